Source: an optimization exercise on an open RTL-to-GDS flow (aim: small area). Production flows keep margins and buffers that such runs may drop. Where RTL was checked, it was by simulation tests only, not by an equivalence proof against the original. The runs stand in the order in which they began. Some may have run side by side, so a run need not build on the results above it, and the first need not be the original design. Not every run is shown, and edits may drop behaviour that the tests do not exercise. For runs 4 to 6, only the layout was checked, not whether the RTL still works. Power and IR drop assume default switching activity.

==> flow/design.v <==
module gaincontroller (
    input clk,
    input rst,
    input [7:0] input_signal,
    output reg [7:0] output_signal,
    output reg vsync,
    output reg hsync
);
reg [5:0] i;
reg [5:0] j;
wire [7:0] multiplied_input;
always @(posedge clk) begin
  if (rst) begin
    i <= 0;
    j <= 0;
    vsync <= 0;
    hsync <= 0;
    output_signal <= 0;
  end else begin
    if (i >= 32) begin
        i <= 0;
        j <= j+1;
        vsync <= 1;
        if (j >= 32) begin
           j <= 0;
           hsync <= 1;
        end 
        else begin
           hsync <= 0;
        end
    end else begin
        i <= i + 1;
        vsync <= 0;
    end
    if (input_signal + ((16-i)*(16-i)+(16-j)*(16-j))/10 > 255) begin
        output_signal <= 255;
    end 
    else begin
        output_signal <= input_signal  + ((16-i)*(16-i)+(16-j)*(16-j))/10;
    end
  end
end
endmodule
==> flow/run.sh <==
#!/bin/bash
# synth_recipe.tcl (not shown) runs the flow's synth.tcl, then flattens the netlist and writes it again
# the make line also repeats each setting of config.mk as NAME=value (left out here)
make -C /OpenROAD-flow-scripts/flow DESIGN_CONFIG=/design/flow/config.mk WORK_HOME=/design/flow/orfs CLKGATE_MAP_FILE= SYNTH_SCRIPT=/design/flow/synth_recipe.tcl finish
==> flow/config.mk <==
export PLATFORM = sky130hd
export DESIGN_NAME = gaincontroller
export DESIGN_NICKNAME = gaincontroller
export VERILOG_FILES = /design/flow/design.v
export SDC_FILE = /design/flow/constraint.sdc
export NUM_CORES = 4
export LEC_CHECK = 0
export CAP_MARGIN = 20
export CORE_MARGIN = 2
export CORE_UTILIZATION = 40
export SLEW_MARGIN = 20
==> flow/constraint.sdc <==
create_clock -name core_clock -period 14.0 [get_ports {clk}]
set_input_delay 2.8000 -clock core_clock [delete_from_list [all_inputs] [get_ports {clk}]]
set_output_delay 2.8000 -clock core_clock [all_outputs]
set_load 0.01 [all_outputs]
==> results.cfg, run 1 <==
[status]
status = finished clean

[sta]
slew_headroom_pct = 40.4
max_freq_mhz = 78.4
clock-skew-final_ns = 0.00438
fin_hold_ws_ns = 0.511
rsz0062_at_grt = no
hold_viol = 0
min_period_ns = 12.75
drv_slew = 0
finalCritPeriodShare_pct = 91.1
tns_ns = 0
worstMarginPinSlew_ns = 0.890
finalSetupViolCount = 0

[yosys]
seq_area_frac_synth_pct = 6.34
synth_seq_cells = 22
ys.warnings.count = 1
postSynthCellCount = 833
syn_area_mm2 = 0.00694
synthesis.nets = 991
synth_cell_types = 99
synth_area_per_cell_um2 = 8.33
ys.flop_type = dfxtp_1
synthArstFlopShare_pct = 0
synth_edf_count = 0

[grt]
grt_first_pass_wirelength_um = 27500
grt-ovfl-total = 0
antenna_found_initial = 0
grt_max_degree = 21
grt_pass1_vias = 5647
grt_usage_pct = 18.0

[routing]
vias_per_cell = 5.31
routed-via-count = 5578
drcViolationCount = 0
antenna_left = 0
drtPass1Iterations = 5
routed_wl_um = 15400
initialDrtViolationCount = 296
wl_per_cell_um = 14.7

[final_layout]
final_common_cell = inv_1
nets = 985
drive_gt1_share_pct = 7.75
area_delta_synth_final_pct = 6.31
antenna-diode-count = 0
final_cell_mix = inv_1 (148), fa_1 (87), nor2_1 (66)

[floorplan]
coreArea_mm2 = 0.0171
start_util_pct = 40.6
die_h_um = 136
die_w_um = 136
ios = 20
dieArea_mm2 = 0.0184
placementRows = 48

[job]
drv_cap = 0

[clocking]
post_cts_buffers = 0
htree_levels = 1
numCtsBuffers = 3
clkTransAtPathRegs_ns = 0.06
cts_resized = 0
cts.path.max_buffers = 2
ctsRootBufferMaster = clkbuf_16
clk_latency_ns = 0.25
ctsHoldBuffers = 0
cts_tree = done
clock_sinks = 22

[setup_path]
critPathLaunchType = register
worst_ep_required_time_ns = 14.12
arrival_ns = 12.87
path_max_fanout = 17
critPathSlowestCell = xnor2_2
cp_slowest_stage_delay_ns = 0.66
cp-end-kind = register
criticalPathCategory = reg -> reg

[power_and_ir_drop]
p_leak_nw = 3.55
p_per_area_mw_per_mm2 = 151
ir_drop_v = 0.000201

[hold_path]
worstHoldPathType = reg -> reg

[place]
portBuffers = 19
gp_congestion = 0.872
dp_hpwl_um = 13100
==> synth_stat cells (3+ instances only) <==
cell	number	area, um^2
inv_1	148	556
fa_1	87	1740
nor2_1	66	248
ha_1	61	763
nand2_1	61	229
a21oi_1	38	190
xnor2_1	24	210
nor3_1	23	115
dfxtp_1	22	440
nand3_1	22	110
clkbuf_1	21	78.8
xor2_1	21	184
o21ai_0	19	95.1
and2_1	11	68.8
a21o_1	10	75.1
nand2b_1	8	50.1
or3_1	8	50.1
buf_2	7	35.0
nand4_1	7	43.8
and3_1	6	37.5
mux2i_1	6	60.1
a31oi_1	5	31.3
nor4_1	5	31.3
o211ai_1	5	37.5
o221ai_1	5	43.8
o31ai_1	5	37.5
a211oi_1	4	30.0
a221oi_1	4	35.0
a311o_1	4	40.0
a31o_2	4	35.0
buf_6	4	45.0
o2111ai_1	4	35.0
or2_2	4	25.0
a211o_1	3	26.3
buf_4	3	22.5
mux2_2	3	33.8
nand3_2	3	30.0
o211ai_2	3	37.5
o21a_1	3	22.5
o21ai_1	3	15.0
o21ai_2	3	26.3
o21bai_1	3	22.5
o22a_1	3	26.3
o32ai_1	3	26.3
o41ai_1	3	26.3
==> metrics by stage <==
step	worst slack (ns)	area [um^2]	util, %	cells	total power (W)
4_1_cts	1.27	7380	43.1	1051	0.00111
3_5_place_dp	1.31	7270	42.5	1047	0.00103
3_3_place_gp	1.45	7270	42.5	1047	0.00104
5_1_grt	0.280	7380	43.1	1051	0.00124
2_1_floorplan	1.82	6940	-	833	0.000861
6_report	1.25	7380	43.1	1051	0.00111
==> sequential cells by signal (all words and copies together), names as in the netlist <==
name,cells
j,6
i,6
output_signal,8
hsync,1
vsync,1
==> kinds of logic after synthesis <==
kind of cell / Yosys count / share of synthesized area [%]
adder cells (fa/ha/maj): 149 / 36.2
XOR/XNOR: 50 / 7.16
buffers and inverters: 184 / 10.7
AND/OR/NAND/NOR: 244 / 17.5
flip-flops: 22 / 6.34
AO/OA/AOI/OAI: 173 / 20.3
multiplexers: 11 / 1.77
==> per-layer routing <==
layer | routed length [um] | GRT usage (%)
met2 | 7350 | 31.0
met1 | 7260 | 25.2
met4 | 268 | 3.76
met5 | 0 | 0
met3 | 568 | 0.973
==> layout make-up <==
cell class / instances / area, um^2
Clock buffer: 3 / 75.1
Inverter: 148 / 556
Fill cell: 1699 / 9740
Tap cell: 225 / 282
Timing Repair Buffer: 25 / 235
Multi-Input combinational cell: 627 / 5760
Sequential cell: 22 / 440
Clock inverter: 1 / 30.0
==> where the power goes <==
part / total [W] / switching (W) / leakage [nW] / internal (W)
sequential: 0.0000814 / 0.00000421 / 0.180 / 0.0000772
clock: 0.0000787 / 0.0000219 / 0.0511 / 0.0000567
combinational: 0.000951 / 0.000562 / 3.32 / 0.000389
==> path summary, 6_finish.rpt <==
kind | startpoint | end | slack (ns) | cells past startpoint
hold reg to reg | hsync | hsync | 0.51 | 2
setup reg to reg | j[0] | output_signal[1] | 1.25 | 47
hold / removal | hsync | hsync | 0.51 | 2
setup / recovery | j[0] | output_signal[1] | 1.25 | 47
==> critical path: cells and delay by family, from the launching register on <==
family          cells  cell delay [ns]
mux                 2             0.69
flops               1             0.54
simple gates        9             1.73
buf+inv             8             0.90
compound gates     17             3.90
fa+ha+maj          10             4.18
xor+xnor            1             0.66
==> run 2: changes to the inputs <==
==> flow/design.v (replaced) <==
module gaincontroller (
    input clk,
    input rst,
    input [7:0] input_signal,
    output reg [7:0] output_signal,
    output vsync,
    output hsync
);
reg [5:0] i;
reg [5:0] j;
assign vsync = i[5] & i[4];
assign hsync = j[5] & j[4];
wire i_end = i[5] & ~i[4];
wire [4:0] ai = i[5] ? 5'd16 : i[4] ? {1'b0, i[3:0]} : (5'd16 - {1'b0, i[3:0]});
wire [4:0] aj = j[5] ? 5'd16 : j[4] ? {1'b0, j[3:0]} : (5'd16 - {1'b0, j[3:0]});
function [7:0] FA;
  input [4:0] a;
  case (a)
    5'd0: FA = 8'd0;
    5'd1: FA = 8'd1;
    5'd2: FA = 8'd2;
    5'd3: FA = 8'd7;
    5'd4: FA = 8'd13;
    5'd5: FA = 8'd19;
    5'd6: FA = 8'd29;
    5'd7: FA = 8'd39;
    5'd8: FA = 8'd50;
    5'd9: FA = 8'd65;
    5'd10: FA = 8'd80;
    5'd11: FA = 8'd97;
    5'd12: FA = 8'd114;
    5'd13: FA = 8'd135;
    5'd14: FA = 8'd156;
    5'd15: FA = 8'd179;
    5'd16: FA = 8'd204;
    default: FA = 8'd204;
  endcase
endfunction
function [7:0] FB;
  input [4:0] a;
  case (a)
    5'd0: FB = 8'd0;
    5'd1: FB = 8'd1;
    5'd2: FB = 8'd4;
    5'd3: FB = 8'd7;
    5'd4: FB = 8'd14;
    5'd5: FB = 8'd21;
    5'd6: FB = 8'd30;
    5'd7: FB = 8'd39;
    5'd8: FB = 8'd52;
    5'd9: FB = 8'd66;
    5'd10: FB = 8'd80;
    5'd11: FB = 8'd98;
    5'd12: FB = 8'd116;
    5'd13: FB = 8'd135;
    5'd14: FB = 8'd158;
    5'd15: FB = 8'd181;
    5'd16: FB = 8'd206;
    default: FB = 8'd206;
  endcase
endfunction
wire [7:0] fa = FA(ai);
wire [7:0] fb = FB(aj);
wire c3 = ({1'b0, fa[2:0]} + {1'b0, fb[2:0]}) >> 3;
wire [8:0] sum = input_signal + fa[7:3] + fb[7:3] + c3;
always @(posedge clk) begin
  if (rst) begin
    i <= 6'd0;
    j <= 6'd0;
    output_signal <= 0;
  end else begin
    if (i[5]) i <= i[4] ? 6'd1 : 6'b110000;
    else i <= i + 1'b1;
    if (i_end) begin
      if (j[5]) j <= j[4] ? 6'd1 : 6'b110000;
      else j <= j + 1'b1;
    end
    output_signal <= sum[8] ? 8'd255 : sum[7:0];
  end
end
endmodule
==> run 2 against run 1 <==
Cell count shrank 71%. Die area shrank 71%. Clock power shrank 46%. Sequential power shrank 12%. Critical path type is now in -> reg. Largest power group unchanged. Highest routed layer is now met3.
==> results.cfg, run 2 <==
[final_layout]
antenna-diode-count = 0
nets = 283
reg_top3 = output_signal (8), i (6), j (6)
area_delta_synth_final_pct = 12.7
regMostFlops = output_signal
layout.cells.non_filler = 301
drive_gt1_share_pct = 6.07
largest_reg_flops = 8
fillers = 467
final_common_cell = inv_1
final_core_util_pct = 46.0
final_cell_mix = inv_1 (26), a21oi_1 (20), dfxtp_1 (20)

[grt]
grt_first_pass_wirelength_um = 7070
antenna_found_initial = 0
grt_usage_pct = 16.8
grt_max_degree = 21
grt_pass1_vias = 1516
grt-ovfl-total = 0

[setup_path]
path_max_fanout = 5
criticalPathCategory = in -> reg
arrival_ns = 5.29
cp.buffers_inverters = 4
cpMostUsedCell = inv_1
cp_top_family = adder cells
critPathLaunchType = input port
cp-end-kind = register
cp_cell_sequence = clkdlybuf4s50_1 > inv_1 > fa_1 > inv_1 > ha_1 > inv_1 > fa_1 > nor2b_1 > o31ai_1 > a21oi_1 > nand2_1 > a21oi_1
critPathSlowestCell = fa_1
cp_slowest_stage_delay_ns = 0.46
worst_ep_required_time_ns = 14.16

[yosys]
synth_top_area_share_pct = 21.1
synth_seq_cells = 20
synth.area.top_cells = dfxtp_1 (21%), ha_1 (13%), fa_1 (6.3%)
synthesis.nets = 272
seq_area_frac_synth_pct = 21.1
yosys-top-cells-count = inv_1 (26), a21oi_1 (20), dfxtp_1 (20)
synth_area_per_cell_um2 = 8.02
synthArstFlopShare_pct = 0
synth_cell_types = 50
ys.warnings.count = 1
synth_most_common_cell = inv_1
postSynthCellCount = 237
syn_area_mm2 = 0.00190
synth_edf_count = 0
synth_area_leader_cell = dfxtp_1
ys.flop_type = dfxtp_1

[hold_path]
worstHoldPathType = reg -> reg

[routing]
vias_per_cell = 5.38
drcViolationCount = 0
drtPass1Iterations = 4
antenna_left = 0
wl_per_cell_um = 13.2
routed_wl_um = 3990
routed-via-count = 1618
initialDrtViolationCount = 56

[clocking]
ctsHoldBuffers = 0
cts_tree = done
htree_levels = 1
clock_sinks = 20
post_cts_buffers = 0
clk_latency_ns = 0.25
cts.path.max_buffers = 2
clkTransAtPathRegs_ns = 0.07
ctsRootBufferMaster = clkbuf_8
cts_resized = 0
numCtsBuffers = 3

[floorplan]
start_util_pct = 40.8
placementRows = 25
die_w_um = 72.9
ios = 20
coreArea_mm2 = 0.00466
dieArea_mm2 = 0.00532
die_h_um = 72.9

[power_and_ir_drop]
p_switching_w = 0.0000893
p_per_area_mw_per_mm2 = 112
p_comb_share_pct = 52.4
clkPwrFrac_pct = 17.7
p_total_w = 0.000241
p_sw_share_pct = 37.1
seq_power_share_pct = 29.9
p_leak_nw = 0.861
ir_drop_v = 0.000100
internal-power_w = 0.000151

[sta]
min_period_ns = 5.13
finalCritPeriodShare_pct = 36.6
hold_viol = 0
worstMarginPinSlew_ns = 0.768
clock-skew-final_ns = 0.00312
rsz0062_at_grt = no
max_freq_mhz = 195
tns_ns = 0
slew_headroom_pct = 48.1
drv_slew = 0
finalSetupViolCount = 0
fin_hold_ws_ns = 0.536

[place]
dp_hpwl_um = 3120
gp_congestion = 0.905
portBuffers = 19
placed_cells = 297

[status]
status = finished clean

[job]
drv_cap = 0
## run 2: cell types whose count changed in the layout (fill, tap and decap cells not counted), moves of 18 or more
cell / previous run / this run
nor2_1: 66 / 19
ha_1: 61 / 19
xnor2_1: 24 / 6
nand2_1: 61 / 13
fa_1: 87 / 6
a21oi_1: 38 / 20
inv_1: 148 / 26
## run 2: logic make-up after synthesis
kind of cell | Yosys count | synth area share, %
mux | 5 | 2.63
xor+xnor | 11 | 5.46
compound gates | 59 | 21.7
fa+ha+maj | 25 | 18.8
flops | 20 | 21.1
simple gates | 78 | 21.5
buf+inv | 39 | 8.89
## run 2: metal layers
layer	vias up	global-route usage [%]	routed length (um)
met5	-	0	0
met4	0	1.23	0
met3	0	3.73	140
met2	26	28.1	1920
met1	753	23.3	1920
li1	839	-	-
## run 2: worst paths after layout
path                                 startpoint               end  slack (ns)  depth (start not counted)
worst max register to register             j[0]  output_signal[2]        9.09                         20
worst max-delay path            input_signal[0]  output_signal[2]        8.87                         12
worst min-delay path                       j[1]              j[1]        0.54                          2
worst min register to register             j[1]              j[1]        0.54                          2
## run 2: metrics by stage
step	setup slack [ns]	area (um^2)
2_1_floorplan	9.25	1900
3_3_place_gp	8.62	2090
3_5_place_dp	8.60	2090
4_1_cts	8.86	2140
5_1_grt	8.61	2140
6_report	8.87	2140
## run 2: worst reg2reg max path, stage by stage, from the launching register on
cell,delay [ns]
dfxtp_1,0.49
inv_1,0.15
ha_1,0.24
or3_4,0.33
a21oi_1,0.43
a21oi_1,0.14
a211o_1,0.31
ha_1,0.27
nand3_1,0.09
a2111oi_4,0.31
a221oi_2,0.10
fa_1,0.43
inv_1,0.07
ha_1,0.16
inv_1,0.06
fa_1,0.39
nor2b_1,0.16
o31ai_1,0.11
a21oi_1,0.23
nand2_1,0.16
a21oi_1,0.18
## run 2: final cells by class
cell class | instances | area, um^2 | share of cell area, %
multi-input combinational | 178 | 1330 | 62.1
sequential | 20 | 400 | 18.7
timing repair buffer | 19 | 190 | 8.88
inverter | 26 | 97.6 | 4.56
tap | 54 | 67.6 | 3.15
clock buffer | 4 | 55.1 | 2.57
## run 2: power groups by stage
stage / registers [W] / logic, W / clock network (W)
2_1_floorplan: 0.0000754 / 0.0000823 / 0
3_3_place_gp: 0.0000732 / 0.000126 / 0
3_5_place_dp: 0.0000727 / 0.000127 / 0
4_1_cts: 0.0000721 / 0.000127 / 0.0000442
5_1_grt: 0.0000733 / 0.000143 / 0.0000468
6_report: 0.0000720 / 0.000126 / 0.0000425
==> run 3: changes to the inputs <==
==> flow/flow/run.sh (new file) <==
#!/bin/bash
# Own layout flow: the standard ORFS flow, with two changes to synthesis
# (no full/half-adder cell extraction; an area-oriented ABC script in
# flow/area.abc) and smaller port buffers. Each tool's output goes to a log
# of its own in this folder (and ORFS's per-step logs under orfs/logs).
set -euo pipefail
W=$PWD
F=$W/flow

# ORFS synth.tcl, minus extract_fa, with our ABC script.
sed -e 's/^  extract_fa .*$/  # extract_fa skipped in this flow/' \
    -e 's/^  log_cmd abc {\*}\$abc_args$/  log_cmd abc -script $::env(MY_ABC_SCRIPT) {*}[lrange $abc_args 2 end]/' \
    "$FLOW_HOME/scripts/synth.tcl" > "$W/synth_mod.tcl"
grep -q 'extract_fa skipped' "$W/synth_mod.tcl"
grep -q 'MY_ABC_SCRIPT' "$W/synth_mod.tcl"

# The standard flow's synthesis wrapper, sourcing the modified synth.tcl.
sed -e "s#\$::env(SCRIPTS_DIR)/synth.tcl#$W/synth_mod.tcl#" "$W/synth_recipe.tcl" > "$W/synth_recipe_mod.tcl"
grep -q "synth_mod.tcl" "$W/synth_recipe_mod.tcl"

# standard.sh, using the modified wrapper.
sed -e "s#SYNTH_SCRIPT=[^ ]*#SYNTH_SCRIPT=$W/synth_recipe_mod.tcl#" "$W/standard.sh" > "$W/standard_mod.sh"
grep -q "synth_recipe_mod.tcl" "$W/standard_mod.sh"

export MY_ABC_SCRIPT=$F/area.abc
bash "$W/standard_mod.sh" synth > "$W/synth.log" 2>&1
bash "$W/standard_mod.sh" \
  "BUFFER_PORTS_ARGS=-buffer_cell sky130_fd_sc_hd__buf_1" \
  finish > "$W/finish.log" 2>&1
==> flow/flow/area.abc (new file) <==
strash
&get -n
&fraig -x
&put
scorr
dc2
strash
dch -f
amap
==> flow/standard.sh (new file) <==
#!/bin/bash
# synth_recipe.tcl (not shown) runs the flow's synth.tcl, then flattens the netlist and writes it again
# the make line also repeats each setting of config.mk as NAME=value (left out here)
make -C /OpenROAD-flow-scripts/flow DESIGN_CONFIG=/design/flow/config.mk WORK_HOME=/design/flow/orfs CLKGATE_MAP_FILE= SYNTH_SCRIPT=/design/flow/synth_recipe.tcl "${@:-finish}"
removed: flow/run.sh
==> run 3 against run 2 <==
Still clean on timing, DRC and antenna. Critical path type unchanged. Clock power is 35% lower. Critical endpoint is now output_signal[0]. Via count fell by 11%. Power decreased by 39%. Cell count is 5.3% lower.
==> results.cfg, run 3 <==
[status]
status = finished clean

[power_and_ir_drop]
p_leak_nw = 0.538
p_per_area_mw_per_mm2 = 98.0
ir_drop_v = 0.0000690

[sta]
max_freq_mhz = 196
slew_headroom_pct = 51.4
min_period_ns = 5.11
finalSetupViolCount = 0
clock-skew-final_ns = 0.0112
worstMarginPinSlew_ns = 0.724
hold_viol = 0
drv_slew = 0
fin_hold_ws_ns = 0.505
rsz0062_at_grt = no
finalCritPeriodShare_pct = 36.5
tns_ns = 0

[grt]
grt_max_degree = 17
grt-ovfl-total = 0
grt_usage_pct = 17.4
antenna_found_initial = 0
grt_first_pass_wirelength_um = 4950
grt_pass1_vias = 1160

[floorplan]
die_w_um = 61.8
placementRows = 20
ios = 20
die_h_um = 61.8
start_util_pct = 42.8
coreArea_mm2 = 0.00313
dieArea_mm2 = 0.00382

[setup_path]
cp-end-kind = register
worst_ep_required_time_ns = 14.24
startpoint = input_signal[0]
timing.rr.start = i[0]
criticalPathCategory = in -> reg
critPathLaunchType = input port
path_max_fanout = 6
r2r_slack_ns = 9.39
crit_path_end = output_signal[0]
reg2reg_to = output_signal[0]
worst-r2r-cell-count = 26
arrival_ns = 5.34

[final_layout]
largest_reg_flops = 8
final-seq-area_um2 = 400
multi_input_comb_area_um2 = 851
drive_gt1_share_pct = 1.66
regMostFlops = output_signal
area_delta_synth_final_pct = 11.7
nets = 253
fillers = 344
final_common_cell = nor2_1
reg_top3 = output_signal (8), i (6), j (6)
final_cell_mix = nor2_1 (66), o21ai_0 (25), clkinv_1 (23), a21oi_1 (23), nand2_1 (22)
antenna-diode-count = 0

[hold_path]
worstHoldPathType = reg -> reg

[yosys]
syn_area_mm2 = 0.00134
synth_seq_cells = 20
ys.warnings.count = 1
synth_cell_types = 25
synth_area_per_cell_um2 = 6.14
seq_area_frac_synth_pct = 29.9
synth_most_common_cell = nor2_1
postSynthCellCount = 218
synth_top_area_share_pct = 29.9
synth_edf_count = 0
synthArstFlopShare_pct = 0
yosys-top-cells-count = nor2_1 (66), o21ai_0 (25), a21oi_1 (23), clkinv_1 (23), nand2_1 (22)
ys.flop_type = dfxtp_1
synth.area.top_cells = dfxtp_1 (30%), nor2_1 (19%), o21ai_0 (9.4%)
synthesis.nets = 228
synth_area_leader_cell = dfxtp_1

[routing]
initialDrtViolationCount = 48
drcViolationCount = 0
routed-via-count = 1433
routed_wl_um = 3040
antenna_left = 0
vias_per_cell = 5.03
drtPass1Iterations = 4
wl_per_cell_um = 10.7

[clocking]
numCtsBuffers = 3
cts_tree = done
ctsRootBufferMaster = clkbuf_4
post_cts_buffers = 0
cts.path.max_buffers = 2
clkTransAtPathRegs_ns = 0.12
clk_latency_ns = 0.30
ctsHoldBuffers = 0
cts_resized = 0
htree_levels = 1
clock_sinks = 20

[place]
portBuffers = 19
dp_hpwl_um = 2410
gp_congestion = 0.898

[job]
drv_cap = 0
## run 3: changes by cell type after synthesis, sizes merged, moves of 6 or more
cell / previous run / this run
or3: 6 / 0
buf: 7 / 0
nand3: 10 / 0
fa: 6 / 0
inv: 26 / 0
clkinv: 0 / 23
nand2: 13 / 22
clkbuf: 6 / 0
ha: 19 / 0
nor2: 19 / 66
xnor2: 6 / 0
o21ai: 10 / 25
## run 3: cell families (layout without fill, tap and decap cells)
group                  count (synthesis)  in the layout  synth area share, %
flip-flops                            20             20                 29.9
AO/OA/AOI/OAI                         73             73                 33.2
AND/OR/NAND/NOR                      102            102                 30.4
buffers and inverters                 23             46                 6.45
## run 3: worst min-delay path by stage
stage | to | cells after the start | slack (ns) | startpoint
after floorplan | i[3] | 2 | 0.46 | i[3]
after global placement | i[3] | 2 | 0.49 | i[3]
after detailed placement | i[3] | 2 | 0.49 | i[3]
after CTS | i[3] | 2 | 0.51 | i[3]
after global routing | i[3] | 2 | 0.54 | i[3]
final | i[3] | 2 | 0.51 | i[3]
## run 3: per-stage QoR
step / area (um^2) / total power (W) / utilization, % / instances / setup slack [ns]
6_report: 1490 / 0.000146 / 47.8 / 285 / 8.89
5_1_grt: 1490 / 0.000161 / 47.8 / 285 / 8.57
4_1_cts: 1490 / 0.000149 / 47.8 / 285 / 8.98
3_5_place_dp: 1470 / 0.000120 / 47.0 / 282 / 8.67
3_3_place_gp: 1470 / 0.000120 / 47.0 / 282 / 8.69
2_1_floorplan: 1340 / 0.000107 / - / 218 / 9.11
## run 3: area by class of cell
cell class | instances | share of cell area [%]
tap | 44 | 3.69
clock buffer | 3 | 1.51
inverter | 23 | 5.78
sequential | 20 | 26.8
timing repair buffer | 20 | 5.28
multi-input combinational | 175 | 57.0
## run 3: critical path, stage by stage
cell	delay [ns]
buf_1	0.09
o21ai_0	0.22
nor2_1	0.09
a21oi_1	0.17
nor2_1	0.08
a21oi_1	0.21
a21oi_1	0.12
nor2_1	0.15
nor2_1	0.07
nor2_1	0.12
a21oi_1	0.07
nor2_1	0.17
a21oi_1	0.08
o21ai_0	0.23
nand2_1	0.13
nor2_1	0.33
nor2_1	0.10
nor2_1	0.11
## run 3: report_power, final
part | switching [W] | internal, W
Sequential | 0.00000163 | 0.0000626
Clock | 0.0000176 | 0.0000100
Combinational | 0.0000348 | 0.0000199
## run 3: layer usage
metal | vias to the layer above | track usage, % | share of wire [%]
li1 | 808 | - | -
met1 | 594 | 23.3 | 53
met2 | 26 | 27.8 | 43
met3 | 5 | 3.73 | 3.0
met4 | 0 | 5.78 | 0.86
met5 | - | 0 | 0
==> run 4: changes to the inputs <==
--- a/flow/design.v
+++ b/flow/design.v
@@ -10,5 +10,11 @@
 reg [5:0] j;
-assign vsync = i[5] & i[4];
-assign hsync = j[5] & j[4];
-wire i_end = i[5] & ~i[4];
+wire i_w = i[5] & i[0];           
+wire j_w = j[5] & j[0];
+assign vsync = i_w;
+assign hsync = j_w;
+wire i_end = i[5] & ~i[0];        
+wire [5:0] i_inc = {1'b0, i[4:0]} + {5'd0, ~i_w};
+wire [5:0] j_inc = {1'b0, j[4:0]} + {5'd0, i_end & ~j_w};
+wire [5:0] i_nxt = {(i[5] & ~i_w) | i_inc[5], i_inc[4:0]};
+wire [5:0] j_nxt = {(j[5] & ~(j_w & i_end)) | j_inc[5], j_inc[4:0]};
 wire [4:0] ai = i[5] ? 5'd16 : i[4] ? {1'b0, i[3:0]} : (5'd16 - {1'b0, i[3:0]});
@@ -63,4 +69,4 @@
 wire [7:0] fb = FB(aj);
-wire c3 = ({1'b0, fa[2:0]} + {1'b0, fb[2:0]}) >> 3;
-wire [8:0] sum = input_signal + fa[7:3] + fb[7:3] + c3;
+wire [7:0] sat;
+gain_add u_add (.x(input_signal), .fa(fa), .fb(fb), .y(sat));
 always @(posedge clk) begin
@@ -71,9 +77,5 @@
   end else begin
-    if (i[5]) i <= i[4] ? 6'd1 : 6'b110000;
-    else i <= i + 1'b1;
-    if (i_end) begin
-      if (j[5]) j <= j[4] ? 6'd1 : 6'b110000;
-      else j <= j + 1'b1;
-    end
-    output_signal <= sum[8] ? 8'd255 : sum[7:0];
+    i <= i_nxt;
+    j <= j_nxt;
+    output_signal <= sat;
   end
@@ -81 +83,31 @@
 endmodule
+module gain_add (
+    input [7:0] x,
+    input [7:0] fa,
+    input [7:0] fb,
+    output [7:0] y
+);
+wire k0 = fa[0] & fb[0];
+wire k1 = (fa[1] & fb[1]) | (fa[1] & k0) | (fb[1] & k0);
+wire k2 = (fa[2] & fb[2]) | (fa[2] & k1) | (fb[2] & k1);
+wire [5:0] g;
+wire [5:0] gc;
+assign {gc[0], g[0]} = fa[3] + fb[3] + k2;
+assign {gc[1], g[1]} = fa[4] + fb[4] + gc[0];
+assign {gc[2], g[2]} = fa[5] + fb[5] + gc[1];
+assign {gc[3], g[3]} = fa[6] + fb[6] + gc[2];
+assign {gc[4], g[4]} = fa[7] + fb[7] + gc[3];
+assign g[5] = gc[4];
+wire [8:0] c;
+wire [7:0] s;
+assign c[0] = 1'b0;
+genvar n;
+generate for (n = 0; n < 8; n = n + 1) begin : rip
+  if (n < 6) begin : f
+    assign {c[n+1], s[n]} = x[n] + g[n] + c[n];
+  end else begin : h
+    assign {c[n+1], s[n]} = x[n] + c[n];
+  end
+end endgenerate
+assign y = s | {8{c[8]}};
+endmodule
==> run 4 against run 3 <==
Non-clock buffer count is the same. Register-to-register slack lost 1.4 ns. First-iteration DRC count grew 52%. Critical path type is now reg -> reg. Highest routed layer unchanged.
==> results.cfg, run 4 <==
[status]
status = finished clean

[yosys]
synth_area_per_cell_um2 = 6.27
ys.flop_type = dfxtp_1
synth_top_area_share_pct = 30.4
synth.area.top_cells = dfxtp_1 (30%), nor2_1 (20%), a21oi_1 (7.2%)
synth_edf_count = 0
synth_most_common_cell = nor2_1
synth_area_leader_cell = dfxtp_1
seq_area_frac_synth_pct = 30.4
synth_seq_cells = 20
synth_cell_types = 23
synthesis.nets = 220
ys.warnings.count = 1
syn_area_mm2 = 0.00132
yosys-top-cells-count = nor2_1 (70), dfxtp_1 (20), a21oi_1 (19), clkinv_1 (19), nand2_1 (19)
synthArstFlopShare_pct = 0
postSynthCellCount = 210

[grt]
grt_max_degree = 19
grt_usage_pct = 17.9
grt-ovfl-total = 0
antenna_found_initial = 0
grt_first_pass_wirelength_um = 5160
grt_pass1_vias = 1224

[sta]
slew_headroom_pct = 34.2
min_period_ns = 6.03
finalCritPeriodShare_pct = 43.1
rsz0062_at_grt = no
worstMarginPinSlew_ns = 0.980
clock-skew-final_ns = 0.0122
hold_viol = 0
max_freq_mhz = 166
finalSetupViolCount = 0
drv_slew = 0
tns_ns = 0

[power_and_ir_drop]
p_leak_nw = 0.578
ir_drop_v = 0.0000618
seq_power_share_pct = 38.6
p_comb_share_pct = 41.7
internal-power_w = 0.000108
p_sw_share_pct = 36.9
p_switching_w = 0.0000632
clkPwrFrac_pct = 19.7
p_per_area_mw_per_mm2 = 115

[final_layout]
layout.cells.non_filler = 278
nets = 245
final-seq-area_um2 = 400
drive_gt1_share_pct = 2.14
final_cell_mix = nor2_1 (70), dfxtp_1 (20)
fillers = 348
area_delta_synth_final_pct = 12.9
regMostFlops = output_signal
largest_reg_flops = 8
antenna-diode-count = 0
reg_top3 = output_signal (8), i (6), j (6)
multi_input_comb_area_um2 = 845
final_common_cell = nor2_1

[clocking]
clock_sinks = 20
ctsHoldBuffers = 0
numCtsBuffers = 3
cts_resized = 0
clk_latency_ns = 0.30
cts_tree = done
ctsRootBufferMaster = clkbuf_4
post_cts_buffers = 0
cts.path.max_buffers = 2
clkTransAtPathRegs_ns = 0.11
htree_levels = 1

[setup_path]
cp_top_family = simple AND/OR/NAND/NOR gates
cpMostUsedCell = nor2_1
cp_slowest_stage_delay_ns = 0.87
criticalPathCategory = reg -> reg
critPathLaunchType = register
worst_ep_required_time_ns = 14.23
path_max_fanout = 8
cp.buffers_inverters = 1
arrival_ns = 6.26
cp-end-kind = register
critPathSlowestCell = a311oi_1

[routing]
drcViolationCount = 0
routed_wl_um = 2870
wl_per_cell_um = 10.3
vias_per_cell = 4.96
antenna_left = 0
drtPass1Iterations = 4
initialDrtViolationCount = 73
routed-via-count = 1378

[hold_path]
worstHoldPathType = reg -> reg

[place]
dp_hpwl_um = 2250
placed_cells = 274
gp_congestion = 0.931
portBuffers = 19

[floorplan]
dieArea_mm2 = 0.00377
start_util_pct = 42.4
die_h_um = 61.4
coreArea_mm2 = 0.00310
die_w_um = 61.4
ios = 20
placementRows = 20

[job]
drv_cap = 0
[run 4: changes by cell type after synthesis, moves of 3 or more]
cell      change
a21oi_1       -4
nand2_1       -3
clkinv_1      -4
o21ai_0       -8
nor2_1        +4
nor3_1        -3
o21a_1        +5
a21o_1        +5
o221ai_1      -3
[run 4: final timing paths]
path | from | cells after the start | to | slack [ns]
setup reg to reg | i[0] | 37 | output_signal[4] | 7.97
setup / recovery | i[0] | 37 | output_signal[4] | 7.97
hold reg to reg | i[3] | 1 | i[3] | 0.53
hold / removal | i[3] | 1 | i[3] | 0.53
[run 4: kinds of logic (layout without fill, tap and decap cells)]
kind of cell	after synthesis	after routing	share of synthesized area [%]
simple gates	104	104	31.9
compound gates	67	67	32.2
flops	20	20	30.4
buf+inv	19	43	5.42
[run 4: routing by layer]
layer	share of wire, %	GRT usage (%)	wire [um]	vias up
met4	1.0	5.17	29	0
met5	0	0	0	-
li1	-	-	-	781
met1	56	28.4	1610	566
met3	3.3	2.52	95	4
met2	39	24.8	1130	27
[run 4: through the flow]
step | hold slack (ns) | total power, W | setup WS [ns] | instance area [um^2] | util [%]
after floorplan | 0.467 | 0.000124 | 8.77 | 1320 | -
after global placement | 0.496 | 0.000139 | 8.04 | 1450 | 46.7
after detailed placement | 0.503 | 0.000139 | 8.00 | 1450 | 46.7
after CTS | 0.532 | 0.000173 | 7.94 | 1490 | 47.9
after global routing | 0.572 | 0.000187 | 7.06 | 1490 | 47.9
final | 0.529 | 0.000171 | 7.97 | 1490 | 47.9
[run 4: cell type report]
cell class / instances / share of cell area, %
timing repair buffer: 20 / 5.30
clock buffer: 4 / 2.44
multi-input combinational: 171 / 56.8
tap: 44 / 3.70
inverter: 19 / 4.80
sequential: 20 / 26.9
[run 4: worst reg2reg max path: cells and delay by family, from the launching register on]
kind	cells	cell delay (ns)
flip-flops	1	0.37
AND/OR/NAND/NOR	24	2.89
AO/OA/AOI/OAI	12	2.47
buffers and inverters	1	0.24
[run 4: power groups by stage]
stage          clock network (W)  logic (W)  registers, W
6_report               0.0000337  0.0000715     0.0000662
5_1_grt                0.0000372  0.0000826     0.0000668
4_1_cts                0.0000353  0.0000720     0.0000662
3_5_place_dp                   0  0.0000715     0.0000673
3_3_place_gp                   0  0.0000719     0.0000674
2_1_floorplan                  0  0.0000537     0.0000706
==> run 5: changes to the inputs <==
--- a/flow/flow/run.sh
+++ b/flow/flow/run.sh
@@ -28,2 +28,3 @@
   "BUFFER_PORTS_ARGS=-buffer_cell sky130_fd_sc_hd__buf_1" \
+  "CTS_BUF_LIST=sky130_fd_sc_hd__clkbuf_8" CTS_CLUSTER_SIZE=30 CTS_CLUSTER_DIAMETER=200 \
   finish > "$W/finish.log" 2>&1
==> run 5 against run 4 <==
Non-clock buffer count stayed put. Count of clock-buffer cells in the layout stayed put. Routed wire length hardly changed. Sequential share of layout area is 0.34 points lower. Via count is 0.29% lower. Clock power is about 30% higher. Global-route usage is 0.13 points lower. Utilization is 0.60 points higher. Sequential power hardly changed. Design area is 1.3% higher. Highest routed layer unchanged.
==> results.cfg, run 5 <==
[yosys]
synth_area_per_cell_um2 = 6.27
synth.area.top_cells = dfxtp_1 (30%), nor2_1 (20%), a21oi_1 (7.2%)
synth_fa_ha_area_share_pct = 0
synth_seq_cells = 20
synth_cell_types = 23
synth_top_area_share_pct = 30.4
syn_area_mm2 = 0.00132
synth_top_family_by_area = compound AO/OA/AOI/OAI gates
synth-simple-area-share_pct = 31.9
yosys-top-cells-count = nor2_1 (70), dfxtp_1 (20), a21oi_1 (19), clkinv_1 (19), nand2_1 (19)
synthMuxAreaShare_pct = 0
seq_area_frac_synth_pct = 30.4
synthesis.nets = 220
synth-compound-area-share_pct = 32.2
synth_area_leader_cell = dfxtp_1
ys.warnings.count = 1
synth_edf_count = 0
synth_most_common_cell = nor2_1
synthArstFlopShare_pct = 0
ys.flop_type = dfxtp_1
postSynthCellCount = 210
synth-xor-area-share_pct = 0

[clocking]
ctsHoldBuffers = 0
cts_resized = 0
numCtsBuffers = 3
cts_tree = done
clock_sinks = 20
clkTransAtPathRegs_ns = 0.08
cts.path.max_buffers = 2
htree_levels = 1
post_cts_buffers = 0
ctsRootBufferMaster = clkbuf_8
clk_latency_ns = 0.26

[routing]
wl_per_cell_um = 10.3
initialDrtViolationCount = 69
drtPass1Iterations = 4
routed-via-count = 1374
routed_wl_um = 2870
drcViolationCount = 0
vias_per_cell = 4.94
antenna_left = 0

[final_layout]
layout.cells.non_filler = 278
antenna-diode-count = 0
largest_reg_flops = 8
drive_gt1_share_pct = 2.14
final_common_cell = nor2_1
area_delta_synth_final_pct = 14.4
reg_top3 = output_signal (8), i (6), j (6)
final_cell_mix = nor2_1 (70), dfxtp_1 (20)
nets = 245
regMostFlops = output_signal

[sta]
max_freq_mhz = 165
drv_slew = 0
worstMarginPinSlew_ns = 0.981
finalCritPeriodShare_pct = 43.2
slew_headroom_pct = 34.2
min_period_ns = 6.04
rsz0062_at_grt = no
clock-skew-final_ns = 0.00881
tns_ns = 0
hold_viol = 0
fin_hold_ws_ns = 0.519
finalSetupViolCount = 0

[status]
status = finished clean

[floorplan]
die_w_um = 61.4
placementRows = 20
ios = 20
coreArea_mm2 = 0.00310
die_h_um = 61.4
start_util_pct = 42.4
dieArea_mm2 = 0.00377

[place]
gp_congestion = 0.931
dp_hpwl_um = 2250
portBuffers = 19
placed_cells = 274

[setup_path]
criticalPathCategory = reg -> reg
worst_ep_required_time_ns = 14.19
cp-end-kind = register
arrival_ns = 6.23
critPathSlowestCell = a311oi_1
critPathLaunchType = register
cpMostUsedCell = nor2_1
cp_slowest_stage_delay_ns = 0.87
path_max_fanout = 8

[grt]
grt_pass1_vias = 1223
grt_first_pass_wirelength_um = 5150
grt_max_degree = 19
grt-ovfl-total = 0
antenna_found_initial = 0
grt_usage_pct = 17.7

[hold_path]
worstHoldPathType = reg -> reg

[power_and_ir_drop]
p_per_area_mw_per_mm2 = 121
ir_drop_v = 0.0000669
p_leak_nw = 0.586

[job]
drv_cap = 0
==> run 5: cell counts after synthesis <==
No cell type changed its count.
==> run 5: power by group <==
part / leakage, nW / internal (W) / total, W / switching [W]
combinational: 0.393 / 0.0000286 / 0.0000715 / 0.0000429
clock: 0.0288 / 0.0000250 / 0.0000439 / 0.0000189
sequential: 0.164 / 0.0000638 / 0.0000662 / 0.00000246
==> run 5: logic make-up after synthesis <==
logic type | after synthesis
AND/OR/NAND/NOR | 104
AO/OA/AOI/OAI | 67
flip-flops | 20
buffers and inverters | 19
==> run 5: path summary, 6_finish.rpt <==
check	endpoint	slack [ns]	depth (start not counted)	start
worst max-delay path	output_signal[4]	7.96	37	i[0]
worst min-delay path	j[2]	0.52	1	j[2]
worst max register to register	output_signal[4]	7.96	37	i[0]
worst min register to register	j[2]	0.52	1	j[2]
==> run 5: area by class of cell <==
| cell class | instances | area [um^2] |
|---|---|---|
| fill | 346 | 1600 |
| clock buffer | 4 | 55.1 |
| multi-input combinational | 171 | 845 |
| tap | 44 | 55.1 |
| inverter | 19 | 71.3 |
| sequential | 20 | 400 |
| timing repair buffer | 20 | 78.8 |
==> run 5: per-stage QoR <==
stage          setup slack, ns  util (%)  cell area (um^2)  power (W)
5_1_grt                   7.07      48.5              1510   0.000197
6_report                  7.96      48.5              1510   0.000182
3_3_place_gp              8.04      46.7              1450   0.000139
2_1_floorplan             8.77         -              1320   0.000124
4_1_cts                   7.95      48.5              1510   0.000183
3_5_place_dp              8.00      46.7              1450   0.000139
==> run 5: worst max-delay path, delay by kind of cell (launching register included) <==
kind | cells | cell delay (ns)
buffers and inverters | 1 | 0.25
AO/OA/AOI/OAI | 12 | 2.47
flip-flops | 1 | 0.36
AND/OR/NAND/NOR | 24 | 2.89
==> run 5: per-layer routing <==
layer	share of wire (%)	vias to the layer above	routed length (um)	GRT usage, %
li1	-	783	-	-
met1	56	564	1610	28.1
met2	40	25	1150	25.1
met3	3.5	2	101	2.52
met4	0.28	0	8	4.26
met5	0	-	0	0
==> run 6: changes to the inputs <==
--- a/flow/flow/run.sh
+++ b/flow/flow/run.sh
@@ -28,3 +28,3 @@
   "BUFFER_PORTS_ARGS=-buffer_cell sky130_fd_sc_hd__buf_1" \
-  "CTS_BUF_LIST=sky130_fd_sc_hd__clkbuf_8" CTS_CLUSTER_SIZE=30 CTS_CLUSTER_DIAMETER=200 \
+  "CTS_BUF_LIST=sky130_fd_sc_hd__clkbuf_16" CTS_CLUSTER_SIZE=30 CTS_CLUSTER_DIAMETER=200 \
   finish > "$W/finish.log" 2>&1
==> run 6 against run 5 <==
Global-route usage is 0.39 points higher. Die area unchanged. First-iteration DRC count is 20% lower. Cell count stayed put. Sequential cell count unchanged. Synthesized cell count unchanged. Sequential share of layout area down 0.41 points. Via count did not move. Combinational power about the same. Highest routed layer unchanged. Critical path type unchanged.
==> results.cfg, run 6 <==
[yosys]
synth_edf_count = 0
synth_area_leader_cell = dfxtp_1
synth_seq_cells = 20
synthesis.nets = 220
synth.area.top_cells = dfxtp_1 (30%), nor2_1 (20%), a21oi_1 (7.2%)
seq_area_frac_synth_pct = 30.4
synth_cell_types = 23
postSynthCellCount = 210
synth_top_area_share_pct = 30.4
ys.flop_type = dfxtp_1
syn_area_mm2 = 0.00132
synthArstFlopShare_pct = 0
synth_most_common_cell = nor2_1
yosys-top-cells-count = nor2_1 (70), dfxtp_1 (20), a21oi_1 (19), clkinv_1 (19), nand2_1 (19)
ys.warnings.count = 1
synth_area_per_cell_um2 = 6.27

[setup_path]
reg2reg_to = output_signal[4]
cpMostUsedCell = nor2_1
critPathLaunchType = register
path_max_fanout = 8
timing.rr.start = i[0]
cp_slowest_stage_delay_ns = 0.85
arrival_ns = 6.19
r2r_slack_ns = 8.00
cp-end-kind = register
worst_ep_required_time_ns = 14.19
critPathSlowestCell = a311oi_1
criticalPathCategory = reg -> reg
worst-r2r-cell-count = 37

[routing]
routed-via-count = 1374
routed_wl_um = 2870
vias_per_cell = 4.94
wl_per_cell_um = 10.3
initialDrtViolationCount = 55
antenna_left = 0
drcViolationCount = 0
drtPass1Iterations = 4

[clocking]
cts_resized = 0
cts.path.max_buffers = 2
clk_latency_ns = 0.25
ctsRootBufferMaster = clkbuf_16
numCtsBuffers = 3
htree_levels = 1
post_cts_buffers = 0
ctsHoldBuffers = 0
cts_tree = done
clkTransAtPathRegs_ns = 0.06
clock_sinks = 20

[sta]
worstMarginPinSlew_ns = 0.954
hold_viol = 0
drv_slew = 0
min_period_ns = 6.00
finalSetupViolCount = 0
slew_headroom_pct = 35.9
max_freq_mhz = 167
tns_ns = 0
finalCritPeriodShare_pct = 42.9
rsz0062_at_grt = no
clock-skew-final_ns = 0.00330

[place]
gp_congestion = 0.931
placed_cells = 274
dp_hpwl_um = 2250
place_area_mm2 = 0.00145
portBuffers = 19

[final_layout]
final_cell_mix = nor2_1 (70), clkinv_1 (20), dfxtp_1 (20)
layout.cells.non_filler = 278
final_common_cell = nor2_1
area_delta_synth_final_pct = 16.2
largest_reg_flops = 8
drive_gt1_share_pct = 1.71
final_area_mm2 = 0.00153
regMostFlops = output_signal
nets = 245
antenna-diode-count = 0
reg_top3 = output_signal (8), i (6), j (6)

[hold_path]
min_path_cells = 1
hold_end = j[2]
hp-start = j[2]
worstHoldPathType = reg -> reg

[grt]
grt_first_pass_wirelength_um = 5180
grt-ovfl-total = 0
grt_max_degree = 19
grt_usage_pct = 18.1
antenna_found_initial = 0
grt_pass1_vias = 1225

[floorplan]
placementRows = 20
ios = 20
dieArea_mm2 = 0.00377
die_w_um = 61.4
start_util_pct = 42.4
coreArea_mm2 = 0.00310
die_h_um = 61.4

[power_and_ir_drop]
p_per_area_mw_per_mm2 = 129
ir_drop_v = 0.0000785
p_leak_nw = 0.596

[status]
status = finished clean

[job]
drv_cap = 0
-- run 6: cell families (layout without fill, tap and decap cells) --
| family | count (synthesis) | in the layout | synth area share [%] |
|---|---|---|---|
| AOI/OAI and AO/OA | 67 | 67 | 32.2 |
| and+or+nand+nor | 104 | 104 | 31.9 |
| buffers and inverters | 19 | 43 | 5.42 |
| DFF | 20 | 20 | 30.4 |
-- run 6: how the worst max path moves through the flow --
| stage | startpoint | endpoint | slack (ns) | cells after the start |
|---|---|---|---|---|
| after global routing | i[0] | output_signal[3] | 7.08 | 37 |
| after CTS | i[0] | output_signal[4] | 7.95 | 37 |
| after floorplan | i[0] | output_signal[0] | 8.77 | 37 |
| after global placement | i[0] | output_signal[0] | 8.04 | 37 |
| after detailed placement | i[0] | output_signal[0] | 8.00 | 37 |
| final | i[0] | output_signal[4] | 8.00 | 37 |
-- run 6: critical path: cells and delay by family, from the launching register on --
| family | cells | cell delay, ns |
|---|---|---|
| buffers and inverters | 1 | 0.24 |
| AND/OR/NAND/NOR | 24 | 2.89 |
| flip-flops | 1 | 0.35 |
| AO/OA/AOI/OAI | 12 | 2.45 |
-- run 6: per-stage QoR --
stage          hold WS (ns)  power (W)  util (%)  worst slack [ns]
2_1_floorplan         0.467   0.000124         -              8.77
3_3_place_gp          0.496   0.000139      46.7              8.04
3_5_place_dp          0.503   0.000139      46.7              8.00
4_1_cts               0.517   0.000200      49.3              7.95
5_1_grt               0.562   0.000213      49.3              7.08
6_report              0.513   0.000197      49.3              8.00
-- run 6: final cells by class --
type | instances | area [um^2]
Tap cell | 44 | 55.1
Sequential cell | 20 | 400
Inverter | 19 | 71.3
Clock inverter | 1 | 3.75
Clock buffer | 3 | 75.1
Fill cell | 343 | 1570
Timing Repair Buffer | 20 | 78.8
Multi-Input combinational cell | 171 | 845
-- run 6: metal layers --
layer,part of all wire [%],vias up,GRT usage [%]
met4,1.4,0,6.08
met1,56,567,28.4
met2,39,21,24.8
met3,3.0,5,3.15
met5,0,-,0
li1,-,781,-
-- run 6: report_power, final --
group	total (W)	internal [W]	switching [W]
Combinational	0.0000715	0.0000286	0.0000429
Clock	0.0000594	0.0000381	0.0000213
Sequential	0.0000663	0.0000639	0.00000246
==> run 7: changes to the inputs <==
--- a/flow/design.v
+++ b/flow/design.v
@@ -28,5 +28,5 @@
     5'd3: FA = 8'd7;
-    5'd4: FA = 8'd13;
+    5'd4: FA = 8'd14;
     5'd5: FA = 8'd19;
-    5'd6: FA = 8'd29;
+    5'd6: FA = 8'd30;
     5'd7: FA = 8'd39;
@@ -38,6 +38,6 @@
     5'd13: FA = 8'd135;
-    5'd14: FA = 8'd156;
+    5'd14: FA = 8'd158;
     5'd15: FA = 8'd179;
-    5'd16: FA = 8'd204;
-    default: FA = 8'd204;
+    5'd16: FA = 8'd205;
+    default: FA = 8'd205;
   endcase
@@ -56,5 +56,5 @@
     5'd8: FB = 8'd52;
-    5'd9: FB = 8'd66;
+    5'd9: FB = 8'd65;
     5'd10: FB = 8'd80;
-    5'd11: FB = 8'd98;
+    5'd11: FB = 8'd97;
     5'd12: FB = 8'd116;
--- a/flow/flow/run.sh
+++ b/flow/flow/run.sh
@@ -28,3 +28,2 @@
   "BUFFER_PORTS_ARGS=-buffer_cell sky130_fd_sc_hd__buf_1" \
-  "CTS_BUF_LIST=sky130_fd_sc_hd__clkbuf_16" CTS_CLUSTER_SIZE=30 CTS_CLUSTER_DIAMETER=200 \
   finish > "$W/finish.log" 2>&1
==> flow/flow/area.abc (replaced) <==
strash
&get -n
&fraig -x
&put
scorr
dc2
strash
dch -f
amap
strash
dch -f
amap
strash
dch -f
amap
==> run 7 against run 6 <==
Utilization is 2.4 points lower. Register-to-register slack lost 0.03 ns. Critical path type unchanged. Clock skew hardly changed. Largest power group unchanged. Routed wire length decreased by 3.9%.
==> results.cfg, run 7 <==
[sta]
finalSetupViolCount = 0
hold_viol = 0
max_freq_mhz = 166
rsz0062_at_grt = no
worstMarginPinSlew_ns = 0.830
drv_slew = 0
tns_ns = 0
fin_hold_ws_ns = 0.516
finalCritPeriodShare_pct = 43.1
min_period_ns = 6.04
clock-skew-final_ns = 0.00291
slew_headroom_pct = 44.7

[grt]
grt_usage_pct = 16.2
grt_pass1_vias = 1125
antenna_found_initial = 0
grt_first_pass_wirelength_um = 4630
grt-ovfl-total = 0
grt_max_degree = 20

[power_and_ir_drop]
ir_drop_v = 0.0000510
internal-power_w = 0.000100
p_comb_share_pct = 42.2
p_switching_w = 0.0000600
p_sw_share_pct = 37.5
seq_power_share_pct = 41.1
clkPwrFrac_pct = 16.7
p_per_area_mw_per_mm2 = 112
p_leak_nw = 0.522

[yosys]
synth_most_common_cell = nor2_1
syn_area_mm2 = 0.00128
synth-compound-area-share_pct = 32.8
synth_top_family_by_area = compound AO/OA/AOI/OAI gates
synth.area.top_cells = dfxtp_1 (31%), nor2_1 (16%), nand2_1 (6.7%)
synth_edf_count = 0
synth-simple-area-share_pct = 29.8
synth_fa_ha_area_share_pct = 0
synthMuxAreaShare_pct = 0
synth-xor-area-share_pct = 0
synth_area_leader_cell = dfxtp_1
yosys-top-cells-count = nor2_1 (55), nand2_1 (23), clkinv_1 (21)
postSynthCellCount = 201
seq_area_frac_synth_pct = 31.3
synth_top_area_share_pct = 31.3
synth_cell_types = 23
synth_seq_cells = 20
synth_area_per_cell_um2 = 6.37
ys.warnings.count = 1
synthArstFlopShare_pct = 0
synthesis.nets = 211
ys.flop_type = dfxtp_1

[final_layout]
final_cell_mix = nor2_1 (55), nand2_1 (23), clkinv_1 (21)
regMostFlops = output_signal
area_delta_synth_final_pct = 11.6
nets = 235
reg_top3 = output_signal (8), i (6), j (6)
antenna-diode-count = 0
final_common_cell = nor2_1
final_core_util_pct = 46.8
layout.cells.non_filler = 267
largest_reg_flops = 8
drive_gt1_share_pct = 1.35
final_area_mm2 = 0.00143
fillers = 339

[routing]
drtPass1Iterations = 4
drcViolationCount = 0
routed-via-count = 1348
vias_per_cell = 5.05
routed_wl_um = 2760
antenna_left = 0
initialDrtViolationCount = 45
wl_per_cell_um = 10.3

[place]
gp_congestion = 0.847
dp_hpwl_um = 2220
place_area_mm2 = 0.00141
portBuffers = 19
placed_cells = 264

[setup_path]
cp-end-kind = register
criticalPathCategory = reg -> reg
crit_path_end = output_signal[1]
cpMostUsedCell = nor2_1
startpoint = i[0]
reg2reg_to = output_signal[1]
cp_slowest_stage_delay_ns = 0.73
critPathLaunchType = register
arrival_ns = 6.27
path_max_fanout = 7
worst_ep_required_time_ns = 14.23
worst-r2r-cell-count = 38
r2r_slack_ns = 7.96
timing.rr.start = i[0]
critPathSlowestCell = a311oi_1

[floorplan]
die_w_um = 60.6
die_h_um = 60.6
placementRows = 20
dieArea_mm2 = 0.00367
start_util_pct = 42.0
ios = 20
coreArea_mm2 = 0.00305

[clocking]
cts_tree = done
ctsHoldBuffers = 0
ctsRootBufferMaster = clkbuf_4
htree_levels = 1
numCtsBuffers = 3
cts.path.max_buffers = 2
clock_sinks = 20
clkTransAtPathRegs_ns = 0.11
clk_latency_ns = 0.29
cts_resized = 0
post_cts_buffers = 0

[hold_path]
worstHoldPathType = reg -> reg
min_path_cells = 2

[status]
status = finished clean

[job]
drv_cap = 0
[run 7: changes by cell type after synthesis, moves of 3 or more]
cell | before | now
nor2_1 | 70 | 55
a31oi_1 | 1 | 7
nand2_1 | 19 | 23
o21ai_0 | 17 | 14
or3_1 | 1 | 4
[run 7: how the worst min path moves through the flow]
stage               start  endpoint  slack (ns)
floorplan            i[2]      i[2]        0.47
global placement     i[4]      i[4]        0.49
detailed placement   i[4]      i[4]        0.50
CTS                  i[4]      i[4]        0.52
global route         j[3]      j[3]        0.56
finish               i[4]      i[4]        0.52
[run 7: cell type report]
cell class                      count  area (um^2)  area share [%]
Sequential cell                    20          400            28.0
Inverter                           21         78.8            5.51
Tap cell                           44         55.1            3.85
Multi-Input combinational cell    160          802            56.1
Timing Repair Buffer               19         71.3            4.99
Clock buffer                        3         22.5            1.57
[run 7: per-stage QoR]
stage,setup slack (ns),total power (W)
detailed placement,8.03,0.000135
global placement,8.21,0.000133
finish,7.96,0.000160
CTS,7.97,0.000163
global route,7.05,0.000176
floorplan,8.86,0.000121
[run 7: worst max-delay path, delay by kind of cell (launching register included)]
| family | cells | cell delay (ns) |
|---|---|---|
| AO/OA/AOI/OAI | 12 | 2.54 |
| flip-flops | 1 | 0.37 |
| AND/OR/NAND/NOR | 23 | 2.50 |
| buffers and inverters | 3 | 0.54 |
[run 7: layer usage]
| metal | up-vias | routed length [um] | track usage (%) |
|---|---|---|---|
| li1 | 756 | - | - |
| met5 | - | 0 | 0 |
| met4 | 0 | 10 | 4.66 |
| met3 | 2 | 93 | 2.13 |
| met1 | 570 | 1490 | 24.2 |
| met2 | 20 | 1170 | 24.3 |
[run 7: kinds of logic (layout without fill, tap and decap cells)]
group,count (synthesis),count (layout)
and+or+nand+nor,94,94
AOI/OAI and AO/OA,66,66
buffers and inverters,21,43
DFF,20,20
[run 7: power groups by stage]
stage / Sequential, W / Combinational (W) / Clock [W]
global placement: 0.0000667 / 0.0000662 / 0
CTS: 0.0000658 / 0.0000679 / 0.0000292
detailed placement: 0.0000671 / 0.0000675 / 0
finish: 0.0000657 / 0.0000675 / 0.0000268
floorplan: 0.0000701 / 0.0000506 / 0
global route: 0.0000664 / 0.0000782 / 0.0000316
==> run 8: changes to the inputs <==
--- a/flow/design.v
+++ b/flow/design.v
@@ -92,21 +92,18 @@
 wire k2 = (fa[2] & fb[2]) | (fa[2] & k1) | (fb[2] & k1);
-wire [5:0] g;
-wire [5:0] gc;
-assign {gc[0], g[0]} = fa[3] + fb[3] + k2;
-assign {gc[1], g[1]} = fa[4] + fb[4] + gc[0];
-assign {gc[2], g[2]} = fa[5] + fb[5] + gc[1];
-assign {gc[3], g[3]} = fa[6] + fb[6] + gc[2];
-assign {gc[4], g[4]} = fa[7] + fb[7] + gc[3];
-assign g[5] = gc[4];
-wire [8:0] c;
+wire [4:0] ps, pc;
+assign {pc[0], ps[0]} = x[0] + fa[3] + fb[3];
+assign {pc[1], ps[1]} = x[1] + fa[4] + fb[4];
+assign {pc[2], ps[2]} = x[2] + fa[5] + fb[5];
+assign {pc[3], ps[3]} = x[3] + fa[6] + fb[6];
+assign {pc[4], ps[4]} = x[4] + fa[7] + fb[7];
+wire [8:1] c;
 wire [7:0] s;
-assign c[0] = 1'b0;
-genvar n;
-generate for (n = 0; n < 8; n = n + 1) begin : rip
-  if (n < 6) begin : f
-    assign {c[n+1], s[n]} = x[n] + g[n] + c[n];
-  end else begin : h
-    assign {c[n+1], s[n]} = x[n] + c[n];
-  end
-end endgenerate
+assign {c[1], s[0]} = ps[0] + k2;
+assign {c[2], s[1]} = ps[1] + pc[0] + c[1];
+assign {c[3], s[2]} = ps[2] + pc[1] + c[2];
+assign {c[4], s[3]} = ps[3] + pc[2] + c[3];
+assign {c[5], s[4]} = ps[4] + pc[3] + c[4];
+assign {c[6], s[5]} = x[5] + pc[4] + c[5];
+assign {c[7], s[6]} = x[6] + c[6];
+assign {c[8], s[7]} = x[7] + c[7];
 assign y = s | {8{c[8]}};
==> flow/flow/run.sh (replaced) <==
#!/bin/bash
# Own layout flow: the standard ORFS flow with these changes:
#  - synthesis: the adder module gain_add is mapped to full/half-adder cells
#    (extract_fa on that module only, before any ABC run); the design is then
#    flattened and mapped by ABC with each script in flow/*.abc, keeping the
#    smallest result (flow/abc_best.tcl);
#  - port buffers are buf_1.
# Each tool's output goes to a log of its own in this folder (synth.log,
# finish.log) and ORFS's per-step logs under orfs/logs.
set -euo pipefail
W=$PWD
F=$W/flow

sed -e 's/synth -top \$::env(DESIGN_NAME) -run fine: /synth -top $::env(DESIGN_NAME) -noabc -run fine: /' \
    -e 's/^  extract_fa .*$/  extract_fa {*}[dont_use_extract_fa_args] gain_add/' \
    -e 's/^  dont_use_after_adder_step$/  dont_use_after_adder_step\n  setattr -mod -unset keep_hierarchy\n  setattr -unset keep_hierarchy\n  flatten\n  opt_clean -purge/' \
    -e 's/^  log_cmd abc {\*}\$abc_args$/  source $::env(MY_ABC_TCL)/' \
    "$FLOW_HOME/scripts/synth.tcl" > "$W/synth_fa.tcl"
grep -q -- '-noabc -run fine:' "$W/synth_fa.tcl"
grep -q 'extract_fa .* gain_add' "$W/synth_fa.tcl"
grep -q '^  flatten$' "$W/synth_fa.tcl"
grep -q 'MY_ABC_TCL' "$W/synth_fa.tcl"

sed -e "s#\$::env(SCRIPTS_DIR)/synth.tcl#$W/synth_fa.tcl#" "$W/synth_recipe.tcl" > "$W/synth_recipe_fa.tcl"
grep -q "synth_fa.tcl" "$W/synth_recipe_fa.tcl"
sed -e "s#SYNTH_SCRIPT=[^ ]*#SYNTH_SCRIPT=$W/synth_recipe_fa.tcl#" "$W/standard.sh" > "$W/standard_fa.sh"
grep -q "synth_recipe_fa.tcl" "$W/standard_fa.sh"

export MY_ABC_TCL=$F/abc_best.tcl
export MY_ABC_SCRIPTS="$F/s_b4.abc $F/s_e1.abc $F/s_a2.abc $F/s_f1.abc $F/s_c4.abc"
bash "$W/standard_fa.sh" SYNTH_HIERARCHICAL=1 synth > "$W/synth.log" 2>&1
bash "$W/standard_fa.sh" SYNTH_HIERARCHICAL=1 \
  "BUFFER_PORTS_ARGS=-buffer_cell sky130_fd_sc_hd__buf_1" \
  finish > "$W/finish.log" 2>&1
==> flow/flow/abc_best.tcl (new file) <==
# Map with each ABC script in MY_ABC_SCRIPTS and keep the result with the
# least cell area (sourced in place of synth.tcl's single abc call).
set my_abc_rest [lrange $abc_args 2 end]
design -save my_pre_abc
set my_best_area ""
set my_best_script ""
foreach my_scr $::env(MY_ABC_SCRIPTS) {
  design -load my_pre_abc
  abc -script $my_scr {*}$my_abc_rest
  set my_st [tee -q -s result.string stat {*}$lib_args]
  if { [regexp {Chip area for module[^:]*: ([0-9.]+)} $my_st -> my_area] } {
    puts "ABC script $my_scr: cell area $my_area"
    if { $my_best_area eq "" || $my_area < $my_best_area } {
      set my_best_area $my_area
      set my_best_script $my_scr
    }
  }
}
design -load my_pre_abc
puts "Using ABC script $my_best_script (cell area $my_best_area)"
abc -script $my_best_script {*}$my_abc_rest
==> flow/flow/s_a2.abc (new file) <==
strash
&get -n
&fraig -x
&put
scorr
dc2
strash
&get -n
&dch -f
&nf -R 1000
&put
==> flow/flow/s_b4.abc (new file) <==
strash
&get -n
&fraig -x
&put
scorr
dc2
strash
dch -f
amap
==> flow/flow/s_c4.abc (new file) <==
strash
dc2
strash
&get -n
&dch -f
&nf -a -R 1000
&put
strash
dch -f
amap
==> flow/flow/s_e1.abc (new file) <==
strash
&get -n
&fraig -x
&put
scorr
dc2
strash
dch -f
amap
strash
dch -f
amap
strash
dch -f
amap
==> flow/flow/s_f1.abc (new file) <==
strash
&get -n
&fraig -x
&put
scorr
dc2
strash
dch -f
amap
strash
dch -f
amap
strash
dch -f
amap
strash
dch -f
amap
strash
dch -f
amap
strash
dch -f
amap
strash
dch -f
amap
strash
dch -f
amap
removed: flow/flow/area.abc
==> run 8 against run 7 <==
Power down 5.7%. Utilization decreased by 0.30 points. Register-to-register slack hardly changed. Cell count down 19%. Critical endpoint is now output_signal[0]. Sequential share of layout area grew 0.65 points. Global-route usage increased by 2.1 points. Non-clock buffer count unchanged. Via count shrank 11%. Sequential cell count did not move. Synthesized area down 2.5%. Count of clock-buffer cells in the layout increased by 1. Still clean on timing, DRC and antenna.
==> results.cfg, run 8 <==
[sta]
min_period_ns = 6.34
rsz0062_at_grt = no
finalCritPeriodShare_pct = 45.3
hold_viol = 0
slew_headroom_pct = 44.1
worstMarginPinSlew_ns = 0.839
drv_slew = 0
tns_ns = 0
clock-skew-final_ns = 0.00280
max_freq_mhz = 158
finalSetupViolCount = 0

[routing]
antenna_left = 0
drcViolationCount = 0
wl_per_cell_um = 12.6
routed-via-count = 1193
vias_per_cell = 5.50
initialDrtViolationCount = 86
drtPass1Iterations = 4
routed_wl_um = 2730

[yosys]
syn_area_mm2 = 0.00125
synth.area.top_cells = dfxtp_1 (32%), fa_1 (16%), nor2_1 (14%)
synthArstFlopShare_pct = 0
synth_cell_types = 21
synth_seq_cells = 20
yosys-top-cells-count = nor2_1 (47), dfxtp_1 (20), clkinv_1 (18)
ys.flop_type = dfxtp_1
synth_most_common_cell = nor2_1
synth_area_leader_cell = dfxtp_1
ys.warnings.count = 7
synth_top_area_share_pct = 32.1
synthesis.nets = 185
seq_area_frac_synth_pct = 32.1
synth_edf_count = 0
postSynthCellCount = 161
synth_area_per_cell_um2 = 7.76

[floorplan]
dieArea_mm2 = 0.00358
die_w_um = 59.9
start_util_pct = 41.6
ios = 20
die_h_um = 59.9
placementRows = 20
coreArea_mm2 = 0.00300

[clocking]
cts_resized = 0
clk_latency_ns = 0.30
htree_levels = 1
clock_sinks = 20
ctsRootBufferMaster = clkbuf_4
post_cts_buffers = 0
cts_tree = done
numCtsBuffers = 3
ctsHoldBuffers = 0
clkTransAtPathRegs_ns = 0.11
cts.path.max_buffers = 2

[final_layout]
reg_top3 = output_signal (8), i (6), j (6)
final_common_cell = nor2_1
drive_gt1_share_pct = 2.17
largest_reg_flops = 8
area_delta_synth_final_pct = 11.9
final_cell_mix = nor2_1 (47), dfxtp_1 (20), buf_1 (19)
nets = 209
regMostFlops = output_signal
layout.cells.non_filler = 217
antenna-diode-count = 0

[job]
drv_cap = 0

[setup_path]
cp_cell_sequence = buf_1 > fa_1 > ha_1 > fa_1 > fa_1 > fa_1 > fa_1 > fa_1 > ha_1 > ha_1 > nor2_1 > nor2_1
cp_slowest_stage_delay_ns = 0.47
r2r_slack_ns = 7.96
critPathLaunchType = input port
worst_ep_required_time_ns = 14.17
path_max_fanout = 7
critPathSlowestCell = fa_1
cp-end-kind = register
arrival_ns = 6.51
cpMostUsedCell = fa_1
criticalPathCategory = in -> reg

[power_and_ir_drop]
seq_power_share_pct = 44.1
p_per_area_mw_per_mm2 = 108
ir_drop_v = 0.0000469
p_comb_share_pct = 33.5
p_switching_w = 0.0000506
clkPwrFrac_pct = 22.4
internal-power_w = 0.000100
p_leak_nw = 0.493
p_sw_share_pct = 33.5
p_total_w = 0.000151

[status]
status = finished clean

[place]
gp_congestion = 0.791
placed_cells = 213
portBuffers = 19
dp_hpwl_um = 2210

[grt]
grt_max_degree = 20
antenna_found_initial = 0
grt-ovfl-total = 0
grt_first_pass_wirelength_um = 4890
grt_usage_pct = 18.2
grt_pass1_vias = 1116

[hold_path]
worstHoldPathType = reg -> reg
-- run 8: cell count changes in the layout (fill, tap and decap cells not counted), sizes merged, moves of 4 or more --
cell	delta
fa	+10
nor2	-8
o21ai	-4
nand2	-14
ha	+4
o21a	-7
a21o	-4
a31oi	-5
-- run 8: cell families (layout without fill, tap and decap cells) --
| kind of cell | after synthesis | in the layout | synth area share [%] |
|---|---|---|---|
| adders and majority gates | 14 | 14 | 20.0 |
| AOI/OAI and AO/OA | 42 | 42 | 20.8 |
| buffers and inverters | 18 | 41 | 5.41 |
| and+or+nand+nor | 67 | 67 | 21.6 |
| DFF | 20 | 20 | 32.1 |
-- run 8: final cells by class --
cell class | count | area [um^2]
clock buffers | 4 | 36.3
repair buffers | 19 | 71.3
fillers | 318 | 1610
well taps | 33 | 41.3
multi-input cells | 123 | 781
flip-flops and latches | 20 | 400
inverters | 18 | 67.6
-- run 8: power groups by stage --
stage                     Sequential (W)  Clock [W]  Combinational [W]
after floorplan                0.0000710          0          0.0000335
after global placement         0.0000676          0          0.0000492
after detailed placement       0.0000680          0          0.0000510
after CTS                      0.0000666  0.0000357          0.0000513
after global routing           0.0000673  0.0000381          0.0000598
final                          0.0000665  0.0000338          0.0000506
-- run 8: critical path: cells and delay by family --
kind,cells,cell delay [ns]
fa+ha+maj,9,3.43
simple gates,2,0.20
buf+inv,1,0.08
-- run 8: stage by stage --
stage          setup slack (ns)  utilization [%]  area (um^2)  hold slack [ns]
4_1_cts                    7.62             46.5         1400            0.519
5_1_grt                    7.41             46.5         1400            0.542
3_3_place_gp               7.36             45.3         1360            0.480
2_1_floorplan              7.60                -         1250            0.457
3_5_place_dp               7.29             45.3         1360            0.501
6_report                   7.66             46.5         1400            0.514
-- run 8: metal layers --
layer / global-route usage (%) / part of all wire (%) / vias to the layer above
li1: - / - / 600
met1: 24.4 / 46 / 552
met2: 26.6 / 46 / 29
met3: 4.33 / 4.4 / 12
met4: 10.8 / 3.6 / 0
met5: 0 / 0 / -
-- run 8: path summary, 6_finish.rpt --
check	startpoint	to	cells past startpoint
min reg2reg	j[1]	j[1]	2
min	j[1]	j[1]	2
max	input_signal[0]	output_signal[0]	12
max reg2reg	j[0]	output_signal[0]	20
==> run 9: changes to the inputs <==
==> flow/design.v (replaced) <==
module gaincontroller (
    input clk,
    input rst,
    input [7:0] input_signal,
    output reg [7:0] output_signal,
    output vsync,
    output hsync
);
reg [5:0] i;
reg [5:0] j;
wire [5:0] i_d;
wire [5:0] j_d;
wire [7:0] fa;
wire [7:0] fb;
wire i_end;                       
gain_iblk u_i (.rst(rst), .i5(i[5]), .i4(i[4]), .i3(i[3]), .i2(i[2]), .i1(i[1]), .i0(i[0]),
    .d5(i_d[5]), .d4(i_d[4]), .d3(i_d[3]), .d2(i_d[2]), .d1(i_d[1]), .d0(i_d[0]),
    .f7(fa[7]), .f6(fa[6]), .f5(fa[5]), .f4(fa[4]), .f3(fa[3]), .f2(fa[2]), .f1(fa[1]), .f0(fa[0]),
    .sync(vsync), .last(i_end));
gain_jblk u_j (.rst(rst), .en(i_end), .j5(j[5]), .j4(j[4]), .j3(j[3]), .j2(j[2]), .j1(j[1]), .j0(j[0]),
    .d5(j_d[5]), .d4(j_d[4]), .d3(j_d[3]), .d2(j_d[2]), .d1(j_d[1]), .d0(j_d[0]),
    .f7(fb[7]), .f6(fb[6]), .f5(fb[5]), .f4(fb[4]), .f3(fb[3]), .f2(fb[2]), .f1(fb[1]), .f0(fb[0]),
    .sync(hsync));
wire [7:0] sat;
gain_add u_add (.x(input_signal), .fa(fa), .fb(fb), .y(sat));
always @(posedge clk) begin
  i <= i_d;
  j <= j_d;
  if (rst)
    output_signal <= 8'd0;
  else
    output_signal <= sat;
end
endmodule
module gain_add (
    input [7:0] x,
    input [7:0] fa,
    input [7:0] fb,
    output [7:0] y
);
wire k0 = fa[0] & fb[0];
wire k1 = (fa[1] & fb[1]) | (fa[1] & k0) | (fb[1] & k0);
wire k2 = (fa[2] & fb[2]) | (fa[2] & k1) | (fb[2] & k1);
wire [4:0] ps, pc;
assign {pc[0], ps[0]} = x[0] + fa[3] + fb[3];
assign {pc[1], ps[1]} = x[1] + fa[4] + fb[4];
assign {pc[2], ps[2]} = x[2] + fa[5] + fb[5];
assign {pc[3], ps[3]} = x[3] + fa[6] + fb[6];
assign {pc[4], ps[4]} = x[4] + fa[7] + fb[7];
wire [8:1] c;
wire [7:0] s;
assign {c[1], s[0]} = ps[0] + k2;
assign {c[2], s[1]} = ps[1] + pc[0] + c[1];
assign {c[3], s[2]} = ps[2] + pc[1] + c[2];
assign {c[4], s[3]} = ps[3] + pc[2] + c[3];
assign {c[5], s[4]} = ps[4] + pc[3] + c[4];
assign {c[6], s[5]} = x[5] + pc[4] + c[5];
assign {c[7], s[6]} = x[6] + c[6];
assign {c[8], s[7]} = x[7] + c[7];
assign y = s | {8{c[8]}};
endmodule
module gain_iblk ( 
    rst, i5, i4, i3, i2, i1, i0,
    d5, d4, d3, d2, d1, d0, f7, f6, f5, f4, f3, f2, f1, f0, sync, last  );
  input  rst, i5, i4, i3, i2, i1, i0;
  output d5, d4, d3, d2, d1, d0, f7, f6, f5, f4, f3, f2, f1, f0, sync, last;
  wire new_n26, new_n27, new_n28, new_n29, new_n30, new_n32, new_n33,
    new_n35, new_n36, new_n38, new_n39, new_n41, new_n42, new_n45, new_n46,
    new_n47, new_n48, new_n49, new_n50, new_n51, new_n52, new_n53, new_n55,
    new_n56, new_n57, new_n59, new_n60, new_n61, new_n62, new_n63, new_n64,
    new_n65, new_n66, new_n67, new_n68, new_n69, new_n70, new_n71, new_n72,
    new_n75, new_n76, new_n77, new_n78, new_n79, new_n80, new_n83, new_n84;
  assign last = i5 & ~i0;
  assign f0 = ~i5 & i0;
  assign new_n26 = i1 & f0;
  assign new_n27 = i2 & new_n26;
  assign new_n28 = i3 & new_n27;
  assign new_n29 = i4 & new_n28;
  assign new_n30 = ~last & ~new_n29;
  assign d5 = ~rst & ~new_n30;
  assign new_n32 = ~i4 & ~new_n28;
  assign new_n33 = ~rst & ~new_n29;
  assign d4 = ~new_n32 & new_n33;
  assign new_n35 = ~i3 & ~new_n27;
  assign new_n36 = ~rst & ~new_n28;
  assign d3 = ~new_n35 & new_n36;
  assign new_n38 = ~i2 & ~new_n26;
  assign new_n39 = ~new_n27 & ~new_n38;
  assign d2 = ~rst & new_n39;
  assign new_n41 = ~i1 & ~f0;
  assign new_n42 = ~new_n26 & ~new_n41;
  assign d1 = ~rst & new_n42;
  assign d0 = ~rst & ~f0;
  assign new_n45 = i4 & ~i2;
  assign new_n46 = i3 & ~new_n45;
  assign new_n47 = i4 & new_n46;
  assign new_n48 = ~i4 & ~i3;
  assign new_n49 = ~new_n47 & ~new_n48;
  assign new_n50 = ~i4 & i2;
  assign new_n51 = ~i3 & ~new_n50;
  assign new_n52 = new_n41 & ~new_n51;
  assign new_n53 = ~new_n50 & ~new_n52;
  assign f7 = ~new_n49 & new_n53;
  assign new_n55 = ~new_n46 & ~new_n51;
  assign new_n56 = ~new_n41 & ~new_n55;
  assign new_n57 = new_n41 & new_n49;
  assign f6 = ~new_n56 & ~new_n57;
  assign new_n59 = ~new_n45 & ~new_n50;
  assign new_n60 = f0 & ~new_n59;
  assign new_n61 = ~new_n52 & ~new_n60;
  assign new_n62 = ~i1 & f0;
  assign new_n63 = ~new_n50 & ~new_n62;
  assign new_n64 = i3 & new_n63;
  assign new_n65 = ~f0 & new_n50;
  assign new_n66 = ~new_n42 & ~new_n65;
  assign new_n67 = ~i3 & ~new_n45;
  assign new_n68 = ~new_n66 & new_n67;
  assign new_n69 = ~new_n64 & ~new_n68;
  assign new_n70 = ~new_n61 & ~new_n69;
  assign new_n71 = f0 & new_n59;
  assign new_n72 = ~new_n39 & new_n71;
  assign f5 = new_n70 | new_n72;
  assign f4 = ~new_n60 & ~new_n69;
  assign new_n75 = i3 & new_n66;
  assign new_n76 = ~i3 & ~new_n63;
  assign new_n77 = i1 & new_n50;
  assign new_n78 = ~new_n26 & new_n45;
  assign new_n79 = ~new_n77 & ~new_n78;
  assign new_n80 = ~new_n76 & new_n79;
  assign f2 = ~new_n75 & new_n80;
  assign f3 = ~f0 & f2;
  assign new_n83 = f0 & ~new_n79;
  assign new_n84 = ~new_n52 & ~new_n56;
  assign f1 = ~new_n83 & ~new_n84;
  assign sync = i5 & i0;
endmodule
module gain_jblk ( 
    rst, en, j5, j4, j3, j2, j1, j0,
    d5, d4, d3, d2, d1, d0, f7, f6, f5, f4, f3, f2, f1, f0, sync  );
  input  rst, en, j5, j4, j3, j2, j1, j0;
  output d5, d4, d3, d2, d1, d0, f7, f6, f5, f4, f3, f2, f1, f0, sync;
  wire new_n24, new_n25, new_n26, new_n27, new_n29, new_n30, new_n31,
    new_n32, new_n33, new_n35, new_n36, new_n37, new_n39, new_n40, new_n42,
    new_n43, new_n45, new_n46, new_n48, new_n49, new_n51, new_n52, new_n53,
    new_n54, new_n55, new_n56, new_n57, new_n58, new_n59, new_n61, new_n62,
    new_n63, new_n64, new_n65, new_n66, new_n67, new_n68, new_n69, new_n70,
    new_n72, new_n73, new_n74, new_n75, new_n77, new_n78, new_n80, new_n81,
    new_n82, new_n84, new_n85, new_n87;
  assign new_n24 = en & j0;
  assign new_n25 = j5 & ~new_n24;
  assign new_n26 = ~j4 & j2;
  assign new_n27 = j3 & ~new_n26;
  assign f0 = ~j5 & j0;
  assign new_n29 = en & f0;
  assign new_n30 = j1 & new_n29;
  assign new_n31 = j2 & new_n30;
  assign new_n32 = new_n27 & new_n31;
  assign new_n33 = ~new_n25 & ~new_n32;
  assign d5 = ~rst & ~new_n33;
  assign new_n35 = j3 & new_n31;
  assign new_n36 = ~j4 & ~new_n35;
  assign new_n37 = ~rst & ~new_n32;
  assign d4 = ~new_n36 & new_n37;
  assign new_n39 = ~j3 & ~new_n31;
  assign new_n40 = ~rst & ~new_n35;
  assign d3 = ~new_n39 & new_n40;
  assign new_n42 = ~j2 & ~new_n30;
  assign new_n43 = ~rst & ~new_n31;
  assign d2 = ~new_n42 & new_n43;
  assign new_n45 = ~j1 & ~new_n29;
  assign new_n46 = ~rst & ~new_n30;
  assign d1 = ~new_n45 & new_n46;
  assign new_n48 = ~en & ~j0;
  assign new_n49 = ~rst & ~new_n48;
  assign d0 = ~new_n29 & new_n49;
  assign new_n51 = j3 & ~j1;
  assign new_n52 = new_n26 & ~new_n51;
  assign new_n53 = ~j1 & ~f0;
  assign new_n54 = ~new_n26 & new_n53;
  assign new_n55 = j3 & new_n54;
  assign new_n56 = ~new_n52 & ~new_n55;
  assign new_n57 = j2 & new_n27;
  assign new_n58 = ~j4 & ~j3;
  assign new_n59 = ~new_n57 & ~new_n58;
  assign f7 = new_n56 & ~new_n59;
  assign new_n61 = new_n53 & ~new_n59;
  assign new_n62 = ~j3 & j1;
  assign new_n63 = j4 & ~j2;
  assign new_n64 = ~new_n62 & new_n63;
  assign new_n65 = ~new_n55 & new_n64;
  assign new_n66 = ~new_n26 & ~new_n65;
  assign new_n67 = ~j3 & ~new_n63;
  assign new_n68 = ~new_n54 & new_n67;
  assign new_n69 = ~new_n27 & ~new_n68;
  assign new_n70 = ~new_n66 & ~new_n69;
  assign f6 = new_n61 | new_n70;
  assign new_n72 = j4 & f0;
  assign new_n73 = ~j1 & ~new_n72;
  assign new_n74 = j1 & new_n72;
  assign new_n75 = ~new_n73 & ~new_n74;
  assign f5 = ~new_n69 & ~new_n75;
  assign new_n77 = ~f0 & ~new_n62;
  assign new_n78 = new_n52 & ~new_n77;
  assign f2 = ~new_n65 & ~new_n78;
  assign new_n80 = ~new_n51 & ~new_n62;
  assign new_n81 = f2 & new_n80;
  assign new_n82 = f0 & ~new_n81;
  assign f4 = ~new_n69 & ~new_n82;
  assign new_n84 = new_n63 & ~new_n74;
  assign new_n85 = new_n56 & ~new_n84;
  assign f3 = ~f0 & new_n85;
  assign new_n87 = f0 & new_n80;
  assign f1 = new_n85 & ~new_n87;
  assign sync = j5 & j0;
endmodule
--- a/flow/flow/run.sh
+++ b/flow/flow/run.sh
@@ -6,3 +6,3 @@
 #    smallest result (flow/abc_best.tcl);
-#  - port buffers are buf_1.
+#  - port buffers are buf_1; CTS adds no dummy loads.
 # Each tool's output goes to a log of its own in this folder (synth.log,
@@ -33,2 +33,3 @@
   "BUFFER_PORTS_ARGS=-buffer_cell sky130_fd_sc_hd__buf_1" \
+  "CTS_ARGS=-sink_clustering_enable -repair_clock_nets -dont_use_dummy_load" \
   finish > "$W/finish.log" 2>&1
--- a/flow/config.mk
+++ b/flow/config.mk
@@ -8,4 +8,4 @@
 export CAP_MARGIN = 20
-export CORE_MARGIN = 2
-export CORE_UTILIZATION = 40
+export CORE_AREA = 2.3 2.72 61.64 59.84
+export DIE_AREA = 0 0 64 62.56
 export SLEW_MARGIN = 20
==> run 9 against run 8 <==
Clock power down about 20%. Highest routed layer unchanged. Synthesized area fell by 3.2%. Global-route usage is 4.9 points lower. Hold slack got worse by 0.016 ns. Die area increased by 12%. Via count is 8.5% lower. Cell count grew 3.7%. Non-clock buffer count stayed put.
==> results.cfg, run 9 <==
[yosys]
synth_cell_types = 21
postSynthCellCount = 157
synth-compound-area-share_pct = 15.2
syn_area_mm2 = 0.00121
synthMuxAreaShare_pct = 0
synthArstFlopShare_pct = 0
synth_area_per_cell_um2 = 7.70
synth_seq_cells = 20
synth-simple-area-share_pct = 25.4
synthesis.nets = 181
seq_area_frac_synth_pct = 33.1
synth_area_leader_cell = dfxtp_1
synth.area.top_cells = dfxtp_1 (33%), nor2_1 (18%), fa_1 (17%)
synth_top_area_share_pct = 33.1
synth_most_common_cell = nor2_1
synth-xor-area-share_pct = 0
ys.warnings.count = 7
synth_fa_ha_area_share_pct = 20.7
synth_edf_count = 0
synth_top_family_by_area = simple AND/OR/NAND/NOR gates
yosys-top-cells-count = nor2_1 (58), dfxtp_1 (20), clkinv_1 (18)
ys.flop_type = dfxtp_1

[sta]
drv_slew = 0
rsz0062_at_grt = no
tns_ns = 0
max_freq_mhz = 158
clock-skew-final_ns = 0.0141
min_period_ns = 6.32
worstMarginPinSlew_ns = 0.893
hold_viol = 0
finalCritPeriodShare_pct = 45.2
slew_headroom_pct = 40.4
finalSetupViolCount = 0

[clocking]
clkTransAtPathRegs_ns = 0.12
cts_resized = 0
cts.path.max_buffers = 2
htree_levels = 1
clock_sinks = 20
cts_tree = done
ctsHoldBuffers = 0
clk_latency_ns = 0.30
numCtsBuffers = 3
ctsRootBufferMaster = clkbuf_4
post_cts_buffers = 0

[power_and_ir_drop]
clkPwrFrac_pct = 21.1
p_sw_share_pct = 31.7
seq_power_share_pct = 50.0
p_comb_share_pct = 29.0
p_leak_nw = 0.498
p_total_w = 0.000129
p_switching_w = 0.0000410
internal-power_w = 0.0000882
p_per_area_mw_per_mm2 = 95.0
ir_drop_v = 0.0000587

[grt]
grt_first_pass_wirelength_um = 4250
antenna_found_initial = 0
grt_usage_pct = 13.3
grt_pass1_vias = 1017
grt_max_degree = 21
grt-ovfl-total = 0

[final_layout]
nets = 205
antenna-diode-count = 0
largest_reg_flops = 8
reg_top3 = output_signal (8), i (6), j (6)
final_cell_mix = nor2_1 (58), dfxtp_1 (20), buf_1 (19)
layout.cells.non_filler = 225
area_delta_synth_final_pct = 12.5
drive_gt1_share_pct = 1.68
regMostFlops = output_signal
final_common_cell = nor2_1

[floorplan]
placementRows = 21
coreArea_mm2 = 0.00339
die_w_um = 64
dieArea_mm2 = 0.00400
die_h_um = 62.6
ios = 20
start_util_pct = 35.7

[place]
portBuffers = 19
dp_hpwl_um = 1920
placed_cells = 222
gp_congestion = 0.926

[status]
status = finished clean

[hold_path]
worstHoldPathType = reg -> reg

[routing]
routed_wl_um = 2380
antenna_left = 0
routed-via-count = 1091
initialDrtViolationCount = 70
wl_per_cell_um = 10.6
vias_per_cell = 4.85
drtPass1Iterations = 4
drcViolationCount = 0

[setup_path]
path_max_fanout = 7
arrival_ns = 6.47
cp-end-kind = register
worst_ep_required_time_ns = 14.15
criticalPathCategory = in -> reg
critPathLaunchType = input port

[job]
drv_cap = 0
-- run 9: changes by cell type in the layout (fill, tap and decap cells not counted), moves of 3 or more --
cell / previous run / this run
a311oi_1: 3 / 0
o31ai_1: 3 / 0
nor2_1: 47 / 58
o21ai_0: 10 / 6
a21oi_1: 14 / 5
-- run 9: area by class of cell --
class	count	area [um^2]
clock buffers	3	22.5
fillers	352	2030
inverters	18	67.6
multi-input cells	119	741
flip-flops and latches	20	400
well taps	46	57.6
repair buffers	19	71.3
-- run 9: kinds of logic after synthesis --
family                   count (synthesis)
adder cells (fa/ha/maj)                 14
buffers and inverters                   18
flip-flops                              20
AND/OR/NAND/NOR                         77
AO/OA/AOI/OAI                           28
-- run 9: worst max-delay path: stages --
cell and delay, ns:
buf_1 0.08, fa_1 0.44, ha_1 0.21, fa_1 0.45, fa_1 0.46, fa_1 0.46, fa_1 0.46, fa_1 0.43
ha_1 0.23, ha_1 0.29, nor2_1 0.13, nor2_1 0.05
-- run 9: power by group through the flow --
stage | Clock [W] | Combinational (W) | Sequential, W
after floorplan | 0 | 0.0000245 | 0.0000686
after global placement | 0 | 0.0000372 | 0.0000655
after detailed placement | 0 | 0.0000380 | 0.0000660
after CTS | 0.0000294 | 0.0000382 | 0.0000647
after global routing | 0.0000310 | 0.0000448 | 0.0000651
final | 0.0000272 | 0.0000374 | 0.0000646
-- run 9: metal layers --
layer | share of wire [%] | wire [um] | track usage (%)
met4 | 0.76 | 18 | 2.45
met5 | 0 | 0 | 0
met1 | 49 | 1170 | 16.8
met2 | 47 | 1120 | 22.7
met3 | 3.4 | 80 | 3.78
-- run 9: through the flow --
step	util [%]	worst slack, ns	cell area (um^2)	hold slack [ns]
after detailed placement	39.5	7.34	1340	0.483
after global routing	40.1	7.49	1360	0.554
final	40.1	7.68	1360	0.499
after floorplan	-	7.60	1210	0.451
after global placement	39.5	7.39	1340	0.470
after CTS	40.1	7.66	1360	0.504
-- run 9: worst paths after layout --
path	start	to	slack, ns	cells past startpoint
worst max-delay path	input_signal[0]	output_signal[0]	7.68	12
worst min-delay path	j[0]	j[0]	0.50	2
worst max register to register	i[0]	output_signal[0]	8.68	19
worst min register to register	j[0]	j[0]	0.50	2
==> run 10: changes to the inputs <==
==> flow/design.v (replaced) <==
module gaincontroller (
    input clk,
    input rst,
    input [7:0] input_signal,
    output reg [7:0] output_signal,
    output vsync,
    output hsync
);
reg [5:0] i;
reg [5:0] j;
wire [5:0] i_d;
wire [5:0] j_d;
wire [7:0] fa;
wire [7:0] fb;
wire i_end;                       
gain_iblk u_i (.rst(rst), .i5(i[5]), .i4(i[4]), .i3(i[3]), .i2(i[2]), .i1(i[1]), .i0(i[0]),
    .d5(i_d[5]), .d4(i_d[4]), .d3(i_d[3]), .d2(i_d[2]), .d1(i_d[1]), .d0(i_d[0]),
    .f7(fa[7]), .f6(fa[6]), .f5(fa[5]), .f4(fa[4]), .f3(fa[3]), .f2(fa[2]), .f1(fa[1]), .f0(fa[0]),
    .sync(vsync), .last(i_end));
gain_jblk u_j (.rst(rst), .en(i_end), .j5(j[5]), .j4(j[4]), .j3(j[3]), .j2(j[2]), .j1(j[1]), .j0(j[0]),
    .d5(j_d[5]), .d4(j_d[4]), .d3(j_d[3]), .d2(j_d[2]), .d1(j_d[1]), .d0(j_d[0]),
    .f7(fb[7]), .f6(fb[6]), .f5(fb[5]), .f4(fb[4]), .f3(fb[3]), .f2(fb[2]), .f1(fb[1]), .f0(fb[0]),
    .sync(hsync));
wire [7:0] sat;
gain_add u_add (.x(input_signal), .fa(fa), .fb(fb), .y(sat));
always @(posedge clk) begin
  i <= i_d;
  j <= j_d;
  if (rst)
    output_signal <= 8'd0;
  else
    output_signal <= sat;
end
endmodule
module gain_add (
    input [7:0] x,
    input [7:0] fa,
    input [7:0] fb,
    output [7:0] y
);
wire k0 = fa[0] & fb[0];
wire k1 = (fa[1] & fb[1]) | (fa[1] & k0) | (fb[1] & k0);
wire k2 = (fa[2] & fb[2]) | (fa[2] & k1) | (fb[2] & k1);
wire [4:0] ps, pc;
assign {pc[0], ps[0]} = x[0] + fa[3] + fb[3];
assign {pc[1], ps[1]} = x[1] + fa[4] + fb[4];
assign {pc[2], ps[2]} = x[2] + fa[5] + fb[5];
assign {pc[3], ps[3]} = x[3] + fa[6] + fb[6];
assign {pc[4], ps[4]} = x[4] + fa[7] + fb[7];
wire [8:1] c;
wire [7:0] s;
assign {c[1], s[0]} = ps[0] + k2;
assign {c[2], s[1]} = ps[1] + pc[0] + c[1];
assign {c[3], s[2]} = ps[2] + pc[1] + c[2];
assign {c[4], s[3]} = ps[3] + pc[2] + c[3];
assign {c[5], s[4]} = ps[4] + pc[3] + c[4];
assign {c[6], s[5]} = x[5] + pc[4] + c[5];
assign {c[7], s[6]} = x[6] + c[6];
assign {c[8], s[7]} = x[7] + c[7];
assign y = s | {8{c[8]}};
endmodule
module gain_iblk ( 
    rst, i5, i4, i3, i2, i1, i0,
    d5, d4, d3, d2, d1, d0, f7, f6, f5, f4, f3, f2, f1, f0, sync, last  );
  input  rst, i5, i4, i3, i2, i1, i0;
  output d5, d4, d3, d2, d1, d0, f7, f6, f5, f4, f3, f2, f1, f0, sync, last;
  wire new_n25, new_n26, new_n27, new_n28, new_n29, new_n30, new_n32,
    new_n33, new_n35, new_n36, new_n38, new_n39, new_n41, new_n42, new_n45,
    new_n46, new_n47, new_n48, new_n49, new_n50, new_n51, new_n52, new_n53,
    new_n54, new_n55, new_n56, new_n57, new_n58, new_n59, new_n60, new_n61,
    new_n62, new_n64, new_n65, new_n66, new_n67, new_n70, new_n71, new_n72,
    new_n74, new_n77, new_n79, new_n80, new_n81;
  assign last = i5 & ~i0;
  assign new_n25 = ~i5 & i0;
  assign new_n26 = i1 & new_n25;
  assign new_n27 = i2 & new_n26;
  assign new_n28 = i3 & new_n27;
  assign new_n29 = i4 & new_n28;
  assign new_n30 = ~last & ~new_n29;
  assign d5 = ~rst & ~new_n30;
  assign new_n32 = ~i4 & ~new_n28;
  assign new_n33 = ~rst & ~new_n29;
  assign d4 = ~new_n32 & new_n33;
  assign new_n35 = ~i3 & ~new_n27;
  assign new_n36 = ~rst & ~new_n28;
  assign d3 = ~new_n35 & new_n36;
  assign new_n38 = ~i2 & ~new_n26;
  assign new_n39 = ~rst & ~new_n27;
  assign d2 = ~new_n38 & new_n39;
  assign new_n41 = ~i1 & ~new_n25;
  assign new_n42 = ~new_n26 & ~new_n41;
  assign d1 = ~rst & new_n42;
  assign d0 = ~rst & ~new_n25;
  assign new_n45 = i4 & ~i3;
  assign new_n46 = ~i4 & i3;
  assign new_n47 = ~new_n45 & ~new_n46;
  assign new_n48 = ~i4 & i2;
  assign new_n49 = ~new_n41 & ~new_n48;
  assign new_n50 = ~i4 & ~i1;
  assign new_n51 = i4 & ~i2;
  assign new_n52 = ~new_n48 & ~new_n51;
  assign new_n53 = ~new_n47 & ~new_n52;
  assign new_n54 = ~i3 & ~i1;
  assign new_n55 = i3 & i1;
  assign new_n56 = ~new_n54 & ~new_n55;
  assign new_n57 = new_n52 & ~new_n56;
  assign new_n58 = new_n41 & new_n57;
  assign new_n59 = ~new_n53 & ~new_n58;
  assign new_n60 = new_n50 & new_n59;
  assign new_n61 = i4 & ~new_n42;
  assign new_n62 = ~new_n35 & new_n61;
  assign f5 = new_n60 | new_n62;
  assign new_n64 = ~new_n49 & f5;
  assign new_n65 = ~new_n50 & ~new_n52;
  assign new_n66 = ~new_n64 & ~new_n65;
  assign new_n67 = new_n26 & new_n35;
  assign f2 = new_n66 | new_n67;
  assign f7 = new_n47 & f2;
  assign new_n70 = ~new_n41 & f2;
  assign new_n71 = new_n41 & new_n51;
  assign new_n72 = new_n47 & ~new_n71;
  assign f6 = ~new_n70 & new_n72;
  assign new_n74 = new_n25 & ~new_n57;
  assign f4 = new_n59 & ~new_n74;
  assign f3 = ~new_n25 & new_n66;
  assign new_n77 = ~new_n41 & ~f4;
  assign f1 = new_n64 | new_n77;
  assign new_n79 = ~i1 & ~new_n51;
  assign new_n80 = ~i3 & ~new_n79;
  assign new_n81 = ~new_n49 & new_n80;
  assign f0 = ~new_n25 & ~new_n81;
  assign sync = i5 & i0;
endmodule
module gain_jblk ( 
    rst, en, j5, j4, j3, j2, j1, j0,
    d5, d4, d3, d2, d1, d0, f7, f6, f5, f4, f3, f2, f1, f0, sync  );
  input  rst, en, j5, j4, j3, j2, j1, j0;
  output d5, d4, d3, d2, d1, d0, f7, f6, f5, f4, f3, f2, f1, f0, sync;
  wire new_n24, new_n25, new_n26, new_n27, new_n28, new_n29, new_n30,
    new_n31, new_n33, new_n34, new_n35, new_n37, new_n38, new_n40, new_n41,
    new_n43, new_n44, new_n46, new_n47, new_n49, new_n50, new_n51, new_n52,
    new_n53, new_n54, new_n55, new_n56, new_n57, new_n58, new_n59, new_n60,
    new_n61, new_n62, new_n63, new_n64, new_n65, new_n67, new_n68, new_n70,
    new_n71, new_n73, new_n74, new_n75, new_n76, new_n78, new_n79, new_n80,
    new_n83, new_n85;
  assign new_n24 = en & j0;
  assign new_n25 = ~j5 & new_n24;
  assign new_n26 = j1 & new_n25;
  assign new_n27 = j2 & new_n26;
  assign new_n28 = j4 & j3;
  assign new_n29 = new_n27 & new_n28;
  assign new_n30 = j5 & ~new_n24;
  assign new_n31 = ~new_n29 & ~new_n30;
  assign d5 = ~rst & ~new_n31;
  assign new_n33 = j3 & new_n27;
  assign new_n34 = ~j4 & ~new_n33;
  assign new_n35 = ~rst & ~new_n29;
  assign d4 = ~new_n34 & new_n35;
  assign new_n37 = ~j3 & ~new_n27;
  assign new_n38 = ~rst & ~new_n33;
  assign d3 = ~new_n37 & new_n38;
  assign new_n40 = ~j2 & ~new_n26;
  assign new_n41 = ~rst & ~new_n27;
  assign d2 = ~new_n40 & new_n41;
  assign new_n43 = ~j1 & ~new_n25;
  assign new_n44 = ~rst & ~new_n26;
  assign d1 = ~new_n43 & new_n44;
  assign new_n46 = ~en & ~j0;
  assign new_n47 = ~rst & ~new_n46;
  assign d0 = ~new_n25 & new_n47;
  assign new_n49 = j4 & ~j2;
  assign new_n50 = ~j4 & j2;
  assign new_n51 = j3 & ~j1;
  assign new_n52 = new_n50 & ~new_n51;
  assign new_n53 = ~new_n49 & ~new_n52;
  assign new_n54 = ~j5 & j0;
  assign new_n55 = ~j1 & ~new_n54;
  assign new_n56 = new_n53 & ~new_n55;
  assign new_n57 = ~j3 & ~new_n50;
  assign new_n58 = ~new_n56 & new_n57;
  assign new_n59 = j3 & new_n50;
  assign new_n60 = ~new_n58 & ~new_n59;
  assign new_n61 = new_n55 & new_n60;
  assign new_n62 = new_n53 & ~new_n61;
  assign new_n63 = ~j3 & j1;
  assign new_n64 = ~j2 & new_n54;
  assign new_n65 = new_n63 & new_n64;
  assign f2 = new_n62 | new_n65;
  assign new_n67 = ~j4 & ~j3;
  assign new_n68 = ~new_n28 & ~new_n67;
  assign f7 = f2 & ~new_n68;
  assign new_n70 = new_n49 & new_n55;
  assign new_n71 = ~new_n68 & ~new_n70;
  assign f6 = ~new_n56 & new_n71;
  assign new_n73 = j4 & new_n54;
  assign new_n74 = j1 & new_n73;
  assign new_n75 = ~j1 & ~new_n73;
  assign new_n76 = ~new_n74 & ~new_n75;
  assign f5 = new_n60 & ~new_n76;
  assign new_n78 = ~new_n51 & ~new_n63;
  assign new_n79 = new_n53 & new_n78;
  assign new_n80 = new_n54 & ~new_n79;
  assign f4 = new_n60 & ~new_n80;
  assign f3 = ~new_n54 & new_n62;
  assign new_n83 = ~new_n55 & ~f4;
  assign f1 = new_n61 | new_n83;
  assign new_n85 = new_n50 & new_n63;
  assign f0 = ~new_n54 & ~new_n85;
  assign sync = j5 & j0;
endmodule
==> run 10 against run 9 <==
Cell count fell by 2.7%. Combinational power up about 20%. First-iteration DRC count fell by 21%. Global-route usage is 0.28 points higher. Utilization down 0.52 points. Still clean on timing, DRC and antenna. Non-clock buffer count is the same. Power is 6.7% higher. Sequential power increased by 2%. Highest routed layer unchanged. Design area decreased by 1.3%. Die area stayed put. Worst setup slack worse by 0.022 ns.
==> results.cfg, run 10 <==
[routing]
routed_wl_um = 2370
vias_per_cell = 4.85
antenna_left = 0
drtPass1Iterations = 4
drcViolationCount = 0
wl_per_cell_um = 10.8
initialDrtViolationCount = 55
routed-via-count = 1063

[job]
drv_cap = 0

[grt]
grt_pass1_vias = 1045
grt_max_degree = 21
grt_usage_pct = 13.6
grt-ovfl-total = 0
grt_first_pass_wirelength_um = 4310
antenna_found_initial = 0

[place]
place_area_mm2 = 0.00132
dp_hpwl_um = 1960
gp_congestion = 0.866
portBuffers = 19

[sta]
rsz0062_at_grt = no
finalSetupViolCount = 0
hold_viol = 0
slew_headroom_pct = 44.5
worstMarginPinSlew_ns = 0.832
max_freq_mhz = 158
clock-skew-final_ns = 0.0172
min_period_ns = 6.34
finalCritPeriodShare_pct = 45.3
tns_ns = 0
drv_slew = 0

[power_and_ir_drop]
p_switching_w = 0.0000456
internal-power_w = 0.0000924
p_sw_share_pct = 33.0
p_per_area_mw_per_mm2 = 103
p_comb_share_pct = 32.4
p_leak_nw = 0.472
clkPwrFrac_pct = 19.7
seq_power_share_pct = 47.9
ir_drop_v = 0.0000453

[clocking]
ctsRootBufferMaster = clkbuf_4
cts.path.max_buffers = 2
clk_latency_ns = 0.31
htree_levels = 1
clkTransAtPathRegs_ns = 0.12
clock_sinks = 20
cts_resized = 0
ctsHoldBuffers = 0
post_cts_buffers = 0
cts_tree = done
numCtsBuffers = 3

[yosys]
ys.warnings.count = 7
synth_most_common_cell = nor2_1
synth_cell_types = 23
seq_area_frac_synth_pct = 33.6
synth.area.top_cells = dfxtp_1 (34%), fa_1 (17%), nor2_1 (17%)
synth_edf_count = 0
synthArstFlopShare_pct = 0
synth_area_leader_cell = dfxtp_1
synth_seq_cells = 20
yosys-top-cells-count = nor2_1 (53), dfxtp_1 (20), clkinv_1 (19)
syn_area_mm2 = 0.00119
synth_top_area_share_pct = 33.6
synthesis.nets = 175
synth_area_per_cell_um2 = 7.89
ys.flop_type = dfxtp_1
postSynthCellCount = 151

[setup_path]
critPathLaunchType = input port
criticalPathCategory = in -> reg
worst_ep_required_time_ns = 14.16
arrival_ns = 6.50
cp-end-kind = register
path_max_fanout = 7
r2r_slack_ns = 8.19

[final_layout]
final_common_cell = nor2_1
largest_reg_flops = 8
area_delta_synth_final_pct = 12.7
final_area_mm2 = 0.00134
regMostFlops = output_signal
drive_gt1_share_pct = 1.73
reg_top3 = output_signal (8), i (6), j (6)
nets = 199
final_cell_mix = nor2_1 (53), dfxtp_1 (20), clkinv_1 (19), buf_1 (19), fa_1 (10)
antenna-diode-count = 0

[floorplan]
dieArea_mm2 = 0.00400
coreArea_mm2 = 0.00339
ios = 20
placementRows = 21
die_w_um = 64
die_h_um = 62.6
start_util_pct = 35.1

[hold_path]
worstHoldPathType = reg -> reg

[status]
status = finished clean
-- run 10: cell types whose count changed in the layout (fill, tap and decap cells not counted), moves of 2 or more --
cell,before,now
a211oi_1,5,3
nor3b_1,0,2
nand3_1,2,0
nor2_1,58,53
o22ai_1,3,5
o21a_1,3,1
o21ai_0,6,3
-- run 10: cell families (layout without fill, tap and decap cells) --
family	after synthesis	count (layout)	share of synthesized area [%]
adders and majority gates	14	14	21.0
and+or+nand+nor	74	74	25.6
buffers and inverters	19	41	5.99
AOI/OAI and AO/OA	24	24	13.8
DFF	20	20	33.6
-- run 10: power groups by stage --
stage / combinational (W) / sequential (W) / clock (W)
CTS: 0.0000460 / 0.0000662 / 0.0000289
detailed placement: 0.0000459 / 0.0000676 / 0
global placement: 0.0000448 / 0.0000669 / 0
finish: 0.0000447 / 0.0000661 / 0.0000272
global route: 0.0000526 / 0.0000672 / 0.0000309
floorplan: 0.0000300 / 0.0000706 / 0
-- run 10: per-stage QoR --
step / hold slack [ns] / worst slack (ns) / cells / utilization [%] / total power (W)
after floorplan: 0.451 / 7.60 / 151 / - / 0.000101
after global placement: 0.469 / 7.39 / 216 / 38.9 / 0.000112
after detailed placement: 0.505 / 7.30 / 216 / 38.9 / 0.000113
after CTS: 0.521 / 7.62 / 219 / 39.6 / 0.000141
after global routing: 0.536 / 7.48 / 219 / 39.6 / 0.000151
final: 0.518 / 7.66 / 219 / 39.6 / 0.000138
-- run 10: worst max-delay path, cell delays in order --
cell    delay [ns]
buf_1         0.11
fa_1          0.43
ha_1          0.22
fa_1          0.45
fa_1          0.45
fa_1          0.45
fa_1          0.46
fa_1          0.44
ha_1          0.23
ha_1          0.28
nor2_1        0.13
nor2_1        0.04
-- run 10: layout make-up --
cell class              instances  area [um^2]
fillers                       343         2050
clock buffers                   3         22.5
repair buffers                 19         71.3
inverters                      19         71.3
well taps                      46         57.6
flip-flops and latches         20          400
multi-input cells             112          719
-- run 10: layer usage --
layer  share of wire (%)  GRT usage (%)  wire [um]
met1                  43           16.0       1030
met2                  50           24.0       1190
met3                 5.3           3.96        125
met4                0.93           3.53         22
met5                   0              0          0
-- run 10: final timing paths --
path,start,to,cells past startpoint
setup / recovery,input_signal[0],output_signal[3],12
hold / removal,j[0],j[0],2
setup reg to reg,j[2],output_signal[3],19
hold reg to reg,j[0],j[0],2
==> run 11: changes to the inputs <==
--- a/flow/design.v
+++ b/flow/design.v
@@ -9,3 +9,3 @@
 reg [5:0] i;
-reg [5:0] j;
+reg [5:0] j;                      
 wire [5:0] i_d;
@@ -139,72 +139,71 @@
   wire new_n24, new_n25, new_n26, new_n27, new_n28, new_n29, new_n30,
-    new_n31, new_n33, new_n34, new_n35, new_n37, new_n38, new_n40, new_n41,
+    new_n31, new_n32, new_n34, new_n35, new_n37, new_n38, new_n40, new_n41,
     new_n43, new_n44, new_n46, new_n47, new_n49, new_n50, new_n51, new_n52,
     new_n53, new_n54, new_n55, new_n56, new_n57, new_n58, new_n59, new_n60,
-    new_n61, new_n62, new_n63, new_n64, new_n65, new_n67, new_n68, new_n70,
-    new_n71, new_n73, new_n74, new_n75, new_n76, new_n78, new_n79, new_n80,
-    new_n83, new_n85;
+    new_n61, new_n62, new_n63, new_n64, new_n66, new_n67, new_n68, new_n71,
+    new_n72, new_n73, new_n75, new_n76, new_n77, new_n78, new_n79, new_n80,
+    new_n82;
   assign new_n24 = en & j0;
-  assign new_n25 = ~j5 & new_n24;
-  assign new_n26 = j1 & new_n25;
-  assign new_n27 = j2 & new_n26;
-  assign new_n28 = j4 & j3;
-  assign new_n29 = new_n27 & new_n28;
-  assign new_n30 = j5 & ~new_n24;
-  assign new_n31 = ~new_n29 & ~new_n30;
-  assign d5 = ~rst & ~new_n31;
-  assign new_n33 = j3 & new_n27;
-  assign new_n34 = ~j4 & ~new_n33;
-  assign new_n35 = ~rst & ~new_n29;
+  assign new_n25 = ~j5 & ~new_n24;
+  assign new_n26 = j5 & j0;
+  assign new_n27 = en & new_n26;
+  assign new_n28 = ~j1 & new_n27;
+  assign new_n29 = ~j2 & new_n28;
+  assign new_n30 = j3 & new_n29;
+  assign new_n31 = j4 & new_n30;
+  assign new_n32 = ~new_n25 & ~new_n31;
+  assign d5 = rst | new_n32;
+  assign new_n34 = ~j4 & ~new_n30;
+  assign new_n35 = ~rst & ~new_n31;
   assign d4 = ~new_n34 & new_n35;
-  assign new_n37 = ~j3 & ~new_n27;
-  assign new_n38 = ~rst & ~new_n33;
+  assign new_n37 = ~j3 & ~new_n29;
+  assign new_n38 = ~rst & ~new_n30;
   assign d3 = ~new_n37 & new_n38;
-  assign new_n40 = ~j2 & ~new_n26;
-  assign new_n41 = ~rst & ~new_n27;
-  assign d2 = ~new_n40 & new_n41;
-  assign new_n43 = ~j1 & ~new_n25;
-  assign new_n44 = ~rst & ~new_n26;
-  assign d1 = ~new_n43 & new_n44;
+  assign new_n40 = j2 & ~new_n28;
+  assign new_n41 = ~rst & ~new_n29;
+  assign d2 = new_n40 | ~new_n41;
+  assign new_n43 = j1 & ~new_n27;
+  assign new_n44 = ~rst & ~new_n28;
+  assign d1 = new_n43 | ~new_n44;
   assign new_n46 = ~en & ~j0;
   assign new_n47 = ~rst & ~new_n46;
-  assign d0 = ~new_n25 & new_n47;
-  assign new_n49 = j4 & ~j2;
-  assign new_n50 = ~j4 & j2;
-  assign new_n51 = j3 & ~j1;
-  assign new_n52 = new_n50 & ~new_n51;
-  assign new_n53 = ~new_n49 & ~new_n52;
-  assign new_n54 = ~j5 & j0;
-  assign new_n55 = ~j1 & ~new_n54;
-  assign new_n56 = new_n53 & ~new_n55;
-  assign new_n57 = ~j3 & ~new_n50;
-  assign new_n58 = ~new_n56 & new_n57;
-  assign new_n59 = j3 & new_n50;
-  assign new_n60 = ~new_n58 & ~new_n59;
-  assign new_n61 = new_n55 & new_n60;
-  assign new_n62 = new_n53 & ~new_n61;
-  assign new_n63 = ~j3 & j1;
-  assign new_n64 = ~j2 & new_n54;
-  assign new_n65 = new_n63 & new_n64;
-  assign f2 = new_n62 | new_n65;
-  assign new_n67 = ~j4 & ~j3;
-  assign new_n68 = ~new_n28 & ~new_n67;
-  assign f7 = f2 & ~new_n68;
-  assign new_n70 = new_n49 & new_n55;
-  assign new_n71 = ~new_n68 & ~new_n70;
-  assign f6 = ~new_n56 & new_n71;
-  assign new_n73 = j4 & new_n54;
-  assign new_n74 = j1 & new_n73;
-  assign new_n75 = ~j1 & ~new_n73;
-  assign new_n76 = ~new_n74 & ~new_n75;
-  assign f5 = new_n60 & ~new_n76;
-  assign new_n78 = ~new_n51 & ~new_n63;
-  assign new_n79 = new_n53 & new_n78;
-  assign new_n80 = new_n54 & ~new_n79;
-  assign f4 = new_n60 & ~new_n80;
-  assign f3 = ~new_n54 & new_n62;
-  assign new_n83 = ~new_n55 & ~f4;
-  assign f1 = new_n61 | new_n83;
-  assign new_n85 = new_n50 & new_n63;
-  assign f0 = ~new_n54 & ~new_n85;
-  assign sync = j5 & j0;
-endmodule
+  assign d0 = ~new_n27 & new_n47;
+  assign new_n49 = j4 & j3;
+  assign new_n50 = ~j4 & ~j3;
+  assign new_n51 = ~new_n49 & ~new_n50;
+  assign new_n52 = j1 & ~new_n26;
+  assign new_n53 = j4 & j2;
+  assign new_n54 = ~j4 & ~j2;
+  assign new_n55 = ~new_n53 & ~new_n54;
+  assign new_n56 = new_n51 & ~new_n55;
+  assign new_n57 = j3 & new_n52;
+  assign new_n58 = ~j2 & new_n50;
+  assign new_n59 = ~new_n26 & ~new_n58;
+  assign new_n60 = ~j4 & ~j1;
+  assign new_n61 = j4 & j1;
+  assign new_n62 = ~new_n60 & ~new_n61;
+  assign new_n63 = ~new_n59 & new_n62;
+  assign new_n64 = ~new_n57 & ~new_n63;
+  assign f5 = ~new_n56 & ~new_n64;
+  assign new_n66 = new_n52 & f5;
+  assign new_n67 = new_n51 & ~new_n64;
+  assign new_n68 = ~new_n55 & ~new_n67;
+  assign f2 = ~new_n66 & ~new_n68;
+  assign f7 = ~new_n51 & f2;
+  assign new_n71 = new_n57 & new_n68;
+  assign new_n72 = ~new_n52 & new_n55;
+  assign new_n73 = ~new_n51 & ~new_n72;
+  assign f6 = ~new_n71 & new_n73;
+  assign new_n75 = ~new_n51 & new_n64;
+  assign new_n76 = ~new_n67 & ~new_n75;
+  assign new_n77 = f2 & new_n76;
+  assign new_n78 = new_n26 & ~new_n77;
+  assign new_n79 = ~j1 & new_n56;
+  assign new_n80 = ~new_n66 & ~new_n79;
+  assign f1 = new_n78 | ~new_n80;
+  assign new_n82 = ~new_n52 & ~f1;
+  assign f4 = new_n66 | new_n82;
+  assign f0 = new_n52 | new_n59;
+  assign f3 = f2 & f0;
+  assign sync = ~j5 & j0;
+endmodule
==> run 11 against run 10 <==
Sequential share of layout area up 0.37 points. Critical endpoint is now output_signal[0]. Non-clock buffer count is the same. Global-route usage shrank 0.15 points. Critical path type unchanged. Maximum frequency barely moved. Synthesized cell count decreased by 0.66%.
==> results.cfg, run 11 <==
[setup_path]
critPathLaunchType = input port
reg2reg_to = output_signal[0]
worst-r2r-cell-count = 21
arrival_ns = 6.52
worst_ep_required_time_ns = 14.17
path_max_fanout = 7
criticalPathCategory = in -> reg
r2r_slack_ns = 8.04
timing.rr.start = j[0]
cp-end-kind = register

[sta]
worstMarginPinSlew_ns = 0.797
hold_viol = 0
rsz0062_at_grt = no
max_freq_mhz = 157
min_period_ns = 6.35
slew_headroom_pct = 46.8
finalSetupViolCount = 0
drv_slew = 0
clock-skew-final_ns = 0.00763
finalCritPeriodShare_pct = 45.4
tns_ns = 0

[grt]
grt_max_degree = 19
grt-ovfl-total = 0
grt_usage_pct = 13.4
grt_pass1_vias = 1027
grt_first_pass_wirelength_um = 4290
antenna_found_initial = 0

[yosys]
synth.area.top_cells = dfxtp_1 (34%), fa_1 (17%), nor2_1 (15%)
synth_edf_count = 0
ys.flop_type = dfxtp_1
synth_most_common_cell = nor2_1
synth_seq_cells = 20
syn_area_mm2 = 0.00117
seq_area_frac_synth_pct = 34.1
synth_cell_types = 20
ys.warnings.count = 7
synth_top_area_share_pct = 34.1
synth_area_leader_cell = dfxtp_1
postSynthCellCount = 150
yosys-top-cells-count = nor2_1 (46), clkinv_1 (20), dfxtp_1 (20)
synthesis.nets = 174
synthArstFlopShare_pct = 0
synth_area_per_cell_um2 = 7.83

[clocking]
cts_tree = done
clkTransAtPathRegs_ns = 0.11
clk_latency_ns = 0.30
numCtsBuffers = 3
cts_resized = 0
post_cts_buffers = 0
cts.path.max_buffers = 2
ctsRootBufferMaster = clkbuf_4
htree_levels = 1
clock_sinks = 20
ctsHoldBuffers = 0

[routing]
vias_per_cell = 4.91
initialDrtViolationCount = 75
wl_per_cell_um = 10.8
routed_wl_um = 2340
antenna_left = 0
routed-via-count = 1071
drcViolationCount = 0
drtPass1Iterations = 4

[final_layout]
final_cell_mix = nor2_1 (46), clkinv_1 (20), dfxtp_1 (20)
multi_input_comb_area_um2 = 699
final-seq-area_um2 = 400
layout.cells.non_filler = 218
antenna-diode-count = 0
largest_reg_flops = 8
fillers = 345
nets = 198
final_area_mm2 = 0.00133
final_common_cell = nor2_1
regMostFlops = output_signal
area_delta_synth_final_pct = 12.9
reg_top3 = output_signal (8), i (6), j (6)
drive_gt1_share_pct = 1.74

[place]
gp_congestion = 0.842
placed_cells = 215
dp_hpwl_um = 1900
place_area_mm2 = 0.00130
portBuffers = 19

[power_and_ir_drop]
p_total_w = 0.000139
ir_drop_v = 0.0000687
p_leak_nw = 0.464
p_per_area_mw_per_mm2 = 105

[floorplan]
start_util_pct = 34.7
placementRows = 21
die_h_um = 62.6
die_w_um = 64
ios = 20
coreArea_mm2 = 0.00339
dieArea_mm2 = 0.00400

[hold_path]
hp-start = j[3]
min_path_cells = 2
worstHoldPathType = reg -> reg
hold_end = j[3]

[status]
status = finished clean

[job]
drv_cap = 0
==> run 11: cell count changes in the layout (fill, tap and decap cells not counted), sizes merged, moves of 2 or more <==
| cell | before | now |
|---|---|---|
| nor3 | 8 | 6 |
| a21oi | 4 | 9 |
| nor3b | 2 | 0 |
| o21ai | 3 | 8 |
| nand2 | 7 | 10 |
| nor2 | 53 | 46 |
==> run 11: critical path, stage by stage <==
cell and delay (ns):
buf_1 0.08, fa_1 0.45, ha_1 0.22, fa_1 0.45
fa_1 0.46, fa_1 0.46, fa_1 0.46, fa_1 0.43
ha_1 0.23, ha_1 0.29, nor2_1 0.13, nor2_1 0.05
==> run 11: cells by family after synthesis <==
| kind of cell | after synthesis | synth area share [%] |
|---|---|---|
| AOI/OAI and AO/OA | 32 | 16.7 |
| buffers and inverters | 20 | 6.39 |
| and+or+nand+nor | 64 | 21.5 |
| adders and majority gates | 14 | 21.3 |
| DFF | 20 | 34.1 |
==> run 11: area by class of cell <==
type                       count  area share [%]
sequential                    20            30.2
clock buffer                   3            1.70
tap                           46            4.34
inverter                      20            5.66
timing repair buffer          19            5.38
multi-input combinational    110            52.7
==> run 11: power breakdown <==
part / internal, W / switching (W) / total (W) / leakage [nW]
Sequential: 0.0000638 / 0.00000231 / 0.0000661 / 0.164
Combinational: 0.0000188 / 0.0000270 / 0.0000458 / 0.286
Clock: 0.0000100 / 0.0000173 / 0.0000273 / 0.0138
Total: 0.0000926 / 0.0000466 / 0.000139 / 0.464
==> run 11: through the flow <==
stage	util [%]	hold slack, ns	worst slack [ns]
5_1_grt	39.1	0.563	7.48
3_3_place_gp	38.5	0.523	7.39
2_1_floorplan	-	0.490	7.60
6_report	39.1	0.542	7.65
4_1_cts	39.1	0.544	7.63
3_5_place_dp	38.5	0.524	7.31
==> run 11: metal layers <==
metal / share of wire [%] / global-route usage, % / vias up
met5: 0 / 0 / -
met4: 1.1 / 3.26 / 0
met3: 4.8 / 3.96 / 4
met2: 49 / 23.4 / 33
met1: 45 / 16.1 / 485
li1: - / - / 549
==> run 11: worst max path at each step <==
stage	startpoint	to	cells after the start
finish	input_signal[0]	output_signal[0]	12
global route	input_signal[0]	output_signal[2]	12
CTS	input_signal[0]	output_signal[2]	12
detailed placement	input_signal[0]	output_signal[2]	12
global placement	input_signal[0]	output_signal[0]	12
floorplan	input_signal[0]	output_signal[0]	11
==> run 12: changes to the inputs <==
--- a/flow/design.v
+++ b/flow/design.v
@@ -8,3 +8,3 @@
 );
-reg [5:0] i;
+reg [5:0] i;                      
 reg [5:0] j;                      
@@ -69,7 +69,7 @@
     new_n46, new_n47, new_n48, new_n49, new_n50, new_n51, new_n52, new_n53,
-    new_n54, new_n55, new_n56, new_n57, new_n58, new_n59, new_n60, new_n61,
-    new_n62, new_n64, new_n65, new_n66, new_n67, new_n70, new_n71, new_n72,
-    new_n74, new_n77, new_n79, new_n80, new_n81;
-  assign last = i5 & ~i0;
-  assign new_n25 = ~i5 & i0;
+    new_n54, new_n55, new_n56, new_n57, new_n59, new_n60, new_n61, new_n64,
+    new_n65, new_n66, new_n67, new_n68, new_n69, new_n71, new_n72, new_n73,
+    new_n74, new_n75, new_n76, new_n78, new_n81, new_n82;
+  assign last = ~i5 & i0;
+  assign new_n25 = i5 & ~i0;
   assign new_n26 = i1 & new_n25;
@@ -79,3 +79,3 @@
   assign new_n30 = ~last & ~new_n29;
-  assign d5 = ~rst & ~new_n30;
+  assign d5 = rst | new_n30;
   assign new_n32 = ~i4 & ~new_n28;
@@ -92,42 +92,43 @@
   assign d1 = ~rst & new_n42;
-  assign d0 = ~rst & ~new_n25;
-  assign new_n45 = i4 & ~i3;
-  assign new_n46 = ~i4 & i3;
+  assign d0 = rst | new_n25;
+  assign new_n45 = i4 & i3;
+  assign new_n46 = ~i4 & ~i3;
   assign new_n47 = ~new_n45 & ~new_n46;
-  assign new_n48 = ~i4 & i2;
-  assign new_n49 = ~new_n41 & ~new_n48;
-  assign new_n50 = ~i4 & ~i1;
-  assign new_n51 = i4 & ~i2;
-  assign new_n52 = ~new_n48 & ~new_n51;
-  assign new_n53 = ~new_n47 & ~new_n52;
-  assign new_n54 = ~i3 & ~i1;
-  assign new_n55 = i3 & i1;
-  assign new_n56 = ~new_n54 & ~new_n55;
-  assign new_n57 = new_n52 & ~new_n56;
-  assign new_n58 = new_n41 & new_n57;
-  assign new_n59 = ~new_n53 & ~new_n58;
-  assign new_n60 = new_n50 & new_n59;
-  assign new_n61 = i4 & ~new_n42;
-  assign new_n62 = ~new_n35 & new_n61;
-  assign f5 = new_n60 | new_n62;
-  assign new_n64 = ~new_n49 & f5;
-  assign new_n65 = ~new_n50 & ~new_n52;
-  assign new_n66 = ~new_n64 & ~new_n65;
-  assign new_n67 = new_n26 & new_n35;
-  assign f2 = new_n66 | new_n67;
-  assign f7 = new_n47 & f2;
-  assign new_n70 = ~new_n41 & f2;
-  assign new_n71 = new_n41 & new_n51;
-  assign new_n72 = new_n47 & ~new_n71;
-  assign f6 = ~new_n70 & new_n72;
-  assign new_n74 = new_n25 & ~new_n57;
-  assign f4 = new_n59 & ~new_n74;
-  assign f3 = ~new_n25 & new_n66;
-  assign new_n77 = ~new_n41 & ~f4;
-  assign f1 = new_n64 | new_n77;
-  assign new_n79 = ~i1 & ~new_n51;
-  assign new_n80 = ~i3 & ~new_n79;
-  assign new_n81 = ~new_n49 & new_n80;
-  assign f0 = ~new_n25 & ~new_n81;
-  assign sync = i5 & i0;
+  assign new_n48 = i4 & ~i2;
+  assign new_n49 = ~i4 & i2;
+  assign new_n50 = ~new_n48 & ~new_n49;
+  assign new_n51 = ~new_n41 & new_n50;
+  assign new_n52 = i3 & ~new_n51;
+  assign new_n53 = i4 & ~new_n26;
+  assign new_n54 = ~i2 & ~new_n53;
+  assign new_n55 = ~new_n52 & new_n54;
+  assign new_n56 = new_n41 & new_n48;
+  assign new_n57 = ~new_n47 & ~new_n51;
+  assign f6 = ~new_n56 & new_n57;
+  assign new_n59 = ~i4 & i1;
+  assign new_n60 = i2 & ~new_n59;
+  assign new_n61 = ~f6 & new_n60;
+  assign f2 = new_n55 | new_n61;
+  assign f7 = ~new_n47 & f2;
+  assign new_n64 = i4 & new_n42;
+  assign new_n65 = i3 & ~new_n49;
+  assign new_n66 = ~i3 & new_n49;
+  assign new_n67 = ~new_n65 & ~new_n66;
+  assign new_n68 = ~new_n51 & new_n67;
+  assign new_n69 = ~new_n59 & ~new_n68;
+  assign f5 = ~new_n64 & new_n69;
+  assign new_n71 = i1 & new_n67;
+  assign new_n72 = new_n50 & ~new_n71;
+  assign new_n73 = new_n25 & ~new_n72;
+  assign new_n74 = ~i1 & ~new_n67;
+  assign new_n75 = ~new_n50 & new_n71;
+  assign new_n76 = ~new_n74 & ~new_n75;
+  assign f1 = new_n73 | ~new_n76;
+  assign new_n78 = new_n25 & f1;
+  assign f4 = ~new_n68 & ~new_n78;
+  assign f3 = ~new_n25 & f2;
+  assign new_n81 = ~i3 & ~new_n50;
+  assign new_n82 = new_n76 & new_n81;
+  assign f0 = ~new_n25 & ~new_n82;
+  assign sync = ~i5 & ~i0;
 endmodule
==> run 12 against run 11 <==
Utilization decreased by 0.41 points. Via count decreased by 2.5%. Worst setup slack improved by 0.038 ns. Largest cell class unchanged. Routed wire length decreased by 9.2%. Register-to-register slack improved by 0.17 ns. Combinational power decreased by 25%. Critical path depth unchanged. Synthesized cell count decreased by 4.0%. Critical endpoint unchanged. Maximum frequency increased by 0.60%.
==> results.cfg, run 12 <==
[status]
status = finished clean

[clocking]
ctsHoldBuffers = 0
cts.path.max_buffers = 2
numCtsBuffers = 3
cts_tree = done
cts_resized = 0
post_cts_buffers = 0
clock_sinks = 20
clkTransAtPathRegs_ns = 0.11
clk_latency_ns = 0.29
ctsRootBufferMaster = clkbuf_4
htree_levels = 1

[grt]
grt_pass1_vias = 957
grt-ovfl-total = 0
grt_first_pass_wirelength_um = 3850
top_usage_layer = met2
gr-usage-met3_pct = 1.80
grt_usage_pct = 12.1
use_met2_pct = 18.5
antenna_found_initial = 0
use_met1_pct = 16.6
grt_max_degree = 17

[sta]
slew_headroom_pct = 52.4
finalCritPeriodShare_pct = 45.1
worstMarginPinSlew_ns = 0.714
rsz0062_at_grt = no
tns_ns = 0
drv_slew = 0
min_period_ns = 6.31
finalSetupViolCount = 0
setup_slack_ns = 7.69
hold_viol = 0
clock-skew-final_ns = 0.00312
fin_hold_ws_ns = 0.548
max_freq_mhz = 158

[yosys]
synthMuxAreaShare_pct = 0
synth-xor-area-share_pct = 0
syn_area_mm2 = 0.00116
ys.flop_type = dfxtp_1
synthesis.nets = 168
synth_fa_ha_area_share_pct = 21.6
seq_area_frac_synth_pct = 34.5
synth_area_leader_cell = dfxtp_1
synth_seq_cells = 20
postSynthCellCount = 144
yosys-top-cells-count = nor2_1 (44), dfxtp_1 (20), clkinv_1 (16)
synth_edf_count = 0
synth-compound-area-share_pct = 18.0
synth-simple-area-share_pct = 20.8
synth_most_common_cell = nor2_1
synth_top_family_by_area = adder cells
synthArstFlopShare_pct = 0
synth_cell_types = 21
ys.warnings.count = 7
synth_area_per_cell_um2 = 8.06
synth.area.top_cells = dfxtp_1 (34%), fa_1 (17%), nor2_1 (14%)
synth_top_area_share_pct = 34.5

[place]
dp_slack_ns = 7.33
dp_hpwl_um = 1740
gp_congestion = 0.803
placed_cells = 209
portBuffers = 19

[setup_path]
startpoint = input_signal[0]
arrival_ns = 6.48
worst-r2r-cell-count = 21
cp-end-kind = register
timing.rr.start = j[0]
reg2reg_to = output_signal[0]
criticalPathCategory = in -> reg
critPathLaunchType = input port
worst_ep_required_time_ns = 14.17
r2r_slack_ns = 8.21
path_max_fanout = 7

[floorplan]
dieArea_mm2 = 0.00400
start_util_pct = 34.3
placementRows = 21
ios = 20
coreArea_mm2 = 0.00339
die_w_um = 64
die_h_um = 62.6

[final_layout]
drive_gt1_share_pct = 1.81
final-seq-area_um2 = 400
fillers = 364
largest_reg_flops = 8
area_delta_synth_final_pct = 13.0
regMostFlops = output_signal
nets = 192
final_cell_mix = nor2_1 (44), dfxtp_1 (20), buf_1 (19)
layout.cells.non_filler = 212
final_common_cell = nor2_1
multi_input_comb_area_um2 = 701
final_core_util_pct = 38.7
reg_top3 = output_signal (8), i (6), j (6)
antenna-diode-count = 0

[routing]
routed_wl_um = 2130
drtPass1Iterations = 4
antenna_left = 0
vias_per_cell = 4.92
initialDrtViolationCount = 51
drcViolationCount = 0
routed-via-count = 1044
wl_per_cell_um = 10.0

[power_and_ir_drop]
ir_drop_v = 0.0000296
seq_power_share_pct = 50.9
clkPwrFrac_pct = 21.7
p_sw_share_pct = 31.0
p_comb_share_pct = 27.5
p_switching_w = 0.0000389
internal-power_w = 0.0000866
p_leak_nw = 0.464
p_per_area_mw_per_mm2 = 95.6

[hold_path]
hold_end = j[1]
worstHoldPathType = reg -> reg
min_path_cells = 2
hp-start = j[1]

[job]
drv_cap = 0
## run 12: how the worst max path moves through the flow
stage | endpoint | cells past startpoint
after global routing | output_signal[6] | 12
after global placement | output_signal[6] | 12
after detailed placement | output_signal[0] | 12
after floorplan | output_signal[0] | 11
final | output_signal[0] | 12
after CTS | output_signal[0] | 12
## run 12: cell type report
cell class                      count  share of cell area (%)
Multi-Input combinational cell    108                    53.4
Inverter                           16                    4.58
Sequential cell                    20                    30.5
Timing Repair Buffer               19                    5.43
Clock buffer                        3                    1.72
Tap cell                           46                    4.39
## run 12: kinds of logic (layout without fill, tap and decap cells)
family / Yosys count / in the layout
AND/OR/NAND/NOR: 61 / 61
AO/OA/AOI/OAI: 33 / 33
flip-flops: 20 / 20
buffers and inverters: 16 / 38
adder cells (fa/ha/maj): 14 / 14
## run 12: layer usage
layer	routed length [um]	vias up	share of wire, %
li1	-	537	-
met1	1000	475	47
met2	1000	30	47
met3	97	2	4.6
met4	23	0	1.1
met5	0	-	0
## run 12: critical path, stage by stage
cell	delay, ns
buf_1	0.08
fa_1	0.44
ha_1	0.21
fa_1	0.45
fa_1	0.46
fa_1	0.46
fa_1	0.46
fa_1	0.43
ha_1	0.23
ha_1	0.29
nor2_1	0.14
nor2_1	0.04
## run 12: per-stage QoR
stage / instance area, um^2 / total power, W
floorplan: 1160 / 0.0000906
global placement: 1290 / 0.0000997
detailed placement: 1290 / 0.000100
CTS: 1310 / 0.000128
global route: 1310 / 0.000137
finish: 1310 / 0.000125
## run 12: power groups by stage
stage / Combinational [W] / Sequential [W] / Clock [W]
floorplan: 0.0000228 / 0.0000679 / 0
global placement: 0.0000347 / 0.0000650 / 0
detailed placement: 0.0000352 / 0.0000652 / 0
CTS: 0.0000353 / 0.0000639 / 0.0000286
global route: 0.0000412 / 0.0000644 / 0.0000311
finish: 0.0000345 / 0.0000638 / 0.0000272
==> run 13: changes to the inputs <==
--- a/flow/design.v
+++ b/flow/design.v
@@ -49,4 +49,4 @@
 assign {pc[4], ps[4]} = x[4] + fa[7] + fb[7];
-wire [8:1] c;
-wire [7:0] s;
+wire [7:1] c;
+wire [6:0] s;
 assign {c[1], s[0]} = ps[0] + k2;
@@ -58,4 +58,4 @@
 assign {c[7], s[6]} = x[6] + c[6];
-assign {c[8], s[7]} = x[7] + c[7];
-assign y = s | {8{c[8]}};
+wire ovf = x[7] & c[7];
+assign y = {x[7] | c[7], s | {7{ovf}}};
 endmodule
==> run 13 against run 12 <==
Critical path depth unchanged. Power decreased by 0.59%. Critical path type unchanged. Routed wire length increased by 13%. Sequential power about the same. Largest cell class unchanged. First-iteration DRC count decreased by 18%. Hold slack got worse by 0.036 ns. Sequential share of layout area increased by 0.68 points. Still clean. Count of clock-buffer cells in the layout unchanged. Worst setup slack improved by 0.038 ns. Design area decreased by 2.2%.
==> results.cfg, run 13 <==
[status]
status = finished clean

[final_layout]
area_delta_synth_final_pct = 13.4
final-seq-area_um2 = 400
regMostFlops = output_signal
fillers = 353
largest_reg_flops = 8
final_common_cell = nor2_1
reg_top3 = output_signal (8), i (6), j (6)
final_core_util_pct = 37.9
final_cell_mix = nor2_1 (42), dfxtp_1 (20), buf_1 (19)
antenna-diode-count = 0
drive_gt1_share_pct = 1.85
nets = 186
multi_input_comb_area_um2 = 668

[place]
gp_congestion = 0.884
portBuffers = 19
dp_hpwl_um = 1930

[yosys]
synth_area_per_cell_um2 = 8.09
synth_edf_count = 0
ys.warnings.count = 7
ys.flop_type = dfxtp_1
synth_cell_types = 20
synth.area.top_cells = dfxtp_1 (35%), fa_1 (18%), nor2_1 (14%)
synthArstFlopShare_pct = 0
postSynthCellCount = 140
synthesis.nets = 162
yosys-top-cells-count = nor2_1 (42), dfxtp_1 (20), clkinv_1 (17)
synth_most_common_cell = nor2_1
synth_top_area_share_pct = 35.4
synth_seq_cells = 20
seq_area_frac_synth_pct = 35.4
syn_area_mm2 = 0.00113
synth_area_leader_cell = dfxtp_1

[setup_path]
criticalPathCategory = in -> reg
worst-r2r-cell-count = 20
critPathLaunchType = input port
startpoint = input_signal[0]
path_max_fanout = 7
arrival_ns = 6.43
reg2reg_to = output_signal[3]
cp-end-kind = register
worst_ep_required_time_ns = 14.16
r2r_slack_ns = 8.17
timing.rr.start = j[4]

[sta]
drv_slew = 0
max_freq_mhz = 159
rsz0062_at_grt = no
hold_viol = 0
tns_ns = 0
finalCritPeriodShare_pct = 44.8
slew_headroom_pct = 52.4
min_period_ns = 6.27
clock-skew-final_ns = 0.00781
finalSetupViolCount = 0
fin_hold_ws_ns = 0.513
worstMarginPinSlew_ns = 0.714

[floorplan]
die_w_um = 64
placementRows = 21
die_h_um = 62.6
coreArea_mm2 = 0.00339
start_util_pct = 33.4
ios = 20
dieArea_mm2 = 0.00400

[grt]
grt_pass1_vias = 955
grt_first_pass_wirelength_um = 4060
antenna_found_initial = 0
grt-ovfl-total = 0
grt_max_degree = 17
grt_usage_pct = 12.9

[routing]
initialDrtViolationCount = 42
vias_per_cell = 4.97
antenna_left = 0
routed-via-count = 1033
routed_wl_um = 2400
wl_per_cell_um = 11.5
drtPass1Iterations = 4
drcViolationCount = 0

[power_and_ir_drop]
seq_power_share_pct = 51.4
p_sw_share_pct = 30.8
p_switching_w = 0.0000384
p_comb_share_pct = 27.2
clkPwrFrac_pct = 21.4
p_leak_nw = 0.432
p_total_w = 0.000125
ir_drop_v = 0.0000252
p_per_area_mw_per_mm2 = 97.2
internal-power_w = 0.0000863

[clocking]
cts_tree = done
post_cts_buffers = 0
numCtsBuffers = 3
ctsHoldBuffers = 0
cts_resized = 0
clk_latency_ns = 0.30
clkTransAtPathRegs_ns = 0.11
ctsRootBufferMaster = clkbuf_4
htree_levels = 1
cts.path.max_buffers = 2
clock_sinks = 20

[hold_path]
hold_end = j[0]
hp-start = j[0]
min_path_cells = 2
worstHoldPathType = reg -> reg

[job]
drv_cap = 0
==> run 13: cells by family (layout without fill, tap and decap cells) <==
group | count (synthesis) | after routing | share of synthesized area, %
DFF | 20 | 20 | 35.4
and+or+nand+nor | 56 | 56 | 19.3
buffers and inverters | 17 | 39 | 5.64
adders and majority gates | 12 | 12 | 19.9
AOI/OAI and AO/OA | 35 | 35 | 19.8
==> run 13: power by group through the flow <==
stage	Sequential (W)	Combinational, W	Clock [W]
4_1_cts	0.0000642	0.0000343	0.0000285
3_3_place_gp	0.0000651	0.0000340	0
5_1_grt	0.0000646	0.0000397	0.0000304
3_5_place_dp	0.0000656	0.0000341	0
2_1_floorplan	0.0000678	0.0000224	0
6_report	0.0000641	0.0000339	0.0000267
==> run 13: how the worst max path moves through the flow <==
stage,to,slack (ns),cells after the start
floorplan,output_signal[0],7.65,11
global placement,output_signal[1],7.43,12
detailed placement,output_signal[2],7.37,12
CTS,output_signal[2],7.71,12
global route,output_signal[1],7.52,12
finish,output_signal[3],7.73,12
==> run 13: cell type report <==
type / count / share of cell area, %
repair buffers: 19 / 5.56
multi-input cells: 103 / 52.0
flip-flops and latches: 20 / 31.2
inverters: 17 / 4.97
clock buffers: 3 / 1.75
well taps: 46 / 4.48
==> run 13: stage by stage <==
step	std cells	instance area, um^2	setup slack [ns]
2_1_floorplan	140	1130	7.65
3_3_place_gp	205	1260	7.43
3_5_place_dp	205	1260	7.37
4_1_cts	208	1280	7.71
5_1_grt	208	1280	7.52
6_report	208	1280	7.73
==> run 13: worst max-delay path: stages <==
cell and delay [ns]:
buf_1 0.08, fa_1 0.43, ha_1 0.21, fa_1 0.45, fa_1 0.46, fa_1 0.46, fa_1 0.46, fa_1 0.43
ha_1 0.21, and2_0 0.26, nor2_1 0.14, nor2_1 0.05
==> run 13: layer usage <==
layer	track usage, %	vias up	share of wire [%]
met5	0	-	0
met4	4.89	0	1.7
met3	1.62	5	1.4
met2	22.7	15	51
met1	15.9	493	46
li1	-	520	-

[static timing again, ports no longer ideal]
No port has a modelled driver above. Below, the same layouts with a new extraction and two added sets of constraints.
Step 1 assumes that a clkbuf_16 drives the clock port and a buf_2 every other input.
Step 2 times the ports against the registers' clock, not the clock port: input delays grow and output delays shrink by t, the midpoint of the rising clock arrivals with the driver on.
Three values: ideal, step 1, step 2; two values: the first two.
run | t (ns) | setup WS [ns] | worst setup path after step 2 | slew at the worst register clock pin (ns) | worst slew at a driven data input, ns
run 1 | 0.279 | 1.249 / 1.249 / 1.249 | register to register | 0.06 / 0.06 | 0.03
run 2 | 0.274 | 8.872 / 8.874 / 8.601 | input to register | 0.07 / 0.07 | 0.03
run 3 | 0.320 | 8.893 / 8.894 / 8.574 | input to register | 0.12 / 0.12 | 0.03
run 4 | 0.317 | 7.972 / 7.972 / 7.972 | register to register | 0.12 / 0.12 | 0.03
run 5 | 0.276 | 7.956 / 7.956 / 7.956 | register to register | 0.08 / 0.08 | 0.03
run 6 | 0.280 | 7.996 / 7.996 / 7.996 | register to register | 0.06 / 0.06 | 0.03
run 7 | 0.309 | 7.963 / 7.963 / 7.963 | register to register | 0.11 / 0.11 | 0.03
run 8 | 0.320 | 7.657 / 7.657 / 7.338 | input to register | 0.11 / 0.11 | 0.03
run 9 | 0.318 | 7.678 / 7.680 / 7.362 | input to register | 0.12 / 0.12 | 0.03
run 10 | 0.321 | 7.656 / 7.657 / 7.337 | input to register | 0.12 / 0.12 | 0.03
run 11 | 0.318 | 7.650 / 7.652 / 7.334 | input to register | 0.11 / 0.11 | 0.03
run 12 | 0.316 | 7.688 / 7.690 / 7.374 | input to register | 0.11 / 0.11 | 0.03
run 13 | 0.315 | 7.727 / 7.728 / 7.413 | input to register | 0.11 / 0.11 | 0.03
After both steps every run listed still meets setup and hold.
